This design comes from an exercise in tuning for small area and a short achievable clock period on the open sky130 flow, not from production work.
RTL that was checked went through simulation tests only; none was proved equivalent to the original.
Runs are listed by start time; runs that overlapped did not see each other's results, and the first one shown may already differ from the original design.
Not every run is shown, and edits may drop behaviour that the tests do not exercise.
Only the layout flow was run in run 3; the RTL was not checked for function there.
Power and IR drop assume default switching activity.

==> design/flow/run.sh <==
#!/bin/bash
# synth_recipe.tcl (not shown) runs the flow's synth.tcl, then flattens the netlist and writes it again
# the make line also repeats each setting of config.mk as NAME=value (left out here)
make -C /OpenROAD-flow-scripts/flow DESIGN_CONFIG=/design/flow/config.mk WORK_HOME=/design/flow/orfs CLKGATE_MAP_FILE= SYNTH_SCRIPT=/design/flow/synth_recipe.tcl finish
==> design/flow/config.mk <==
export PLATFORM = sky130hd
export DESIGN_NAME = mips_core
export DESIGN_NICKNAME = mips_core
export VERILOG_FILES = /design/flow/design.v
export SDC_FILE = /design/flow/constraint.sdc
export NUM_CORES = 4
export LEC_CHECK = 0
export CAP_MARGIN = 20
export CORE_MARGIN = 2
export CORE_UTILIZATION = 40
export SLEW_MARGIN = 20
==> design/flow/constraint.sdc <==
create_clock -name core_clock -period 20.0 [get_ports {clk}]
set_input_delay 4.0000 -clock core_clock [delete_from_list [all_inputs] [get_ports {clk}]]
set_output_delay 4.0000 -clock core_clock [all_outputs]
set_load 0.01 [all_outputs]
==> design/flow/design.v <==
`timescale 1ns / 1ps
localparam
	PC_NEXT    = 0,
	PC_JUMP    = 3,
	PC_JR      = 2,
	PC_BRANCH  = 1;
localparam
	EXE_A_RS     = 0,
	EXE_A_NEXT   = 1,
	EXE_A_SA     = 2,
	EXE_A_IR     = 3;
localparam
	EXE_B_RT     = 2,
	EXE_B_IMM    = 0,
	EXE_B_FOUR   = 1,
	EXE_B_IR		 = 3;
localparam
	ID_A_FWD_ALUOUT     = 0,
	ID_A_FWD_MEMIN   = 1,
	ID_A_FWD_MEMOUT   = 2,
	ID_A_FWD_RS = 3;
localparam
	ID_B_FWD_ALUOUT     = 0,
	ID_B_FWD_MEMIN    = 1,
	ID_B_FWD_MEMOUT   = 2,
	ID_B_FWD_RT = 3;
localparam
	EXE_ALU_ADD    = 0,
	EXE_ALU_SUB    = 1,
	EXE_ALU_SLT    = 2,
	EXE_ALU_LUI    = 3,
	EXE_ALU_AND    = 4,
	EXE_ALU_OR     = 5,
	EXE_ALU_XOR    = 6,
	EXE_ALU_NOR    = 7,
	EXE_ALU_SL     = 8,
	EXE_ALU_SR     = 9;
localparam
	WB_ADDR_RD    = 0,
	WB_ADDR_RT    = 1,
	WB_ADDR_LINK  = 2;
localparam
	WB_DATA_ALU   = 0,
	WB_DATA_MEM   = 1;
localparam
	PC_RESET  = 32'h0000_0000;
localparam   
	INST_R          = 6'b000000,   
	R_FUNC_SLL      = 6'b000000,
	R_FUNC_SRL      = 6'b000010,   
	R_FUNC_SRA      = 6'b000011,
	R_FUNC_SLLV     = 6'b000100,
	R_FUNC_SRLV     = 6'b000110,   
	R_FUNC_SRAV     = 6'b000111,
	R_FUNC_JR       = 6'b001000,
	R_FUNC_ADD      = 6'b100000,
	R_FUNC_ADDU     = 6'b100001,
	R_FUNC_SUB      = 6'b100010,
	R_FUNC_SUBU     = 6'b100011,
	R_FUNC_AND      = 6'b100100,
	R_FUNC_OR       = 6'b100101,
	R_FUNC_XOR      = 6'b100110,
	R_FUNC_NOR      = 6'b100111,
	R_FUNC_SLT      = 6'b101010,
	R_FUNC_SLTU     = 6'b101011,
	INST_J          = 6'b000010,
	INST_JAL        = 6'b000011,
	INST_BEQ        = 6'b000100,
	INST_BNE        = 6'b000101,
	INST_ADDI       = 6'b001000,
	INST_ADDIU      = 6'b001001,
	INST_SLTI       = 6'b001010,
	INST_SLTIU      = 6'b001011,
	INST_ANDI       = 6'b001100,
	INST_ORI        = 6'b001101,
	INST_XORI       = 6'b001110,
	INST_LUI        = 6'b001111,
	INST_CP0        = 6'b010000,   
	CP_FUNC_MF     = 4'b0000,
	CP_FUNC_MT     = 4'b0100,
	CP0_CO_ERET     = 6'b011000,
	INST_LW         = 6'b100011,
	INST_SW         = 6'b101011;
localparam
    CP0_EPCR = 2,
    CP0_EHBR = 3,
	 CP0_TCR = 9; 
localparam
    EXE_CP_NONE = 0,
    EXE_CP_STORE = 1,
    EXE_CP0_ERET = 2;
localparam
	GPR_ZERO = 0,
	GPR_AT = 1,
	GPR_V0 = 2,
	GPR_V1 = 3,
	GPR_A0 = 4,
	GPR_A1 = 5,
	GPR_A2 = 6,
	GPR_A3 = 7,
	GPR_T0 = 8,
	GPR_T1 = 9,
	GPR_T2 = 10,
	GPR_T3 = 11,
	GPR_T4 = 12,
	GPR_T5 = 13,
	GPR_T6 = 14,
	GPR_T7 = 15,
	GPR_S0 = 16,
	GPR_S1 = 17,
	GPR_S2 = 18,
	GPR_S3 = 19,
	GPR_S4 = 20,
	GPR_S5 = 21,
	GPR_S6 = 22,
	GPR_S7 = 23,
	GPR_T8 = 24,
	GPR_T9 = 25,
	GPR_K0 = 26,
	GPR_K1 = 27,
	GPR_GP = 28,
	GPR_SP = 29,
	GPR_FP = 30,
	GPR_RA = 31;
 `timescale 1ns / 1ps
module alu (
	input wire [31:0] a, b,   
	input wire [3:0] oper,   
	output reg [31:0] result,   
	input wire sign  
	);
localparam
	PC_NEXT    = 0,
	PC_JUMP    = 3,
	PC_JR      = 2,
	PC_BRANCH  = 1;
localparam
	EXE_A_RS     = 0,
	EXE_A_NEXT   = 1,
	EXE_A_SA     = 2,
	EXE_A_IR     = 3;
localparam
	EXE_B_RT     = 2,
	EXE_B_IMM    = 0,
	EXE_B_FOUR   = 1,
	EXE_B_IR		 = 3;
localparam
	ID_A_FWD_ALUOUT     = 0,
	ID_A_FWD_MEMIN   = 1,
	ID_A_FWD_MEMOUT   = 2,
	ID_A_FWD_RS = 3;
localparam
	ID_B_FWD_ALUOUT     = 0,
	ID_B_FWD_MEMIN    = 1,
	ID_B_FWD_MEMOUT   = 2,
	ID_B_FWD_RT = 3;
localparam
	EXE_ALU_ADD    = 0,
	EXE_ALU_SUB    = 1,
	EXE_ALU_SLT    = 2,
	EXE_ALU_LUI    = 3,
	EXE_ALU_AND    = 4,
	EXE_ALU_OR     = 5,
	EXE_ALU_XOR    = 6,
	EXE_ALU_NOR    = 7,
	EXE_ALU_SL     = 8,
	EXE_ALU_SR     = 9;
localparam
	WB_ADDR_RD    = 0,
	WB_ADDR_RT    = 1,
	WB_ADDR_LINK  = 2;
localparam
	WB_DATA_ALU   = 0,
	WB_DATA_MEM   = 1;
localparam
	PC_RESET  = 32'h0000_0000;
localparam   
	INST_R          = 6'b000000,   
	R_FUNC_SLL      = 6'b000000,
	R_FUNC_SRL      = 6'b000010,   
	R_FUNC_SRA      = 6'b000011,
	R_FUNC_SLLV     = 6'b000100,
	R_FUNC_SRLV     = 6'b000110,   
	R_FUNC_SRAV     = 6'b000111,
	R_FUNC_JR       = 6'b001000,
	R_FUNC_ADD      = 6'b100000,
	R_FUNC_ADDU     = 6'b100001,
	R_FUNC_SUB      = 6'b100010,
	R_FUNC_SUBU     = 6'b100011,
	R_FUNC_AND      = 6'b100100,
	R_FUNC_OR       = 6'b100101,
	R_FUNC_XOR      = 6'b100110,
	R_FUNC_NOR      = 6'b100111,
	R_FUNC_SLT      = 6'b101010,
	R_FUNC_SLTU     = 6'b101011,
	INST_J          = 6'b000010,
	INST_JAL        = 6'b000011,
	INST_BEQ        = 6'b000100,
	INST_BNE        = 6'b000101,
	INST_ADDI       = 6'b001000,
	INST_ADDIU      = 6'b001001,
	INST_SLTI       = 6'b001010,
	INST_SLTIU      = 6'b001011,
	INST_ANDI       = 6'b001100,
	INST_ORI        = 6'b001101,
	INST_XORI       = 6'b001110,
	INST_LUI        = 6'b001111,
	INST_CP0        = 6'b010000,   
	CP_FUNC_MF     = 4'b0000,
	CP_FUNC_MT     = 4'b0100,
	CP0_CO_ERET     = 6'b011000,
	INST_LW         = 6'b100011,
	INST_SW         = 6'b101011;
localparam
    CP0_EPCR = 2,
    CP0_EHBR = 3,
	 CP0_TCR = 9; 
localparam
    EXE_CP_NONE = 0,
    EXE_CP_STORE = 1,
    EXE_CP0_ERET = 2;
localparam
	GPR_ZERO = 0,
	GPR_AT = 1,
	GPR_V0 = 2,
	GPR_V1 = 3,
	GPR_A0 = 4,
	GPR_A1 = 5,
	GPR_A2 = 6,
	GPR_A3 = 7,
	GPR_T0 = 8,
	GPR_T1 = 9,
	GPR_T2 = 10,
	GPR_T3 = 11,
	GPR_T4 = 12,
	GPR_T5 = 13,
	GPR_T6 = 14,
	GPR_T7 = 15,
	GPR_S0 = 16,
	GPR_S1 = 17,
	GPR_S2 = 18,
	GPR_S3 = 19,
	GPR_S4 = 20,
	GPR_S5 = 21,
	GPR_S6 = 22,
	GPR_S7 = 23,
	GPR_T8 = 24,
	GPR_T9 = 25,
	GPR_K0 = 26,
	GPR_K1 = 27,
	GPR_GP = 28,
	GPR_SP = 29,
	GPR_FP = 30,
	GPR_RA = 31;
	always @(*) begin
		result = 0;
		case (oper)
			EXE_ALU_ADD: begin
				result = a + b;
			end
			EXE_ALU_SUB: begin
				result = a - b;
			end
			EXE_ALU_SLT: begin
				if (sign) 
					result = $signed(a) < $signed(b);
				else 
					result = $unsigned(a) < $unsigned(b);
			end
			EXE_ALU_AND: begin
				result = a & b;
			end
			EXE_ALU_OR: begin
				result = a | b;
			end
			EXE_ALU_XOR: begin
				result = a ^ b;
			end
			EXE_ALU_NOR: begin
				result = ~(a | b);
			end
			EXE_ALU_SL: begin
				result = b << a;
			end
			EXE_ALU_SR: begin
				if(sign)
					result = $signed(b) >>> a;  
				else 
					result = $unsigned(b) >> a;  
			end
			EXE_ALU_LUI: begin
				result = {b[15:0], 16'b0};
			end
		endcase
	end
endmodule
 `timescale 1ns / 1ps
module regfile (
	input wire clk,   
	input wire [4:0] addr_a,
	output wire [31:0] data_a,
	input wire [4:0] addr_b,
	output wire [31:0] data_b,
	input wire en_w,
	input wire [4:0] addr_w,
	input wire [31:0] data_w
	);
	reg [31:0] regfile [1:31];   
	always @(negedge clk) begin
		if (en_w && addr_w != 0)
			regfile[addr_w] <= data_w;
	end
	assign data_a = (addr_a == 0) ? 0 : regfile[addr_a];
	assign data_b = (addr_b == 0) ? 0 : regfile[addr_b];
endmodule
`timescale 1ns / 1ps
module cp0(
		input wire clk,  
		input wire [1:0] oper,  
		input wire [4:0] addr_r,  
		output wire [31:0] data_r, 
		input wire [4:0] addr_w,  
		input wire [31:0] data_w,  
		input wire rst,  
		input wire ir_en,  
		input wire ir_in,  
		input wire [31:0] ret_addr,  
		output reg jump_en,  
		output reg [31:0] jump_addr,  
		output reg ir,
		output reg ir_valid,
		output reg ir_wait,
		input wire if_rst,
		input wire if_en
	 );
localparam
	PC_NEXT    = 0,
	PC_JUMP    = 3,
	PC_JR      = 2,
	PC_BRANCH  = 1;
localparam
	EXE_A_RS     = 0,
	EXE_A_NEXT   = 1,
	EXE_A_SA     = 2,
	EXE_A_IR     = 3;
localparam
	EXE_B_RT     = 2,
	EXE_B_IMM    = 0,
	EXE_B_FOUR   = 1,
	EXE_B_IR		 = 3;
localparam
	ID_A_FWD_ALUOUT     = 0,
	ID_A_FWD_MEMIN   = 1,
	ID_A_FWD_MEMOUT   = 2,
	ID_A_FWD_RS = 3;
localparam
	ID_B_FWD_ALUOUT     = 0,
	ID_B_FWD_MEMIN    = 1,
	ID_B_FWD_MEMOUT   = 2,
	ID_B_FWD_RT = 3;
localparam
	EXE_ALU_ADD    = 0,
	EXE_ALU_SUB    = 1,
	EXE_ALU_SLT    = 2,
	EXE_ALU_LUI    = 3,
	EXE_ALU_AND    = 4,
	EXE_ALU_OR     = 5,
	EXE_ALU_XOR    = 6,
	EXE_ALU_NOR    = 7,
	EXE_ALU_SL     = 8,
	EXE_ALU_SR     = 9;
localparam
	WB_ADDR_RD    = 0,
	WB_ADDR_RT    = 1,
	WB_ADDR_LINK  = 2;
localparam
	WB_DATA_ALU   = 0,
	WB_DATA_MEM   = 1;
localparam
	PC_RESET  = 32'h0000_0000;
localparam   
	INST_R          = 6'b000000,   
	R_FUNC_SLL      = 6'b000000,
	R_FUNC_SRL      = 6'b000010,   
	R_FUNC_SRA      = 6'b000011,
	R_FUNC_SLLV     = 6'b000100,
	R_FUNC_SRLV     = 6'b000110,   
	R_FUNC_SRAV     = 6'b000111,
	R_FUNC_JR       = 6'b001000,
	R_FUNC_ADD      = 6'b100000,
	R_FUNC_ADDU     = 6'b100001,
	R_FUNC_SUB      = 6'b100010,
	R_FUNC_SUBU     = 6'b100011,
	R_FUNC_AND      = 6'b100100,
	R_FUNC_OR       = 6'b100101,
	R_FUNC_XOR      = 6'b100110,
	R_FUNC_NOR      = 6'b100111,
	R_FUNC_SLT      = 6'b101010,
	R_FUNC_SLTU     = 6'b101011,
	INST_J          = 6'b000010,
	INST_JAL        = 6'b000011,
	INST_BEQ        = 6'b000100,
	INST_BNE        = 6'b000101,
	INST_ADDI       = 6'b001000,
	INST_ADDIU      = 6'b001001,
	INST_SLTI       = 6'b001010,
	INST_SLTIU      = 6'b001011,
	INST_ANDI       = 6'b001100,
	INST_ORI        = 6'b001101,
	INST_XORI       = 6'b001110,
	INST_LUI        = 6'b001111,
	INST_CP0        = 6'b010000,   
	CP_FUNC_MF     = 4'b0000,
	CP_FUNC_MT     = 4'b0100,
	CP0_CO_ERET     = 6'b011000,
	INST_LW         = 6'b100011,
	INST_SW         = 6'b101011;
localparam
    CP0_EPCR = 2,
    CP0_EHBR = 3,
	 CP0_TCR = 9; 
localparam
    EXE_CP_NONE = 0,
    EXE_CP_STORE = 1,
    EXE_CP0_ERET = 2;
localparam
	GPR_ZERO = 0,
	GPR_AT = 1,
	GPR_V0 = 2,
	GPR_V1 = 3,
	GPR_A0 = 4,
	GPR_A1 = 5,
	GPR_A2 = 6,
	GPR_A3 = 7,
	GPR_T0 = 8,
	GPR_T1 = 9,
	GPR_T2 = 10,
	GPR_T3 = 11,
	GPR_T4 = 12,
	GPR_T5 = 13,
	GPR_T6 = 14,
	GPR_T7 = 15,
	GPR_S0 = 16,
	GPR_S1 = 17,
	GPR_S2 = 18,
	GPR_S3 = 19,
	GPR_S4 = 20,
	GPR_S5 = 21,
	GPR_S6 = 22,
	GPR_S7 = 23,
	GPR_T8 = 24,
	GPR_T9 = 25,
	GPR_K0 = 26,
	GPR_K1 = 27,
	GPR_GP = 28,
	GPR_SP = 29,
	GPR_FP = 30,
	GPR_RA = 31;
	reg [31:0] regs[31:0];
	reg ir_in_prev;
	wire eret;
	assign eret	= (oper ==  EXE_CP0_ERET);
	always @(posedge clk)begin
		if(rst)begin
			ir_valid = 1;
			ir_wait = 0;
			ir_in_prev = 0;
		end
		else begin
			if(eret)
				ir_valid = 1;
			else if (ir)
				ir_valid = 0; 
			if (ir_in && !ir_in_prev)
				ir_wait = 1;
			else if(eret)
				ir_wait = 0;
			ir_in_prev = ir_in;
		end
		ir = ir_en & ir_wait & ir_valid;
	end
	assign data_r = regs[addr_r];
	always @(negedge clk)begin
		if(if_rst)begin
			jump_addr=0;
			jump_en=0;
		end 
		else begin
			if(oper == EXE_CP0_ERET) begin  
				jump_addr = regs[CP0_EPCR];
				jump_en = 1;
			end
			else if (oper == EXE_CP_STORE) begin
				regs[addr_w] = data_w;
			end
			else if (ir) begin  
				jump_addr = regs[CP0_EHBR];
				jump_en = 1;
			end
			else begin
				if(if_en)begin
					jump_en = 0;
					jump_addr = 32'b0;
				end
			end
		end
		if(ir)
			regs[CP0_EPCR]=ret_addr;
		if(rst)begin
			regs[CP0_TCR]=0;
		end
		else begin
			regs[CP0_TCR]=regs[CP0_TCR]+1;
		end
	end
endmodule
 `timescale 1ns / 1ps
module controller ( 
	input wire clk,   
	input wire rst,   
	input wire [31:0] inst,   
	input wire [4:0] regw_addr_exe,   
	input wire wb_wen_exe,   
	input wire [4:0] regw_addr_mem,   
	input wire wb_wen_mem, 	 
	output reg [2:0] pc_src,   
	output reg imm_ext,   
	output reg [1:0] exe_a_src,   
	output reg [1:0] exe_b_src,   
	output reg [3:0] exe_alu_oper,   
	output reg mem_ren,   
	output reg mem_wen,   
	output reg [1:0] wb_addr_src,   
	output reg wb_data_src,   
	output reg wb_wen,   
	output reg unrecognized,   
	output reg if_rst,   
	output reg if_en,   
	input wire if_valid,   
	output reg id_rst,
	output reg id_en,
	input wire id_valid,
	output reg exe_rst,
	output reg exe_en,
	input wire exe_valid,
	output reg mem_rst,
	output reg mem_en,
	input wire mem_valid,
	output reg wb_rst,
	output reg wb_en,
	input wire wb_valid,
	input wire [4:0] regw_addr_wb,
	input wire mem_ren_mem,
	input wire wb_wen_wb,
	output reg [1:0] exe_fwd_a_ctrl,
	output reg [1:0] exe_fwd_b_ctrl,
	input wire rs_rt_equal,
	output reg fwd_m,
	output reg sign, 
	output reg [1:0] oper, 
	input wire jump_en, 
	input wire rom_stall,
	input wire ram_stall,
	output wire rom_cs,
	output reg ram_cs
	);
localparam
	PC_NEXT    = 0,
	PC_JUMP    = 3,
	PC_JR      = 2,
	PC_BRANCH  = 1;
localparam
	EXE_A_RS     = 0,
	EXE_A_NEXT   = 1,
	EXE_A_SA     = 2,
	EXE_A_IR     = 3;
localparam
	EXE_B_RT     = 2,
	EXE_B_IMM    = 0,
	EXE_B_FOUR   = 1,
	EXE_B_IR		 = 3;
localparam
	ID_A_FWD_ALUOUT     = 0,
	ID_A_FWD_MEMIN   = 1,
	ID_A_FWD_MEMOUT   = 2,
	ID_A_FWD_RS = 3;
localparam
	ID_B_FWD_ALUOUT     = 0,
	ID_B_FWD_MEMIN    = 1,
	ID_B_FWD_MEMOUT   = 2,
	ID_B_FWD_RT = 3;
localparam
	EXE_ALU_ADD    = 0,
	EXE_ALU_SUB    = 1,
	EXE_ALU_SLT    = 2,
	EXE_ALU_LUI    = 3,
	EXE_ALU_AND    = 4,
	EXE_ALU_OR     = 5,
	EXE_ALU_XOR    = 6,
	EXE_ALU_NOR    = 7,
	EXE_ALU_SL     = 8,
	EXE_ALU_SR     = 9;
localparam
	WB_ADDR_RD    = 0,
	WB_ADDR_RT    = 1,
	WB_ADDR_LINK  = 2;
localparam
	WB_DATA_ALU   = 0,
	WB_DATA_MEM   = 1;
localparam
	PC_RESET  = 32'h0000_0000;
localparam   
	INST_R          = 6'b000000,   
	R_FUNC_SLL      = 6'b000000,
	R_FUNC_SRL      = 6'b000010,   
	R_FUNC_SRA      = 6'b000011,
	R_FUNC_SLLV     = 6'b000100,
	R_FUNC_SRLV     = 6'b000110,   
	R_FUNC_SRAV     = 6'b000111,
	R_FUNC_JR       = 6'b001000,
	R_FUNC_ADD      = 6'b100000,
	R_FUNC_ADDU     = 6'b100001,
	R_FUNC_SUB      = 6'b100010,
	R_FUNC_SUBU     = 6'b100011,
	R_FUNC_AND      = 6'b100100,
	R_FUNC_OR       = 6'b100101,
	R_FUNC_XOR      = 6'b100110,
	R_FUNC_NOR      = 6'b100111,
	R_FUNC_SLT      = 6'b101010,
	R_FUNC_SLTU     = 6'b101011,
	INST_J          = 6'b000010,
	INST_JAL        = 6'b000011,
	INST_BEQ        = 6'b000100,
	INST_BNE        = 6'b000101,
	INST_ADDI       = 6'b001000,
	INST_ADDIU      = 6'b001001,
	INST_SLTI       = 6'b001010,
	INST_SLTIU      = 6'b001011,
	INST_ANDI       = 6'b001100,
	INST_ORI        = 6'b001101,
	INST_XORI       = 6'b001110,
	INST_LUI        = 6'b001111,
	INST_CP0        = 6'b010000,   
	CP_FUNC_MF     = 4'b0000,
	CP_FUNC_MT     = 4'b0100,
	CP0_CO_ERET     = 6'b011000,
	INST_LW         = 6'b100011,
	INST_SW         = 6'b101011;
localparam
    CP0_EPCR = 2,
    CP0_EHBR = 3,
	 CP0_TCR = 9; 
localparam
    EXE_CP_NONE = 0,
    EXE_CP_STORE = 1,
    EXE_CP0_ERET = 2;
localparam
	GPR_ZERO = 0,
	GPR_AT = 1,
	GPR_V0 = 2,
	GPR_V1 = 3,
	GPR_A0 = 4,
	GPR_A1 = 5,
	GPR_A2 = 6,
	GPR_A3 = 7,
	GPR_T0 = 8,
	GPR_T1 = 9,
	GPR_T2 = 10,
	GPR_T3 = 11,
	GPR_T4 = 12,
	GPR_T5 = 13,
	GPR_T6 = 14,
	GPR_T7 = 15,
	GPR_S0 = 16,
	GPR_S1 = 17,
	GPR_S2 = 18,
	GPR_S3 = 19,
	GPR_S4 = 20,
	GPR_S5 = 21,
	GPR_S6 = 22,
	GPR_S7 = 23,
	GPR_T8 = 24,
	GPR_T9 = 25,
	GPR_K0 = 26,
	GPR_K1 = 27,
	GPR_GP = 28,
	GPR_SP = 29,
	GPR_FP = 30,
	GPR_RA = 31;
	reg rs_used, rt_used; 
	reg is_load, is_store;
	reg is_load_exe;
	reg load_stall;
	always@(posedge clk)begin
		is_load_exe<=is_load;
	end
	assign rom_cs = 1;
	always @(*) begin
		sign=0; 
		is_store=0;
		is_load=0;
		pc_src = PC_NEXT;
		imm_ext = 0;
		exe_a_src = EXE_A_RS;
		exe_b_src = EXE_B_RT;
		exe_alu_oper = EXE_ALU_ADD;
		mem_ren = 0;
		mem_wen = 0;
		wb_addr_src = WB_ADDR_RD;
		wb_data_src = WB_DATA_ALU;
		wb_wen = 0;
		rs_used = 0;
		rt_used = 0;
		unrecognized = 0;
		oper=EXE_CP_NONE; 
		ram_cs = 0;
		case (inst[31:26])
			INST_R: begin
				case (inst[5:0])
					R_FUNC_JR: begin
						pc_src = PC_JR;
						rs_used = 1;
					end
					R_FUNC_ADD: begin
						exe_alu_oper = EXE_ALU_ADD;
						wb_addr_src = WB_ADDR_RD;
						wb_data_src = WB_DATA_ALU;
						wb_wen = 1;
						rs_used = 1;
						rt_used = 1;
					end
					R_FUNC_SUB: begin
						exe_alu_oper = EXE_ALU_SUB;
						wb_addr_src = WB_ADDR_RD;
						wb_data_src = WB_DATA_ALU;
						wb_wen = 1;
						rs_used = 1;
						rt_used = 1;
					end
					R_FUNC_AND: begin
						exe_alu_oper = EXE_ALU_AND;
						wb_addr_src = WB_ADDR_RD;
						wb_data_src = WB_DATA_ALU;
						wb_wen = 1;
						rs_used = 1;
						rt_used = 1;
					end
					R_FUNC_OR: begin
						exe_alu_oper = EXE_ALU_OR;
						wb_addr_src = WB_ADDR_RD;
						wb_data_src = WB_DATA_ALU;
						wb_wen = 1;
						rs_used = 1;
						rt_used = 1;
					end
					R_FUNC_SLT: begin
						exe_alu_oper = EXE_ALU_SLT;
						wb_addr_src = WB_ADDR_RD;
						wb_data_src = WB_DATA_ALU;
						wb_wen = 1;
						rs_used = 1;
						rt_used = 1;
					end
					R_FUNC_ADDU:begin 
						exe_alu_oper = EXE_ALU_ADD; 
                  wb_addr_src = WB_ADDR_RD; 
                  wb_data_src = WB_DATA_ALU; 
                  wb_wen = 1; 
                  rs_used = 1; 
                  rt_used = 1; 
						sign=0; 
					end	
					R_FUNC_SUBU:begin
						exe_alu_oper = EXE_ALU_SUB; 
                  wb_addr_src = WB_ADDR_RD; 
                  wb_data_src = WB_DATA_ALU; 
                  wb_wen = 1; 
                  rs_used = 1; 
                  rt_used = 1; 
						sign=0; 
					end
					R_FUNC_XOR:begin
						exe_alu_oper = EXE_ALU_XOR; 
						wb_addr_src = WB_ADDR_RD; 
						wb_data_src = WB_DATA_ALU; 
						wb_wen = 1; 
						rs_used = 1; 
						rt_used = 1; 
						sign=0; 
					end
					R_FUNC_NOR:begin
						exe_alu_oper = EXE_ALU_NOR; 
						wb_addr_src = WB_ADDR_RD; 
						wb_data_src = WB_DATA_ALU; 
						wb_wen = 1; 
						rs_used = 1; 
						rt_used = 1; 
						sign=0; 
					end
					R_FUNC_SLTU:begin 
						exe_alu_oper = EXE_ALU_SLT; 
                  sign = 0; 
						wb_addr_src = WB_ADDR_RD; 
						wb_data_src = WB_DATA_ALU; 
						wb_wen = 1; 
						rs_used = 1; 
						rt_used = 1; 
					end
					R_FUNC_SLL: begin 
						exe_alu_oper = EXE_ALU_SL; 
                  wb_addr_src = WB_ADDR_RD; 
						wb_data_src = WB_DATA_ALU; 
                  exe_a_src = EXE_A_SA; 
                  wb_wen = 1; 
						rt_used = 1; 
                  sign = 0; 
					end
               R_FUNC_SRL: begin 
						exe_alu_oper = EXE_ALU_SR; 
                  wb_addr_src = WB_ADDR_RD; 
						wb_data_src = WB_DATA_ALU; 
                  exe_a_src = EXE_A_SA; 
                  wb_wen = 1; 
						rt_used = 1; 
                  sign = 0; 
               end
					R_FUNC_SRA: begin 
						exe_alu_oper = EXE_ALU_SR; 
                  wb_addr_src = WB_ADDR_RD; 
						wb_data_src = WB_DATA_ALU; 
                  exe_a_src = EXE_A_SA; 
                  wb_wen = 1; 
						rt_used = 1; 
                  sign = 1; 
                end
                R_FUNC_SLLV: begin 
						exe_alu_oper = EXE_ALU_SL; 
						wb_addr_src = WB_ADDR_RD; 
                  wb_data_src = WB_DATA_ALU; 
                  wb_wen = 1; 
                  rs_used = 1; 
                  rt_used = 1; 
						sign=0; 
					end
					R_FUNC_SRLV: begin 
						exe_alu_oper = EXE_ALU_SR; 
                  wb_addr_src = WB_ADDR_RD; 
                  wb_data_src = WB_DATA_ALU; 
                  wb_wen = 1; 
                  rs_used = 1; 
                  rt_used = 1; 
                  sign = 0; 
               end
               R_FUNC_SRAV: begin 
						exe_alu_oper = EXE_ALU_SR; 
               	wb_addr_src = WB_ADDR_RD; 
               	wb_data_src = WB_DATA_ALU; 
               	wb_wen = 1; 
               	rs_used = 1; 
               	rt_used = 1; 
               	sign = 1; 
					end
					default: begin
						unrecognized = 1;
					end
				endcase
			end
			INST_J: begin
				pc_src = PC_JUMP;
			end
			INST_JAL: begin
				pc_src = PC_JUMP;
				exe_a_src = EXE_A_NEXT;
				exe_b_src = EXE_B_FOUR;
				exe_alu_oper = EXE_ALU_ADD;
				wb_addr_src = WB_ADDR_LINK;
				wb_data_src = WB_DATA_ALU;
				wb_wen = 1;
			end
			INST_BEQ: begin
				pc_src = rs_rt_equal ? PC_BRANCH:PC_NEXT;
				imm_ext = 1;
				rs_used = 1;
				rt_used = 1;
			end
			INST_BNE: begin
				pc_src = rs_rt_equal ? PC_NEXT:PC_BRANCH;
				imm_ext = 1;
				rs_used = 1;
				rt_used = 1;
			end
			INST_ADDI: begin
				imm_ext = 1;
				exe_b_src = EXE_B_IMM;
				exe_alu_oper = EXE_ALU_ADD;
				wb_addr_src = WB_ADDR_RT;
				wb_data_src = WB_DATA_ALU;
				wb_wen = 1;
				rs_used = 1;
			end
			INST_ANDI: begin
				imm_ext = 0; 
				exe_b_src = EXE_B_IMM;
				exe_alu_oper =EXE_ALU_AND;
				wb_addr_src = WB_ADDR_RT;
				wb_data_src = WB_DATA_ALU;
				wb_wen = 1;
				rs_used = 1;
			end
			INST_ORI: begin
				imm_ext = 0; 
				exe_b_src = EXE_B_IMM;
				exe_alu_oper = EXE_ALU_OR;
				wb_addr_src = WB_ADDR_RT;
				wb_data_src = WB_DATA_ALU;
				wb_wen = 1;
				rs_used = 1;
			end
			INST_LW: begin
				imm_ext = 1;
				exe_b_src = EXE_B_IMM;
				exe_alu_oper = EXE_ALU_ADD;
				mem_ren = 1;
				wb_addr_src = WB_ADDR_RT;
				wb_data_src = WB_DATA_MEM;
				wb_wen = 1;
				rs_used = 1;
				is_load = 1; 
				ram_cs = 1;
			end
			INST_SW: begin
				imm_ext = 1;
				exe_b_src = EXE_B_IMM;
				exe_alu_oper = EXE_ALU_ADD;
				mem_wen = 1;
				rs_used = 1;
				rt_used = 1;
				is_store = 1;
				ram_cs = 1;
			end
			INST_ADDIU:begin
				imm_ext = 1; 
				exe_b_src = EXE_B_IMM; 
				exe_alu_oper = EXE_ALU_ADD; 
				wb_addr_src = WB_ADDR_RT; 
				wb_data_src = WB_DATA_ALU; 
				wb_wen = 1; 
				rs_used = 1; 
				sign=0; 
			end
			INST_XORI: begin
				imm_ext = 0; 
				exe_b_src = EXE_B_IMM; 
				exe_alu_oper = EXE_ALU_XOR; 
				wb_addr_src = WB_ADDR_RT; 
				wb_data_src = WB_DATA_ALU; 
				wb_wen = 1; 
				rs_used = 1; 
				sign=0; 
			end
         	INST_SLTI: begin
				imm_ext = 1; 
				exe_b_src = EXE_B_IMM; 
				exe_alu_oper = EXE_ALU_SLT; 
				wb_addr_src = WB_ADDR_RT; 
				wb_data_src = WB_DATA_ALU; 
				wb_wen = 1; 
				rs_used = 1; 
            	sign = 1; 
			end
        	INST_SLTIU: begin
				imm_ext = 1; 
				exe_b_src = EXE_B_IMM; 
				exe_alu_oper = EXE_ALU_SLT; 
				wb_addr_src = WB_ADDR_RT; 
				wb_data_src = WB_DATA_ALU; 
				wb_wen = 1; 
				rs_used = 1; 
            	sign = 0; 
			end
			INST_LUI: begin
				exe_b_src = EXE_B_IMM; 
				exe_alu_oper = EXE_ALU_LUI; 
				wb_wen = 1; 
				rt_used = 1; 
            	wb_wen = 1; 
            	wb_addr_src =  WB_ADDR_RT; 
            	wb_data_src = WB_DATA_ALU; 
			end
			INST_CP0: begin
				if(inst[25]) begin
					if(inst[5:0] == CP0_CO_ERET) begin
						oper = EXE_CP0_ERET;
					end
				end
				else begin
					case(inst[24:21])
						CP_FUNC_MT: begin  
							oper = EXE_CP_STORE;
						end
						CP_FUNC_MF:begin  
							exe_a_src = EXE_A_IR;
							exe_b_src = EXE_B_IR;
							exe_alu_oper =  EXE_ALU_ADD;
							wb_addr_src = WB_ADDR_RT;
							wb_data_src = WB_DATA_ALU;
							wb_wen = 1;
						end
					endcase
				end
			end
			default: begin
				unrecognized = 1;
			end
		endcase
	end
	reg branch_stall;
	wire [4:0] addr_rs, addr_rt;
	assign
		addr_rs = inst[25:21],
		addr_rt = inst[20:16];
	always @(*) begin 
		exe_fwd_a_ctrl = ID_A_FWD_RS;
		exe_fwd_b_ctrl = ID_B_FWD_RT;
		fwd_m = 1'b0;
		load_stall = 1'b0;
		if (wb_wen_mem && regw_addr_mem != 0) begin
			if (regw_addr_mem == addr_rs)
				exe_fwd_a_ctrl = ID_A_FWD_MEMIN;
			if(regw_addr_mem == addr_rt)
				exe_fwd_b_ctrl = ID_B_FWD_MEMIN;
			if(regw_addr_mem == addr_rs && mem_ren_mem)
				exe_fwd_a_ctrl = ID_A_FWD_MEMOUT;
			if(regw_addr_mem == addr_rt && mem_ren_mem)
				exe_fwd_b_ctrl = ID_B_FWD_MEMOUT;
		end
		if(wb_wen_exe && regw_addr_exe != 0) begin
			if(regw_addr_exe == addr_rs)
				exe_fwd_a_ctrl = ID_A_FWD_ALUOUT;
			if(regw_addr_exe == addr_rt)
				exe_fwd_b_ctrl = ID_B_FWD_ALUOUT;
		end	
		if (rt_used && regw_addr_exe == addr_rt && wb_wen_exe && is_load_exe && is_store) begin
			fwd_m = 1;
		end	
		if((rs_used && regw_addr_exe == addr_rs && wb_wen_exe && is_load_exe)
			|| (rt_used && regw_addr_exe == addr_rt && wb_wen_exe && is_load_exe && ~is_store)) begin
				load_stall = 1;
			end
	end
	always @(*) begin
		if_rst = 0;
		if_en = 1;
		id_rst = 0;
		id_en = 1;
		exe_rst = 0;
		exe_en = 1;
		mem_rst = 0;
		mem_en = 1;
		wb_rst = 0;
		wb_en = 1;
		if (rst) begin
			if_rst = 1;
			id_rst = 1;
			exe_rst = 1;
			mem_rst = 1;
			wb_rst = 1;
		end
		else if(rom_stall) begin
			if_en = 0;
			id_en = 0;
			exe_rst = 1;
		end
		else if (ram_stall) begin
			if_en = 0;
			id_en = 0;
			exe_en = 0;
			mem_en = 0;
			wb_rst = 1;
		end
		else if (load_stall) begin
			if_en = 0;
			id_en = 0;
			exe_rst = 1;
		end	
		else if(jump_en)begin
			id_rst = 1; 
		end
	end
endmodule
 `timescale 1ns / 1ps
module datapath (
	input wire clk,   
	output reg [31:0] inst_data_id,   
	output reg [4:0] regw_addr_exe,   
	output reg wb_wen_exe,   
	output reg [4:0] regw_addr_mem,   
	output reg wb_wen_mem, 	 
	input wire [2:0] pc_src_ctrl,   
	input wire imm_ext_ctrl,   
	input wire [1:0] exe_a_src_ctrl,   
	input wire [1:0] exe_b_src_ctrl,   
	input wire [1:0] exe_fwd_a_ctrl, 
	input wire [1:0] exe_fwd_b_ctrl, 
	input wire [3:0] exe_alu_oper_ctrl,   
	input wire mem_ren_ctrl,   
	input wire mem_wen_ctrl,   
	input wire [1:0] wb_addr_src_ctrl,   
	input wire wb_data_src_ctrl,   
	input wire wb_wen_ctrl,   
	input wire if_rst,   
	input wire if_en,   
	output reg if_valid,   
	output reg inst_ren,   
	output reg [31:0] inst_addr,   
	input wire [31:0] inst_data,   
	input wire id_rst,
	input wire id_en,
	output reg id_valid,
	input wire exe_rst,
	input wire exe_en,
	output reg exe_valid,
	input wire mem_rst,
	input wire mem_en,
	output reg mem_valid,
	output wire mem_ren,   
	output wire mem_wen,   
	output wire [31:0] mem_addr,   
	output wire [31:0] mem_dout,   
	input wire [31:0] mem_din,   
	input wire wb_rst,
	input wire wb_en,
	output reg wb_valid,
	output reg wb_wen_wb,
	output reg [4:0] regw_addr_wb,
	output reg mem_ren_mem, 
	output wire rs_rt_equal,
	input wire fwd_m,
	input wire alu_sign, 
	output wire [4:0] addr_r,
	input wire [31:0] data_r, 
	output wire [4:0] addr_w,
	output wire [31:0] data_w, 
	output wire ir_en,
	output wire [31:0] ret_addr, 
	input wire jump_en,  
	input wire [31:0] jump_addr  
	);
localparam
	PC_NEXT    = 0,
	PC_JUMP    = 3,
	PC_JR      = 2,
	PC_BRANCH  = 1;
localparam
	EXE_A_RS     = 0,
	EXE_A_NEXT   = 1,
	EXE_A_SA     = 2,
	EXE_A_IR     = 3;
localparam
	EXE_B_RT     = 2,
	EXE_B_IMM    = 0,
	EXE_B_FOUR   = 1,
	EXE_B_IR		 = 3;
localparam
	ID_A_FWD_ALUOUT     = 0,
	ID_A_FWD_MEMIN   = 1,
	ID_A_FWD_MEMOUT   = 2,
	ID_A_FWD_RS = 3;
localparam
	ID_B_FWD_ALUOUT     = 0,
	ID_B_FWD_MEMIN    = 1,
	ID_B_FWD_MEMOUT   = 2,
	ID_B_FWD_RT = 3;
localparam
	EXE_ALU_ADD    = 0,
	EXE_ALU_SUB    = 1,
	EXE_ALU_SLT    = 2,
	EXE_ALU_LUI    = 3,
	EXE_ALU_AND    = 4,
	EXE_ALU_OR     = 5,
	EXE_ALU_XOR    = 6,
	EXE_ALU_NOR    = 7,
	EXE_ALU_SL     = 8,
	EXE_ALU_SR     = 9;
localparam
	WB_ADDR_RD    = 0,
	WB_ADDR_RT    = 1,
	WB_ADDR_LINK  = 2;
localparam
	WB_DATA_ALU   = 0,
	WB_DATA_MEM   = 1;
localparam
	PC_RESET  = 32'h0000_0000;
localparam   
	INST_R          = 6'b000000,   
	R_FUNC_SLL      = 6'b000000,
	R_FUNC_SRL      = 6'b000010,   
	R_FUNC_SRA      = 6'b000011,
	R_FUNC_SLLV     = 6'b000100,
	R_FUNC_SRLV     = 6'b000110,   
	R_FUNC_SRAV     = 6'b000111,
	R_FUNC_JR       = 6'b001000,
	R_FUNC_ADD      = 6'b100000,
	R_FUNC_ADDU     = 6'b100001,
	R_FUNC_SUB      = 6'b100010,
	R_FUNC_SUBU     = 6'b100011,
	R_FUNC_AND      = 6'b100100,
	R_FUNC_OR       = 6'b100101,
	R_FUNC_XOR      = 6'b100110,
	R_FUNC_NOR      = 6'b100111,
	R_FUNC_SLT      = 6'b101010,
	R_FUNC_SLTU     = 6'b101011,
	INST_J          = 6'b000010,
	INST_JAL        = 6'b000011,
	INST_BEQ        = 6'b000100,
	INST_BNE        = 6'b000101,
	INST_ADDI       = 6'b001000,
	INST_ADDIU      = 6'b001001,
	INST_SLTI       = 6'b001010,
	INST_SLTIU      = 6'b001011,
	INST_ANDI       = 6'b001100,
	INST_ORI        = 6'b001101,
	INST_XORI       = 6'b001110,
	INST_LUI        = 6'b001111,
	INST_CP0        = 6'b010000,   
	CP_FUNC_MF     = 4'b0000,
	CP_FUNC_MT     = 4'b0100,
	CP0_CO_ERET     = 6'b011000,
	INST_LW         = 6'b100011,
	INST_SW         = 6'b101011;
localparam
    CP0_EPCR = 2,
    CP0_EHBR = 3,
	 CP0_TCR = 9; 
localparam
    EXE_CP_NONE = 0,
    EXE_CP_STORE = 1,
    EXE_CP0_ERET = 2;
localparam
	GPR_ZERO = 0,
	GPR_AT = 1,
	GPR_V0 = 2,
	GPR_V1 = 3,
	GPR_A0 = 4,
	GPR_A1 = 5,
	GPR_A2 = 6,
	GPR_A3 = 7,
	GPR_T0 = 8,
	GPR_T1 = 9,
	GPR_T2 = 10,
	GPR_T3 = 11,
	GPR_T4 = 12,
	GPR_T5 = 13,
	GPR_T6 = 14,
	GPR_T7 = 15,
	GPR_S0 = 16,
	GPR_S1 = 17,
	GPR_S2 = 18,
	GPR_S3 = 19,
	GPR_S4 = 20,
	GPR_S5 = 21,
	GPR_S6 = 22,
	GPR_S7 = 23,
	GPR_T8 = 24,
	GPR_T9 = 25,
	GPR_K0 = 26,
	GPR_K1 = 27,
	GPR_GP = 28,
	GPR_SP = 29,
	GPR_FP = 30,
	GPR_RA = 31;
	reg [1:0] exe_a_src_exe, exe_b_src_exe;
	reg [3:0] exe_alu_oper_exe;
	reg mem_ren_exe;  
	reg mem_wen_exe, mem_wen_mem;
	reg wb_data_src_exe, wb_data_src_mem, wb_data_src_wb;
	wire [31:0] inst_addr_next;
	reg [31:0] inst_addr_id;
	reg [31:0] inst_addr_next_id;
	reg [4:0] regw_addr_id;
	wire [4:0] addr_rs, addr_rt, addr_rd;
	wire [31:0] data_rs, data_rt, data_imm;
	reg [31:0] fwda_id,fwdb_id; 
	reg [31:0] inst_addr_exe;
	reg [31:0] inst_addr_next_exe;
	reg [31:0] inst_data_exe;
	reg [31:0] data_rs_exe, data_rt_exe, data_imm_exe;
	reg [31:0] opa_exe, opb_exe;
	wire [31:0] alu_out_exe;
	reg [31:0] fwda_exe,fwdb_exe; 
	reg exe_fwd_m_exe;
	reg alu_sign_exe;
	reg [31:0] cp0_data_r_exe;  
	reg [31:0] inst_addr_mem;
	reg [31:0] inst_data_mem;
	reg [4:0] data_rs_mem;
	reg [31:0] data_rt_mem;
	reg [31:0] alu_out_mem;
	reg [31:0] branch_target_mem;
	reg mem_fwd_m_mem; 
	reg [31:0] alu_out_wb;
	reg [31:0] mem_din_wb;
	reg [31:0] regw_data_wb; 
	assign
		inst_addr_next = inst_addr + 4;
	always @(*) begin
		if_valid = ~if_rst & if_en;
		inst_ren = ~if_rst;
	end
	always @(posedge clk) begin
		if (if_rst) begin
			inst_addr <= 0;
		end
		else if (if_en) begin
			if(jump_en) begin
				inst_addr <= jump_addr;
			end
			else begin
				case(pc_src_ctrl)
					PC_NEXT: inst_addr<=inst_addr_next; 
					PC_JR: inst_addr<=fwda_id; 
					PC_BRANCH: inst_addr<=inst_addr_next_id[31:0]+{data_imm[29:0], 2'b0}; 
					PC_JUMP: inst_addr<={inst_addr_id[31:28],inst_data_id[25:0],2'b0}; 
				endcase
			end
		end 
	end
	assign ret_addr = pc_src_ctrl ? inst_addr_id : inst_addr; 
	always @(posedge clk) begin
		if (id_rst) begin
			id_valid <= 0;
			inst_addr_id <= 0;
			inst_data_id <= 0;
			inst_addr_next_id <= 0;
		end
		else if (id_en) begin
			id_valid <= if_valid;
			inst_addr_id <= inst_addr;
			inst_data_id <= inst_data;
			inst_addr_next_id <= inst_addr_next;
		end
	end
	assign
		addr_rs = inst_data_id[25:21],
		addr_rt = inst_data_id[20:16],
		addr_rd = inst_data_id[15:11],
		data_imm = imm_ext_ctrl ? {{16{inst_data_id[15]}}, inst_data_id[15:0]} : {16'b0, inst_data_id[15:0]};
	always @(*) begin
		fwda_id = data_rs_exe;
		fwdb_id = data_rt_exe;
		case (exe_fwd_a_ctrl)
			ID_A_FWD_ALUOUT: fwda_id = alu_out_exe; 
			ID_A_FWD_MEMIN: fwda_id = alu_out_mem; 
			ID_A_FWD_MEMOUT: fwda_id = mem_din; 
			ID_A_FWD_RS: fwda_id = data_rs; 
		endcase
		case (exe_fwd_b_ctrl)
			ID_B_FWD_ALUOUT:fwdb_id = alu_out_exe; 
			ID_B_FWD_MEMIN: fwdb_id = alu_out_mem; 
			ID_B_FWD_MEMOUT: fwdb_id = mem_din; 
			ID_B_FWD_RT: fwdb_id = data_rt; 
		endcase
	end
	assign rs_rt_equal = (fwda_id == fwdb_id); 
	always @(*) begin
		regw_addr_id = inst_data_id[15:11];
		case (wb_addr_src_ctrl)
			WB_ADDR_RD: regw_addr_id = addr_rd;
			WB_ADDR_RT: regw_addr_id = addr_rt;
			WB_ADDR_LINK: regw_addr_id = GPR_RA;
		endcase
	end
	assign 
		data_w = fwdb_id, 
		addr_w = inst_data_id[15:11], 
		addr_r = inst_data_id[15:11],
		ir_en = 1;
	regfile REGFILE (
		.clk(clk),
		.addr_a(addr_rs),
		.data_a(data_rs),
		.addr_b(addr_rt),
		.data_b(data_rt),
		.en_w(wb_wen_wb),
		.addr_w(regw_addr_wb),
		.data_w(regw_data_wb)
		);
	always @(posedge clk) begin
		if (exe_rst) begin
			exe_valid <= 0;
			inst_addr_exe <= 0;
			inst_data_exe <= 0;
			inst_addr_next_exe <= 0;
			regw_addr_exe <= 0;
			exe_a_src_exe <= 0;
			exe_b_src_exe <= 0;
			data_rs_exe <= 0;
			data_rt_exe <= 0;
			data_imm_exe <= 0;
			exe_alu_oper_exe <= 0;
			mem_ren_exe <= 0;
			mem_wen_exe <= 0;
			wb_data_src_exe <= 0;
			wb_wen_exe <= 0;
			fwda_exe <= 0;
			fwdb_exe <= 0;
			exe_fwd_m_exe<=0;
			alu_sign_exe<=0;
			cp0_data_r_exe <= 0;
		end
		else if (exe_en) begin
			exe_valid <= id_valid;
			inst_addr_exe <= inst_addr_id;
			inst_data_exe <= inst_data_id;
			inst_addr_next_exe <= inst_addr_next_id;
			regw_addr_exe <= regw_addr_id;
			exe_a_src_exe <= exe_a_src_ctrl;
			exe_b_src_exe <= exe_b_src_ctrl;
			data_rs_exe <= data_rs;
			data_rt_exe <= data_rt;
			data_imm_exe <= data_imm;
			exe_alu_oper_exe <= exe_alu_oper_ctrl;
			mem_ren_exe <= mem_ren_ctrl;
			mem_wen_exe <= mem_wen_ctrl;
			wb_data_src_exe <= wb_data_src_ctrl;
			wb_wen_exe <= wb_wen_ctrl;
			fwda_exe <= fwda_id;
			fwdb_exe <= fwdb_id;
			exe_fwd_m_exe<=fwd_m;
			alu_sign_exe<=alu_sign;
			cp0_data_r_exe <= data_r;
		end
	end
	always @(*) begin  
		opa_exe = fwda_exe;
		opb_exe = fwdb_exe;
		case (exe_a_src_exe) 
			EXE_A_RS: opa_exe = fwda_exe;
			EXE_A_NEXT: opa_exe = inst_addr_next_exe;
			EXE_A_SA: opa_exe={27'b0, inst_data_exe[10:6]}; 
			EXE_A_IR: opa_exe = cp0_data_r_exe; 
			default:;
		endcase
		case (exe_b_src_exe) 
			EXE_B_IMM: opb_exe = data_imm_exe;
			EXE_B_FOUR: opb_exe = 3'h4;  
			EXE_B_RT: opb_exe = fwdb_exe;
			EXE_B_IR: opb_exe = 0; 
		endcase
	end
	alu ALU (
		.a(opa_exe),
		.b(opb_exe),
		.oper(exe_alu_oper_exe),
		.result(alu_out_exe),
		.sign(alu_sign_exe)
		);
	always @(posedge clk) begin
		if (mem_rst) begin
			mem_valid <= 0;
			inst_addr_mem <= 0;
			inst_data_mem <= 0;
			regw_addr_mem <= 0;
			data_rs_mem <= 0;
			data_rt_mem <= 0;
			alu_out_mem <= 0;
			mem_ren_mem <= 0;
			mem_wen_mem <= 0;
			wb_data_src_mem <= 0;
			wb_wen_mem <= 0;
			mem_fwd_m_mem<=0;
		end
		else if (mem_en) begin
			mem_valid <= exe_valid;
			inst_addr_mem <= inst_addr_exe;
			inst_data_mem <= inst_data_exe;
			regw_addr_mem <= regw_addr_exe;
			data_rs_mem <= fwda_exe; 
			data_rt_mem <= fwdb_exe;
			alu_out_mem <= alu_out_exe;
			mem_ren_mem <= mem_ren_exe;
			mem_wen_mem <= mem_wen_exe;
			wb_data_src_mem <= wb_data_src_exe;
			wb_wen_mem <= wb_wen_exe;
			mem_fwd_m_mem<=exe_fwd_m_exe;
		end
	end
	assign
		mem_ren = mem_ren_mem,
		mem_wen = mem_wen_mem,
		mem_addr = alu_out_mem,
		mem_dout = mem_fwd_m_mem?data_rt_mem:regw_data_wb;
	always @(posedge clk) begin
		if (wb_rst) begin
			wb_valid <= 0;
			wb_wen_wb <= 0;
			wb_data_src_wb <= 0;
			regw_addr_wb <= 0;
			alu_out_wb <= 0;
			mem_din_wb <= 0;
		end
		else if (wb_en) begin
			wb_valid <= mem_valid;
			wb_wen_wb <= wb_wen_mem;
			wb_data_src_wb <= wb_data_src_mem;
			regw_addr_wb <= regw_addr_mem;
			alu_out_wb <= alu_out_mem;
			mem_din_wb <= mem_din;
		end
	end
	always @(*) begin
		regw_data_wb = alu_out_wb;
		case (wb_data_src_wb)
			WB_DATA_ALU: regw_data_wb = alu_out_wb;
			WB_DATA_MEM: regw_data_wb = mem_din_wb;
		endcase
	end
endmodule
 `timescale 1ns / 1ps
module mips_core (
	input wire clk,   
	input wire rst,   
	output wire inst_ren,   
	output wire [31:0] inst_addr,   
	input wire [31:0] inst_data,   
	output wire mem_ren,   
	output wire mem_wen,   
	output wire [31:0] mem_addr,   
	output wire [31:0] mem_dout,   
	input wire [31:0] mem_din,   
	input wire interrupter,
	output wire ir,
	output wire ir_en,
	output wire ir_valid,
	output wire ir_wait,
	output wire jump_en,
	input wire ram_stall,
	input wire rom_stall,
	output wire rom_cs,
	output wire ram_cs
	);
	wire [31:0] inst_data_ctrl;
	wire [2:0] pc_src_ctrl;
	wire imm_ext_ctrl;
	wire [1:0] exe_a_src_ctrl, exe_b_src_ctrl;
	wire [3:0] exe_alu_oper_ctrl;
	wire mem_ren_ctrl;
	wire mem_wen_ctrl;
	wire [1:0] wb_addr_src_ctrl;
	wire wb_data_src_ctrl;
	wire wb_wen_ctrl;
	wire [4:0] regw_addr_exe, regw_addr_mem;
	wire wb_wen_exe, wb_wen_mem;
	wire if_rst, if_en, if_valid;
	wire id_rst, id_en, id_valid;
	wire exe_rst, exe_en, exe_valid;
	wire mem_rst, mem_en, mem_valid;
	wire wb_rst, wb_en, wb_valid;
	wire is_load_exe,is_load;
	wire [1:0] exe_fwd_a_ctrl;
	wire [1:0] exe_fwd_b_ctrl;
	wire [4:0] regw_addr_wb;
	wire mem_ren_mem;
	wire wb_wen_wb;
	wire rs_rt_equal, fwd_m; 
	wire sign;
	wire [1:0] oper;
	wire [4:0] addr_r;
	wire [31:0] data_r;
	wire [4:0] addr_w;
	wire [31:0] data_w;
	wire [31:0] ret_addr;
	wire [31:0] jump_addr;
	controller CONTROLLER (
		.clk(clk),
		.rst(rst),
		.inst(inst_data_ctrl),
		.regw_addr_exe(regw_addr_exe),
		.wb_wen_exe(wb_wen_exe),
		.regw_addr_mem(regw_addr_mem),
		.wb_wen_mem(wb_wen_mem),
		.pc_src(pc_src_ctrl),
		.imm_ext(imm_ext_ctrl),
		.exe_a_src(exe_a_src_ctrl),
		.exe_b_src(exe_b_src_ctrl),
		.exe_alu_oper(exe_alu_oper_ctrl),
		.mem_ren(mem_ren_ctrl),
		.mem_wen(mem_wen_ctrl),
		.wb_addr_src(wb_addr_src_ctrl),
		.wb_data_src(wb_data_src_ctrl),
		.wb_wen(wb_wen_ctrl),
		.unrecognized(),
		.if_rst(if_rst),
		.if_en(if_en),
		.if_valid(if_valid),
		.id_rst(id_rst),
		.id_en(id_en),
		.id_valid(id_valid),
		.exe_rst(exe_rst),
		.exe_en(exe_en),
		.exe_valid(exe_valid),
		.mem_rst(mem_rst),
		.mem_en(mem_en),
		.mem_valid(mem_valid),
		.wb_rst(wb_rst),
		.wb_en(wb_en),
		.wb_valid(wb_valid),
		.regw_addr_wb(regw_addr_wb),
		.wb_wen_wb(wb_wen_wb),
		.mem_ren_mem(mem_ren_mem),
		.exe_fwd_a_ctrl(exe_fwd_a_ctrl),
		.exe_fwd_b_ctrl(exe_fwd_b_ctrl),
		.rs_rt_equal(rs_rt_equal),
		.fwd_m(fwd_m),
		.sign(sign),
		.oper(oper),
		.jump_en(jump_en),
		.ram_stall(ram_stall),
		.rom_stall(rom_stall),
		.ram_cs(ram_cs),
		.rom_cs(rom_cs)
	);
	datapath DATAPATH (
		.clk(clk),
		.inst_data_id(inst_data_ctrl),
		.regw_addr_exe(regw_addr_exe),
		.wb_wen_exe(wb_wen_exe),
		.regw_addr_mem(regw_addr_mem),
		.wb_wen_mem(wb_wen_mem),
		.pc_src_ctrl(pc_src_ctrl),
		.imm_ext_ctrl(imm_ext_ctrl),
		.exe_a_src_ctrl(exe_a_src_ctrl),
		.exe_b_src_ctrl(exe_b_src_ctrl),
		.exe_fwd_a_ctrl(exe_fwd_a_ctrl),
		.exe_fwd_b_ctrl(exe_fwd_b_ctrl),
		.exe_alu_oper_ctrl(exe_alu_oper_ctrl),
		.mem_ren_ctrl(mem_ren_ctrl),
		.mem_wen_ctrl(mem_wen_ctrl),
		.wb_addr_src_ctrl(wb_addr_src_ctrl),
		.wb_data_src_ctrl(wb_data_src_ctrl),
		.wb_wen_ctrl(wb_wen_ctrl),
		.if_rst(if_rst),
		.if_en(if_en),
		.if_valid(if_valid),
		.inst_ren(inst_ren),
		.inst_addr(inst_addr),
		.inst_data(inst_data),
		.id_rst(id_rst),
		.id_en(id_en),
		.id_valid(id_valid),
		.exe_rst(exe_rst),
		.exe_en(exe_en),
		.exe_valid(exe_valid),
		.mem_rst(mem_rst),
		.mem_en(mem_en),
		.mem_valid(mem_valid),
		.mem_ren(mem_ren),
		.mem_wen(mem_wen),
		.mem_addr(mem_addr),
		.mem_dout(mem_dout),
		.mem_din(mem_din),
		.wb_rst(wb_rst),
		.wb_en(wb_en),
		.wb_valid(wb_valid),
		.regw_addr_wb(regw_addr_wb),
		.mem_ren_mem(mem_ren_mem),
		.wb_wen_wb(wb_wen_wb),
		.rs_rt_equal(rs_rt_equal),
		.fwd_m(fwd_m),
		.alu_sign(sign),
		.addr_r(addr_r),
		.data_r(data_r),
		.addr_w(addr_w),
		.data_w(data_w),
		.ir_en(ir_en),
		.ret_addr(ret_addr),
		.jump_en(jump_en),
		.jump_addr(jump_addr)
	);
	cp0 CP0(
		 .clk(clk), 
		 .oper(oper),  
		 .addr_r(addr_r),  
		 .data_r(data_r),  
		 .addr_w(addr_w),  
		 .data_w(data_w),  
		 .rst(rst), 
		 .ir_en(ir_en),  
		 .ir_in(interrupter),  
		 .ret_addr(ret_addr), 
		 .jump_en(jump_en), 
		 .jump_addr(jump_addr), 
		 .ir(ir),
		 .ir_valid(ir_valid),
		 .ir_wait(ir_wait),
		 .if_rst(if_rst),
		 .if_en(if_en)
	);
endmodule
==> impl_metrics.yaml, run 1 <==
outcome:
  status: "no timing/DRC/antenna violations"
synthesis:
  synth_ff_type: "edfxtp_1"
  synth_async_sr_flop_share_pct: 0
  ys_types: 119
  synth-seq-area-share_pct: 59.1
  synth_seq_cells: 2496
  netlist_instances: 8623
  syn_area_per_cell_um2: 13.7
  syn_area_um2: 118000
  synth-edff-count: 1984
  ys.warnings.count: 6
final_layout:
  largest_reg_flops: 1024
  fin_area_um2: 143000
  nets: 11009
  final_common_cell: "inv_1"
  stdcell_count: 14965
  drive_above_1_share_pct: 16.1
  area_delta_synth_final_pct: 21.2
  final_cell_mix: "2233 x inv_1, 1984 x edfxtp_1, 591 x mux4_2"
  final_util_pct: 48.7
sta:
  maxSlewHeadroom_pct: 11.9
  tightest_slew_ns: 1.31
  grt_setup_unrepaired: "false"
  finalMaxSlewViolations: 0
  tns_ns: 0
  setup_violations: 0
  hold_violations: 0
  timing.clock.skew_ns: 0.0946
cts:
  h-tree-depth: 5
  cts_resized: 0
  cts_sinks: 2496
  clk_latency_ns: 0.95
  cts_buffers: 289
  cts_root_buf: "clkbuf_16"
  cts_tree: "yes"
  cts_hold_buffers: 0
  clock_path_buffers: 4
  cts_setup_buffers: 0
  clk_pin_slew_ns: 0.07
setup_path:
  critPathRequiredTime_ns: 10.57
  startpoint: "DATAPATH.exe_a_src_exe[0]$_SDFFE_PP0P_"
  reg2reg_from: "DATAPATH.exe_a_src_exe[0]$_SDFFE_PP0P_"
  r2r-end: "CP0.regs[2][28]$_DFFE_NP_"
  crit_path_end_kind: "flip-flop"
  critPathArrivalTime_ns: 9.76
  critical_path_class: "flip-flop to flip-flop"
  startpoint_type: "flip-flop"
  ff2ff_path_depth: 24
  r2r_slack_ns: 0.81
  cp_max_fo: 33
grt:
  grt_pass1_vias: 94062
  grt_antenna_before_repair: 28
  grt_overflow: 0
  grtUsageTotal_pct: 33.7
  grt_start_max_net_pins: 128
  grt_pass1_wl_mm: 711
placement:
  dp_hpwl_mm: 330
  gp_congestion: 1.01
  portBuffers: 172
  place_inst: 12384
  place_area_um2: 126000
detailed_routing:
  num_vias: 94722
  drt_first_iter_violations: 14217
  routed_wl_mm: 518
  drc_errors: 0
  viasPerCell: 6.33
  drt-wirelength-per-cell_um: 34.6
  postRouteAntennaNets: 0
  drt-pass1-iter-count: 9
power:
  switching_share_pct: 29.9
  cellInternalPower_w: 0.00988
  vdd_drop_max_mv: 0.0862
  combinationalPowerShare_pct: 8.3
  leakagePower_nw: 54.8
  switchingPower_w: 0.00421
  clockPowerShare_pct: 50.6
  power.total_w: 0.0141
  powerDensity_nw_per_um2: 98.4
  p_seq_share_pct: 41.1
job:
  drv_cap: 0
floorplanning:
  core_area_um2: 294000
  initial_core_util_pct: 40.2
  die_w_um: 548
  dieArea_um2: 300000
  die_y_um: 548
  io_pins: 175
  rows: 199
worst_hold_path:
  min_to: "DATAPATH.wb_data_src_mem$_SDFFE_PP0P_"
  hold_class: "flip-flop to flip-flop"
  min_path_cells: 2
  min_from: "DATAPATH.wb_data_src_exe$_SDFFE_PP0P_"
==> critical path: stages, from the launching register on <==
cell	delay, ns
dfxtp_2	0.65
buf_4	0.44
mux2_2	0.53
inv_2	0.61
a211oi_1	0.21
o32ai_1	0.93
nor2_1	0.10
a21oi_1	0.16
o21ai_0	0.09
a211oi_1	1.04
o21ai_0	0.46
a31o_2	0.42
mux2i_1	0.14
a2111oi_0	0.64
nand4_1	0.25
nor4_1	0.53
buf_4	0.20
and2_1	0.11
o31ai_1	0.08
nor2_1	0.24
ha_4	0.22
buf_12	0.19
mux2_2	0.36
nand2_1	0.06
o21ai_0	0.12
==> synth_stat cells, types with 29 or more instances <==
| master | number | area (um2) |
|---|---|---|
| nor3_1 | 134 | 671 |
| a22oi_1 | 39 | 293 |
| nand2_1 | 574 | 2150 |
| nand3_1 | 124 | 621 |
| nor4_1 | 29 | 181 |
| buf_2 | 75 | 375 |
| a22o_1 | 366 | 3210 |
| o21ai_0 | 399 | 2000 |
| or3_1 | 29 | 181 |
| a21o_1 | 35 | 263 |
| mux2i_1 | 272 | 2720 |
| nand4_1 | 88 | 551 |
| a221oi_1 | 289 | 2530 |
| a311oi_1 | 46 | 403 |
| ha_1 | 133 | 1660 |
| o21a_1 | 34 | 255 |
| edfxtp_1 | 1984 | 59600 |
| clkbuf_1 | 499 | 1870 |
| a211oi_1 | 82 | 616 |
| o211ai_1 | 64 | 480 |
| buf_1 | 85 | 319 |
| dfxtp_1 | 512 | 10200 |
| o221ai_1 | 82 | 718 |
| nor2_1 | 524 | 1970 |
| o22ai_1 | 43 | 269 |
| and3_1 | 92 | 576 |
| mux4_2 | 591 | 13300 |
| mux2_2 | 116 | 1310 |
| xnor2_1 | 97 | 850 |
| nor2b_1 | 31 | 194 |
| inv_1 | 145 | 544 |
| xor2_1 | 59 | 517 |
| nand2b_1 | 41 | 257 |
| a31oi_1 | 53 | 332 |
| a21oi_1 | 389 | 1950 |
==> worst max path at each step <==
stage	endpoint	slack, ns	cells after the start
6_report	CP0.regs[2][28]$_DFFE_NP_	0.81	24
5_1_grt	CP0.regs[2][28]$_DFFE_NP_	0.69	27
4_1_cts	CP0.regs[2][28]$_DFFE_NP_	1.16	27
3_5_place_dp	CP0.regs[2][28]$_DFFE_NP_	0.70	20
3_3_place_gp	CP0.regs[2][9]$_DFFE_NP_	0.81	28
2_1_floorplan	CP0.regs[2][11]$_DFFE_NP_	1.50	16
==> layout make-up <==
class	instances	area [um2]
flip-flops and latches	2496	69900
multi-input cells	5287	45800
clock buffers	318	7560
inverters	153	577
clock inverters	2249	9980
fillers	25991	151000
repair buffers	528	4560
diodes	15	37.5
well taps	3919	4900
==> cells by family after synthesis <==
logic type | share of synthesized area (%)
adder cells (fa/ha/maj) | 1.46
flip-flops | 59.1
XOR/XNOR | 1.16
AO/OA/AOI/OAI | 13.4
multiplexers | 14.9
AND/OR/NAND/NOR | 7.20
buffers and inverters | 2.88
other | 0.00317
==> per-stage QoR <==
step                      hold slack, ns  worst slack [ns]
final                              0.451             0.808
after global routing               0.462             0.689
after CTS                          0.447              1.16
after detailed placement           0.440             0.696
after global placement             0.435             0.813
after floorplan                    0.420              1.50
==> power groups by stage <==
stage | Combinational (W) | Clock [W] | Sequential [W]
final | 0.00117 | 0.00713 | 0.00580
after global routing | 0.00120 | 0.00776 | 0.00579
after CTS | 0.00113 | 0.00724 | 0.00579
after detailed placement | 0.00113 | 0.000606 | 0.00587
after global placement | 0.00112 | 0.000606 | 0.00587
after floorplan | 0.000643 | 0.000606 | 0.00581
==> metal layers <==
layer	vias to the layer above	share of wire (%)	track usage, %
met5	-	0.027	0
met2	6563	44	49.8
met3	1235	11	9.17
met4	20	6.9	22.2
li1	38935	-	-
met1	47969	38	43.6
==> run 2: changes to the inputs <==
==> design/flow/design.v (replaced) <==
module alu (
	input wire [31:0] a,
	input wire [31:0] b,
	input wire [3:0] oper,
	input wire sign,
	output reg [31:0] result
	);
	wire sub = (oper == 4'd1) | (oper == 4'd2);
	wire [32:0] sum = {1'b0, a} + {1'b0, b ^ {32{sub}}} + {32'b0, sub};
	wire lt = sign ? ((a[31] ^ b[31]) ? a[31] : sum[31]) : ~sum[32];
	wire left = (oper == 4'd8);
	wire [31:0] b_rev;
	wire [31:0] sr;
	wire [31:0] sr_rev;
	genvar i;
	generate
		for (i = 0; i < 32; i = i + 1) begin : g_rev
			assign b_rev[i] = b[31 - i];
			assign sr_rev[i] = sr[31 - i];
		end
	endgenerate
	wire [31:0] sin = left ? b_rev : b;
	wire fill = sign & b[31];
	wire big = |a[31:5];
	wire [32:0] sx = $signed({fill, sin}) >>> a[4:0];
	assign sr = big ? {32{fill}} : sx[31:0];
	always @(*) begin
		case (oper)
			4'd0, 4'd1: result = sum[31:0];
			4'd2: result = {31'b0, lt};
			4'd4: result = a & b;
			4'd5: result = a | b;
			4'd6: result = a ^ b;
			4'd7: result = ~(a | b);
			4'd8: result = sr_rev;
			4'd9: result = sr;
			default: result = 32'b0;
		endcase
	end
endmodule
module regfile (
	input wire clk,
	input wire [4:0] addr_a,
	output wire [31:0] data_a,
	input wire [4:0] addr_b,
	output wire [31:0] data_b,
	input wire en_w,
	input wire [4:0] addr_w,
	input wire [31:0] data_w
	);
	reg [31:0] regs [1:31];
	always @(posedge clk) begin
		if (en_w && addr_w != 0)
			regs[addr_w] <= data_w;
	end
	wire [31:0] dec_a = 32'b1 << addr_a;
	wire [31:0] dec_b = 32'b1 << addr_b;
	reg [31:0] ra, rb;
	integer i;
	always @(*) begin
		ra = 32'b0;
		rb = 32'b0;
		for (i = 1; i < 32; i = i + 1) begin
			ra = ra | ({32{dec_a[i]}} & regs[i]);
			rb = rb | ({32{dec_b[i]}} & regs[i]);
		end
	end
	assign data_a = ra;
	assign data_b = rb;
endmodule
module mips_core (
	input wire clk,   
	input wire rst,   
	output wire inst_ren,
	output wire [31:0] inst_addr,
	input wire [31:0] inst_data,
	output wire mem_ren,
	output wire mem_wen,
	output wire [31:0] mem_addr,
	output wire [31:0] mem_dout,
	input wire [31:0] mem_din,
	input wire interrupter,
	output wire ir,
	output wire ir_en,
	output wire ir_valid,
	output wire ir_wait,
	output wire jump_en,
	input wire ram_stall,
	input wire rom_stall,
	output wire rom_cs,
	output wire ram_cs
	);
	localparam [3:0]
		OP_ADD = 4'd0, OP_SUB = 4'd1, OP_SLT = 4'd2, OP_ZERO = 4'd3,
		OP_AND = 4'd4, OP_OR = 4'd5, OP_XOR = 4'd6, OP_NOR = 4'd7,
		OP_SL = 4'd8, OP_SR = 4'd9;
	reg [31:0] pc;
	reg [31:0] id_pc, id_ir;
	reg [31:0] ex_a, ex_b;
	reg [3:0] ex_op;
	reg ex_sign;
	reg [4:0] ex_rd;
	reg ex_wen, ex_ld, ex_st, ex_fm, ex_fmz;
	reg ld_prev;   
	reg [31:0] mem_alu, mem_sd;
	reg [4:0] mem_rd;
	reg mem_wen_r, mem_ld, mem_st, mem_fm;
	reg [31:0] wb_data;
	reg [4:0] wb_rd;
	reg wb_wen;
	reg ir_valid_r, ir_wait_r, ir_prev;
	reg je_q;
	reg [31:0] ja_q;
	reg [31:0] cp0 [0:31];
	wire [5:0] op = id_ir[31:26];
	wire [5:0] fn = id_ir[5:0];
	wire [4:0] rs = id_ir[25:21];
	wire [4:0] rt = id_ir[20:16];
	wire [4:0] rd = id_ir[15:11];
	wire op_r = (op == 6'h00);
	wire r_jr = op_r & (fn == 6'h08);
	wire r_add = op_r & ((fn == 6'h20) | (fn == 6'h21));
	wire r_sub = op_r & ((fn == 6'h22) | (fn == 6'h23));
	wire r_and = op_r & (fn == 6'h24);
	wire r_or = op_r & (fn == 6'h25);
	wire r_xor = op_r & (fn == 6'h26);
	wire r_nor = op_r & (fn == 6'h27);
	wire r_slt = op_r & ((fn == 6'h2a) | (fn == 6'h2b));
	wire r_sll = op_r & (fn == 6'h00);
	wire r_srl = op_r & (fn == 6'h02);
	wire r_sra = op_r & (fn == 6'h03);
	wire r_sllv = op_r & (fn == 6'h04);
	wire r_srlv = op_r & (fn == 6'h06);
	wire r_srav = op_r & (fn == 6'h07);
	wire r_alu = r_add | r_sub | r_and | r_or | r_xor | r_nor | r_slt;
	wire r_sh = r_sll | r_srl | r_sra;
	wire r_shv = r_sllv | r_srlv | r_srav;
	wire i_j = (op == 6'h02);
	wire i_jal = (op == 6'h03);
	wire i_beq = (op == 6'h04);
	wire i_bne = (op == 6'h05);
	wire i_addi = (op == 6'h08) | (op == 6'h09);
	wire i_slti = (op == 6'h0a);
	wire i_sltiu = (op == 6'h0b);
	wire i_andi = (op == 6'h0c);
	wire i_ori = (op == 6'h0d);
	wire i_xori = (op == 6'h0e);
	wire i_lui = (op == 6'h0f);
	wire i_lw = (op == 6'h23);
	wire i_sw = (op == 6'h2b);
	wire i_cp0 = (op == 6'h10);
	wire c_eret = i_cp0 & id_ir[25] & (fn == 6'b011000);
	wire c_mt = i_cp0 & ~id_ir[25] & (id_ir[24:21] == 4'b0100);
	wire c_mf = i_cp0 & ~id_ir[25] & (id_ir[24:21] == 4'b0000);
	wire i_imm = (op[5:3] == 3'b001);   
	wire wen_id = r_alu | r_sh | r_shv | i_jal | i_imm | i_lw | c_mf;
	wire [4:0] rd_id = i_jal ? 5'd31 : (i_imm | i_lw | c_mf) ? rt : rd;
	wire rs_used = r_jr | r_alu | r_shv | i_beq | i_bne | (i_imm & ~i_lui) | i_lw | i_sw;
	wire rt_used = r_alu | r_sh | r_shv | i_beq | i_bne | i_lui | i_sw;
	wire imm_ext = i_beq | i_bne | i_addi | i_slti | i_sltiu | i_lw | i_sw;
	wire sign_id = r_sra | r_srav | i_slti;
	reg [3:0] op_id;
	always @(*) begin
		op_id = OP_ADD;
		if (r_sub) op_id = OP_SUB;
		if (r_slt | i_slti | i_sltiu) op_id = OP_SLT;
		if (r_and | i_andi) op_id = OP_AND;
		if (r_or | i_ori) op_id = OP_OR;
		if (r_xor | i_xori) op_id = OP_XOR;
		if (r_nor) op_id = OP_NOR;
		if (r_sll | r_sllv | i_lui) op_id = OP_SL;
		if (r_srl | r_sra | r_srlv | r_srav) op_id = OP_SR;
	end
	wire [31:0] imm = {{16{imm_ext & id_ir[15]}}, id_ir[15:0]};
	wire [31:0] rf_a, rf_b;   
	regfile REGFILE (
		.clk(clk),
		.addr_a(rs),
		.data_a(rf_a),
		.addr_b(rt),
		.data_b(rf_b),
		.en_w(wb_wen),
		.addr_w(wb_rd),
		.data_w(wb_data)
		);
	wire [31:0] alu_out;
	wire ex_ok = ex_wen & (ex_rd != 5'd0);
	wire mem_ok = mem_wen_r & (mem_rd != 5'd0);
	wire wb_ok = wb_wen & (wb_rd != 5'd0);
	wire ex_hit_a = ex_ok & (ex_rd == rs);
	wire ex_hit_b = ex_ok & (ex_rd == rt);
	wire mem_hit_a = mem_ok & (mem_rd == rs);
	wire mem_hit_b = mem_ok & (mem_rd == rt);
	wire wb_hit_a = wb_ok & (wb_rd == rs);
	wire wb_hit_b = wb_ok & (wb_rd == rt);
	wire [31:0] mem_fwd = mem_ld ? mem_din : mem_alu;
	wire [31:0] em_a = ex_hit_a ? alu_out : mem_fwd;
	wire [31:0] em_b = ex_hit_b ? alu_out : mem_fwd;
	wire em_sel_a = ex_hit_a | mem_hit_a;
	wire em_sel_b = ex_hit_b | mem_hit_b;
	wire [31:0] fwda = em_sel_a ? em_a : (wb_hit_a ? wb_data : rf_a);
	wire [31:0] fwdb = em_sel_b ? em_b : (wb_hit_b ? wb_data : rf_b);
	wire [31:0] fwda_s = em_sel_a ? em_a : rf_a;
	wire [31:0] fwdb_s = em_sel_b ? em_b : rf_b;
	wire eq = (fwda == fwdb);
	wire eq_s = (fwda_s == fwdb_s);
	wire ex_load = ld_prev & ex_wen;
	wire load_stall = ex_load & ((rs_used & (ex_rd == rs)) | (rt_used & ~i_sw & (ex_rd == rt)));
	wire fwd_m = i_sw & ex_load & (ex_rd == rt);
	wire go = ~rom_stall & ~ram_stall & ~load_stall;   
	wire exe_clr = rst | rom_stall | (~ram_stall & load_stall);
	wire exe_hold = ~rst & ~rom_stall & ram_stall;
	wire wb_clr = rst | (~rom_stall & ram_stall);
	wire ir_q = ir_wait_r & ir_valid_r;
	wire [31:0] data_w = fwdb_s;
	wire st_ok = c_mt & ~rst;
	wire je_go = c_eret | (c_mt ? je_q : ir_q);
	assign jump_en = ~rst & (c_eret | (c_mt ? je_q : (ir_q | (je_q & ~go))));
	wire [31:0] ja = c_eret ? cp0[2] : (~c_mt & ir_q) ? cp0[3] : ja_q;
	wire take_s = (i_beq & eq_s) | (i_bne & ~eq_s);
	wire pcs_s = r_jr | i_j | i_jal | take_s;
	wire [31:0] ret_addr = pcs_s ? id_pc : pc;
	wire [31:0] cnt_inc = ((st_ok & (rd == 5'd9)) ? data_w : cp0[9]) + 32'd1;
	wire [31:0] rd_dec = 32'b1 << rd;
	reg [31:0] cp0_rd;
	integer ci;
	always @(*) begin
		cp0_rd = ({32{rd_dec[9]}} & cnt_inc) | ({32{rd_dec[2] & ir_q}} & pc) | ({32{rd_dec[2] & ~ir_q}} & cp0[2]);
		for (ci = 0; ci < 32; ci = ci + 1)
			if (ci != 9 && ci != 2)
				cp0_rd = cp0_rd | ({32{rd_dec[ci]}} & cp0[ci]);
	end
	always @(posedge clk) begin
		if (rst) begin
			ir_valid_r <= 1'b1;
			ir_wait_r <= 1'b0;
			ir_prev <= 1'b0;
		end
		else begin
			if (c_eret)
				ir_valid_r <= 1'b1;
			else if (ir_q)
				ir_valid_r <= 1'b0;
			if (interrupter & ~ir_prev)
				ir_wait_r <= 1'b1;
			else if (c_eret)
				ir_wait_r <= 1'b0;
			ir_prev <= interrupter;
		end
	end
	always @(posedge clk) begin
		je_q <= jump_en;
		ja_q <= ja;
	end
	genvar k;
	generate
		for (k = 0; k < 32; k = k + 1) begin : g_cp0
			if (k == 9) begin : g_cnt
				always @(posedge clk)
					cp0[k] <= rst ? 32'b0 : cnt_inc;
			end
			else if (k == 2) begin : g_epc
				always @(posedge clk)
					if (ir_q)
						cp0[k] <= ret_addr;
					else if (st_ok & (rd == k))
						cp0[k] <= data_w;
			end
			else begin : g_reg
				always @(posedge clk)
					if (st_ok & (rd == k))
						cp0[k] <= data_w;
			end
		end
	endgenerate
	wire take = (i_beq & eq) | (i_bne & ~eq);
	wire [31:0] pc4 = pc + 32'd4;
	wire [31:0] btgt = {id_pc[31:2] + imm[29:0] + 30'd1, id_pc[1:0]};
	wire [31:0] jtgt = {id_pc[31:28], id_ir[25:0], 2'b00};
	wire [31:0] pc_sel = je_go ? ja : r_jr ? fwda : (i_j | i_jal) ? jtgt : take ? btgt : pc4;
	always @(posedge clk) begin
		if (rst)
			pc <= 32'b0;
		else if (go)
			pc <= pc_sel;
	end
	always @(posedge clk) begin
		if (rst | (go & je_go))
			id_ir <= 32'b0;
		else if (go)
			id_ir <= inst_data;
		if (go)
			id_pc <= pc;
		ld_prev <= i_lw;
	end
	wire [31:0] a_id = c_mf ? cp0_rd : i_jal ? id_pc : (r_sh | i_lui) ? {27'b0, i_lui ? 5'd16 : id_ir[10:6]} : fwda;
	wire [31:0] b_id = c_mf ? 32'b0 : i_jal ? 32'd8 : (i_imm | i_lw | i_sw) ? imm : fwdb;
	always @(posedge clk) begin
		if (exe_clr) begin
			ex_op <= OP_ZERO;
			ex_wen <= 1'b0;
			ex_ld <= 1'b0;
			ex_st <= 1'b0;
			ex_fm <= 1'b0;
			ex_fmz <= 1'b0;
		end
		else if (~exe_hold) begin
			ex_op <= op_id;
			ex_wen <= wen_id;
			ex_ld <= i_lw;
			ex_st <= i_sw;
			ex_fm <= fwd_m;
			ex_fmz <= fwd_m & (rt == 5'd0);
		end
		if (~exe_clr & ~exe_hold) begin
			ex_a <= a_id;
			ex_b <= b_id;
			ex_sign <= sign_id;
			ex_rd <= rd_id;
		end
	end
	alu ALU (
		.a(ex_a),
		.b(ex_b),
		.oper(ex_op),
		.sign(ex_sign),
		.result(alu_out)
		);
	always @(posedge clk) begin
		if (rst) begin
			mem_alu <= 32'b0;
			mem_wen_r <= 1'b0;
			mem_ld <= 1'b0;
			mem_st <= 1'b0;
			mem_fm <= 1'b0;
		end
		else if (~exe_hold) begin
			mem_alu <= alu_out;
			mem_wen_r <= ex_wen;
			mem_ld <= ex_ld;
			mem_st <= ex_st;
			mem_fm <= ex_fm;
		end
		if (~rst & ~exe_hold) begin
			mem_rd <= ex_rd;
			mem_sd <= ex_fmz ? 32'b0 : mem_alu;
		end
	end
	always @(posedge clk) begin
		if (wb_clr) begin
			wb_wen <= 1'b0;
			wb_data <= 32'b0;
		end
		else begin
			wb_wen <= mem_wen_r;
			wb_data <= mem_ld ? mem_din : mem_alu;
		end
		wb_rd <= mem_rd;
	end
	assign inst_ren = ~rst;
	assign inst_addr = pc;
	assign mem_ren = mem_ld;
	assign mem_wen = mem_st;
	assign mem_addr = mem_alu;
	assign mem_dout = mem_fm ? mem_sd : wb_data;
	assign ir = ir_q;
	assign ir_en = 1'b1;
	assign ir_valid = ir_valid_r;
	assign ir_wait = ir_wait_r;
	assign rom_cs = 1'b1;
	assign ram_cs = i_lw | i_sw;
endmodule
==> impl_metrics.yaml, run 2 <==
sta:
  hold_ws_ns: 0.459
  max_freq_mhz: 98.4
  grt_setup_unrepaired: "false"
  setup_violations: 0
  timing.clock.skew_ns: 0.111
  maxSlewHeadroom_pct: 10.9
  hold_violations: 0
  tns_ns: 0
  finalMaxSlewViolations: 0
  period_minus_slack_ns: 10.16
  post-route-period-util_pct: 50.8
  tightest_slew_ns: 1.32
synthesis:
  synth_async_sr_flop_share_pct: 0
  synth_largest_area_cell: "edfxtp_1"
  ys.warnings.count: 4
  synthTopCellsByArea: "edfxtp_1 57%, a22oi_1 5.6%, dfxtp_1 3.9%"
  yosys.area_share.simple_pct: 13.8
  netlist_instances: 9269
  synth_top_family_by_area: "compound AO/OA/AOI/OAI gates"
  ys_types: 96
  synth_ff_type: "edfxtp_1"
  synthAdderAreaFrac_pct: 1.46
  synth_compound_area_share_pct: 15.2
  syn_area_um2: 111000
  synth_common_cells: "2123 x edfxtp_1, 835 x a22oi_1, 648 x nand3_1"
  synth-seq-area-share_pct: 61.2
  synth-edff-count: 2123
  syn_area_per_cell_um2: 12.0
  synth_seq_cells: 2339
  muxShareOfSynthArea_pct: 3.69
  synthXorXnorAreaFrac_pct: 1.93
  post-synth-top-count-cell: "edfxtp_1"
  netlist.area_leader.share_pct: 57.3
placement:
  place_inst: 12894
  portBuffers: 172
  dp_hpwl_mm: 353
  gp_congestion: 1.03
power:
  vdd_drop_max_mv: 0.0891
  switching_share_pct: 26.3
  clockPowerShare_pct: 40.5
  leakagePower_nw: 43.8
  switchingPower_w: 0.00297
  power.total_w: 0.0113
  powerDensity_nw_per_um2: 88.4
  combinationalPowerShare_pct: 11.0
  p_seq_share_pct: 48.6
  cellInternalPower_w: 0.00833
floorplanning:
  initial_core_util_pct: 40.2
  die_y_um: 531
  dieArea_um2: 282000
  die_w_um: 531
  io_pins: 175
  rows: 193
  core_area_um2: 277000
final_layout:
  largest_reg_flops: 1024
  area_delta_synth_final_pct: 14.9
  stdcell_count: 13351
  nets: 9636
  register_area_um2: 68100
  multi_input_area_um2: 41600
  fillCellCount: 24867
  final_cell_mix: "2123 x edfxtp_1, 833 x a22oi_1, 645 x nand3_1"
  drive_above_1_share_pct: 13.2
  final_common_cell: "edfxtp_1"
setup_path:
  critical_path_class: "primary input to output pin"
  slowest_delay_ns: 0.59
  crit_path_end_kind: "output pin"
  critPathRequiredTime_ns: 16.00
  cp_max_fo: 35
  crit_path_top_delay_cell: "clkdlybuf4s50_1"
  critPathArrivalTime_ns: 6.16
  startpoint_type: "primary input"
  cp_cell_sequence: "clkdlybuf4s50_1, nor2_1, nand2_4, a21oi_1, nor2_1, clkdlybuf4s50_1"
outcome:
  status: "no timing/DRC/antenna violations"
detailed_routing:
  routed_wl_mm: 568
  drt-pass1-iter-count: 9
  drt-wirelength-per-cell_um: 42.5
  num_vias: 96545
  viasPerCell: 7.23
  drc_errors: 0
  drt_first_iter_violations: 19603
  postRouteAntennaNets: 0
grt:
  grtUsageTotal_pct: 38.7
  grt_antenna_before_repair: 53
  grt_pass1_vias: 89210
  grt_overflow: 0
  grt_start_max_net_pins: 70
  grt_pass1_wl_mm: 762
cts:
  cts_root_buf: "clkbuf_16"
  cts_buffers: 243
  cts_resized: 0
  cts_setup_buffers: 0
  clock_path_buffers: 4
  clk_latency_ns: 0.99
  cts_tree: "yes"
  cts_sinks: 2339
  h-tree-depth: 4
  clk_pin_slew_ns: 0.06
  cts_hold_buffers: 0
job:
  drv_cap: 0
worst_hold_path:
  hold_class: "flip-flop to flip-flop"
run 2: cell types whose count changed after synthesis, sizes merged, moves of 72 or more:
| cell | delta |
|---|---|
| edfxtp | +139 |
| a221oi | -158 |
| nand4 | +200 |
| a22o | -271 |
| mux4 | -542 |
| dfxtp | -296 |
| nand3 | +522 |
| a2111oi | +96 |
| and3 | +258 |
| nor4 | +72 |
| o21ai | -206 |
| a22oi | +781 |
| clkbuf | +97 |
| buf | -79 |
run 2: final timing paths:
check             slack, ns             endpoint                  start  depth (start not counted)
setup / recovery       9.84              jump_en              ram_stall                          6
hold / removal         0.46   ex_fm$_SDFFE_PP0N_     ex_fm$_SDFFE_PP0N_                          2
setup reg to reg      11.11  cp0[2][3]$_DFFE_PP_  ex_op[3]$_SDFFE_PP0N_                         22
hold reg to reg        0.46   ex_fm$_SDFFE_PP0N_     ex_fm$_SDFFE_PP0N_                          2
run 2: stage by stage:
stage,instance area (um2),setup slack (ns),utilization [%]
floorplan,111000,11.01,-
global placement,120000,9.86,43.3
detailed placement,120000,9.85,43.3
CTS,128000,9.83,46.1
global route,128000,9.70,46.2
finish,128000,9.84,46.2
run 2: layer usage:
metal	part of all wire (%)	global-route usage, %
met1	35	50.3
met2	40	53.9
met3	16	13.8
met4	8.7	25.8
met5	0.061	0.152
run 2: cells by family after synthesis:
group / after synthesis
DFF: 2339
muxes: 339
adders and majority gates: 129
AOI/OAI and AO/OA: 2365
other: 1
buffers and inverters: 820
xor gates and xnor gates: 245
and+or+nand+nor: 3031
run 2: cell type report:
type	count	share of cell area, %
flip-flops and latches	2339	53.3
multi-input cells	6111	32.5
clock buffers	309	5.11
repair buffers	628	4.07
well taps	3705	3.62
clock inverters	123	1.03
inverters	115	0.339
diodes	21	0.0411
run 2: critical path, delay by kind of cell:
| family | cells | cell delay (ns) |
|---|---|---|
| buffers and inverters | 2 | 1.15 |
| AND/OR/NAND/NOR | 3 | 0.78 |
| AO/OA/AOI/OAI | 1 | 0.17 |
run 2: power by group through the flow:
stage / Sequential (W) / Combinational (W) / Clock (W)
5_1_grt: 0.00549 / 0.00126 / 0.00474
6_report: 0.00549 / 0.00124 / 0.00458
2_1_floorplan: 0.00556 / 0.000617 / 0
3_5_place_dp: 0.00559 / 0.00116 / 0
4_1_cts: 0.00548 / 0.00117 / 0.00456
3_3_place_gp: 0.00559 / 0.00116 / 0
==> run 3: changes to the inputs <==
--- a/design/flow/design.v
+++ b/design/flow/design.v
@@ -112,3 +112,2 @@
 	reg je_q;
-	reg [31:0] ja_q;
 	reg [31:0] cp0 [0:31];
@@ -200,6 +199,6 @@
 	wire em_sel_b = ex_hit_b | mem_hit_b;
-	wire [31:0] fwda = em_sel_a ? em_a : (wb_hit_a ? wb_data : rf_a);
-	wire [31:0] fwdb = em_sel_b ? em_b : (wb_hit_b ? wb_data : rf_b);
 	wire [31:0] fwda_s = em_sel_a ? em_a : rf_a;
 	wire [31:0] fwdb_s = em_sel_b ? em_b : rf_b;
+	wire [31:0] fwda = (wb_hit_a & ~em_sel_a) ? wb_data : fwda_s;
+	wire [31:0] fwdb = (wb_hit_b & ~em_sel_b) ? wb_data : fwdb_s;
 	wire eq = (fwda == fwdb);
@@ -216,5 +215,5 @@
 	wire st_ok = c_mt & ~rst;
-	wire je_go = c_eret | (c_mt ? je_q : ir_q);
-	assign jump_en = ~rst & (c_eret | (c_mt ? je_q : (ir_q | (je_q & ~go))));
-	wire [31:0] ja = c_eret ? cp0[2] : (~c_mt & ir_q) ? cp0[3] : ja_q;
+	wire je_go = c_eret | (~c_mt & ir_q);
+	assign jump_en = ~rst & (c_eret | (~c_mt & (ir_q | (je_q & ~go))));
+	wire [31:0] ja = c_eret ? cp0[2] : cp0[3];
 	wire take_s = (i_beq & eq_s) | (i_bne & ~eq_s);
@@ -252,3 +251,2 @@
 		je_q <= jump_en;
-		ja_q <= ja;
 	end
==> design/flow/flow/run.sh (new file) <==
#!/bin/bash
# Layout flow: the standard ORFS flow (standard.sh, unchanged synthesis,
# floorplan, power grid, placement, CTS and routing) with two settings added:
#  - the input and output port buffers are sky130_fd_sc_hd__buf_2 cells
#    (the default pick is a slow delay buffer);
#  - timing repair aims for a setup slack margin, so that paths are made
#    faster than the clock period strictly needs.
# The full make output goes to standard_flow.log; ORFS keeps each step's log
# under orfs/logs/.
set -uo pipefail
export BUFFER_PORTS_ARGS="-buffer_cell sky130_fd_sc_hd__buf_2"
export SETUP_SLACK_MARGIN=11.3
bash standard.sh > standard_flow.log 2>&1
status=$?
tail -20 standard_flow.log
exit $status
==> design/flow/standard.sh (new file) <==
#!/bin/bash
# synth_recipe.tcl (not shown) runs the flow's synth.tcl, then flattens the netlist and writes it again
# the make line also repeats each setting of config.mk as NAME=value (left out here)
make -C /OpenROAD-flow-scripts/flow DESIGN_CONFIG=/design/flow/config.mk WORK_HOME=/design/flow/orfs CLKGATE_MAP_FILE= SYNTH_SCRIPT=/design/flow/synth_recipe.tcl "${@:-finish}"
removed: design/flow/run.sh
==> impl_metrics.yaml, run 3 <==
outcome:
  status: "no timing/DRC/antenna violations"
synthesis:
  netlist.area_leader.share_pct: 59.7
  synth-seq-area-share_pct: 63.1
  synth_async_sr_flop_share_pct: 0
  synth_ff_type: "edfxtp_1"
  synth_seq_cells: 2307
  synth-edff-count: 2123
  synth_largest_area_cell: "edfxtp_1"
  post-synth-top-count-cell: "edfxtp_1"
  ys_types: 98
  netlist_instances: 8540
  synth_common_cells: "2123 x edfxtp_1, 1025 x a22oi_1, 689 x nand2_1"
  syn_area_um2: 107000
  ys.warnings.count: 4
  syn_area_per_cell_um2: 12.5
  synthTopCellsByArea: "edfxtp_1 60%, a22oi_1 7.2%, dfxtp_1 3.4%"
sta:
  setup_violations: 0
  post-route-period-util_pct: 45.5
  period_minus_slack_ns: 9.11
  tns_ns: 0
  finalWorstSetupSlack_ns: 10.89
  maxSlewHeadroom_pct: 10.9
  hold_violations: 0
  tightest_slew_ns: 1.33
  grt_setup_unrepaired: "true"
  max_freq_mhz: 110
  finalMaxSlewViolations: 0
  timing.clock.skew_ns: 0.130
setup_path:
  critPathRequiredTime_ns: 16.00
  crit_path_end_kind: "output pin"
  slowest_delay_ns: 0.48
  startpoint_type: "primary input"
  critPathTopFamily: "simple AND/OR/NAND/NOR gates"
  cp_cell_sequence: "buf_12, or3_4, a31oi_4, nor2_1, buf_4, buf_6"
  crit_buf_inv: 3
  critical_path_class: "primary input to output pin"
  cp_max_fo: 2
  crit_path_top_delay_cell: "or3_4"
  critPathArrivalTime_ns: 5.11
grt:
  grt_start_max_net_pins: 76
  grt_pass1_wl_mm: 708
  grt_antenna_before_repair: 22
  use_met3_pct: 14.1
  grt_overflow: 0
  grt_busiest_layer: "met2"
  gr-usage-met1_pct: 48.7
  met2_usage_pct: 52.4
  grtUsageTotal_pct: 37.7
  grt_pass1_vias: 82784
job:
  drv_cap: 0
cts:
  cts_tree: "yes"
  clk_pin_slew_ns: 0.06
  clk_latency_ns: 0.99
  h-tree-depth: 4
  cts_sinks: 2307
  clock_path_buffers: 4
  cts_buffers: 240
  cts_root_buf: "clkbuf_16"
floorplanning:
  io_pins: 175
  initial_core_util_pct: 40.3
  die_y_um: 521
  rows: 189
  dieArea_um2: 271000
  core_area_um2: 265000
  die_w_um: 521
placement:
  portBuffers: 172
  dp_hpwl_mm: 323
  gp_congestion: 1.01
  post-place-ws_ns: 10.59
detailed_routing:
  viasPerCell: 7.23
  drt_first_iter_violations: 18038
  drt-wirelength-per-cell_um: 42.4
  routed_wl_mm: 529
  drt-pass1-iter-count: 12
  drc_errors: 0
  postRouteAntennaNets: 0
  num_vias: 90236
worst_hold_path:
  hold_class: "flip-flop to flip-flop"
final_layout:
  nets: 8933
  drive_above_1_share_pct: 14.3
  largest_reg_flops: 1024
  final_cell_mix: "2123 x edfxtp_1, 1025 x a22oi_1, 688 x nand2_1"
  final_common_cell: "edfxtp_1"
  area_delta_synth_final_pct: 14.2
power:
  power.total_w: 0.0110
  vdd_drop_max_mv: 0.0843
  powerDensity_nw_per_um2: 90.1
  leakagePower_nw: 41.1
run 3: cell families (layout without fill, tap and decap cells):
logic type	count (synthesis)	after routing	synth area share [%]
buffers and inverters	718	1107	2.61
and+or+nand+nor	2291	2292	10.3
xor gates and xnor gates	275	275	2.25
DFF	2307	2307	63.1
muxes	296	296	3.26
adders and majority gates	128	128	1.51
other	1	14	0.00351
AOI/OAI and AO/OA	2524	2524	16.9
run 3: per-stage QoR:
stage,cells,hold WS (ns),utilization [%],instance area (um2)
2_1_floorplan,8541,0.416,-,107000
5_1_grt,12466,0.463,46.0,122000
6_report,12476,0.447,46.0,122000
3_3_place_gp,12013,0.430,42.9,114000
4_1_cts,12455,0.449,45.9,122000
3_5_place_dp,12013,0.441,42.9,114000
run 3: power breakdown:
| part | internal [W] | switching, W | total (W) |
|---|---|---|---|
| combinational | 0.000295 | 0.000776 | 0.00107 |
| sequential | 0.00534 | 0.0000661 | 0.00541 |
| clock | 0.00256 | 0.00195 | 0.00451 |
run 3: worst reg2reg max path: cells and delay by family, from the launching register on:
family | cells | cell delay (ns)
compound gates | 8 | 2.94
simple gates | 9 | 3.09
xor+xnor | 4 | 0.82
buf+inv | 2 | 0.56
fa+ha+maj | 1 | 0.40
flops | 1 | 0.73
run 3: layout make-up:
class | instances | area, um2
flip-flops and latches | 2307 | 67400
inverters | 107 | 407
diodes | 12 | 30.0
repair buffers | 563 | 3920
clock buffers | 308 | 6540
clock inverters | 129 | 1210
multi-input cells | 5517 | 38100
fillers | 23709 | 143000
well taps | 3533 | 4420
run 3: repair_timing:
action,in CTS,in global routing
setup buffers,4,5
cloned,1,0
pin swaps,3,4
gates resized for setup,18,8
hold buffers,0,0
setup endpoints to repair,34,67
run 3: path summary, 6_finish.rpt:
path	cells after the start	slack, ns	startpoint	end
setup / recovery	6	10.89	rom_stall	jump_en
setup reg to reg	24	11.34	ex_op[2]$_SDFFE_PP0N_	pc[16]$_SDFFE_PP0P_
hold / removal	2	0.45	ex_fm$_SDFFE_PP0N_	ex_fm$_SDFFE_PP0N_
hold reg to reg	2	0.45	ex_fm$_SDFFE_PP0N_	ex_fm$_SDFFE_PP0N_
run 3: layer usage:
metal,vias to the layer above,part of all wire [%]
li1,34312,-
met1,44658,35
met2,9046,40
met3,2208,16
met4,12,8.6
met5,-,0.015
==> run 4: changes to the inputs <==
--- a/design/flow/design.v
+++ b/design/flow/design.v
@@ -2,13 +2,23 @@
 	input wire [31:0] a,
-	input wire [31:0] b,
+	input wire [31:0] b,   
 	input wire [3:0] oper,
 	input wire sign,
+	input wire sub,        
 	output reg [31:0] result
 	);
-	wire sub = (oper == 4'd1) | (oper == 4'd2);
-	wire [32:0] sum = {1'b0, a} + {1'b0, b ^ {32{sub}}} + {32'b0, sub};
-	wire lt = sign ? ((a[31] ^ b[31]) ? a[31] : sum[31]) : ~sum[32];
-	wire left = (oper == 4'd8);
-	wire [31:0] b_rev;
-	wire [31:0] sr;
+	wire [31:0] sum;
+	wire cout;
+	add_bk #(.N(32)) ADD (
+		.a(a),
+		.b(b),
+		.cin(sub),
+		.sum(sum),
+		.cout(cout)
+		);
+	wire b31 = b[31] ^ sub;   
+	wire lt = sign ? ((a[31] ^ b31) ? a[31] : sum[31]) : ~cout;
+	wire fill = sign & b[31];
+	wire big = |a[31:5];
+	wire [32:0] sx = $signed({fill, b}) >>> a[4:0];
+	wire [31:0] sr = big ? {32{fill}} : sx[31:0];
 	wire [31:0] sr_rev;
@@ -17,3 +27,2 @@
 		for (i = 0; i < 32; i = i + 1) begin : g_rev
-			assign b_rev[i] = b[31 - i];
 			assign sr_rev[i] = sr[31 - i];
@@ -21,10 +30,5 @@
 	endgenerate
-	wire [31:0] sin = left ? b_rev : b;
-	wire fill = sign & b[31];
-	wire big = |a[31:5];
-	wire [32:0] sx = $signed({fill, sin}) >>> a[4:0];
-	assign sr = big ? {32{fill}} : sx[31:0];
 	always @(*) begin
 		case (oper)
-			4'd0, 4'd1: result = sum[31:0];
+			4'd0, 4'd1: result = sum;
 			4'd2: result = {31'b0, lt};
@@ -40,2 +44,46 @@
 endmodule
+module add_bk #(parameter N = 32, parameter L = 5) (
+	input wire [N-1:0] a,
+	input wire [N-1:0] b,
+	input wire cin,
+	output wire [N-1:0] sum,
+	output wire cout
+	);
+	wire [N-1:0] p0 = a ^ b;
+	wire [N-1:0] g0 = a & b;
+	wire [N-1:0] g [0:2*L];
+	wire [N-1:0] p [0:2*L];
+	assign g[0] = {g0[N-1:1], g0[0] | (p0[0] & cin)};
+	assign p[0] = p0;
+	genvar l, i;
+	generate
+		for (l = 0; l < L; l = l + 1) begin : g_up
+			for (i = 0; i < N; i = i + 1) begin : g_b
+				if (((i + 1) % (2 << l)) == 0) begin : g_n
+					assign g[l + 1][i] = g[l][i] | (p[l][i] & g[l][i - (1 << l)]);
+					assign p[l + 1][i] = p[l][i] & p[l][i - (1 << l)];
+				end
+				else begin : g_k
+					assign g[l + 1][i] = g[l][i];
+					assign p[l + 1][i] = p[l][i];
+				end
+			end
+		end
+		for (l = 0; l < L; l = l + 1) begin : g_dn
+			for (i = 0; i < N; i = i + 1) begin : g_b
+				if ((i >= 3 * (1 << (L - 1 - l)) - 1) && (((i + 1) % (2 << (L - 1 - l))) == (1 << (L - 1 - l)))) begin : g_n
+					assign g[L + l + 1][i] = g[L + l][i] | (p[L + l][i] & g[L + l][i - (1 << (L - 1 - l))]);
+					assign p[L + l + 1][i] = p[L + l][i] & p[L + l][i - (1 << (L - 1 - l))];
+				end
+				else begin : g_k
+					assign g[L + l + 1][i] = g[L + l][i];
+					assign p[L + l + 1][i] = p[L + l][i];
+				end
+			end
+		end
+	endgenerate
+	wire [N:0] c = {g[2 * L], cin};
+	assign sum = p0 ^ c[N-1:0];
+	assign cout = c[N];
+endmodule
 module regfile (
@@ -100,3 +148,3 @@
 	reg [3:0] ex_op;
-	reg ex_sign;
+	reg ex_sign, ex_sub;
 	reg [4:0] ex_rd;
@@ -216,3 +264,5 @@
 	wire je_go = c_eret | (~c_mt & ir_q);
-	assign jump_en = ~rst & (c_eret | (~c_mt & (ir_q | (je_q & ~go))));
+	wire je_keep = ~c_eret & ~c_mt & je_q;
+	wire je_reg = je_go | (je_keep & load_stall);
+	assign jump_en = ~rst & (je_reg | (je_keep & (rom_stall | ram_stall)));
 	wire [31:0] ja = c_eret ? cp0[2] : cp0[3];
@@ -221,3 +271,10 @@
 	wire [31:0] ret_addr = pcs_s ? id_pc : pc;
-	wire [31:0] cnt_inc = ((st_ok & (rd == 5'd9)) ? data_w : cp0[9]) + 32'd1;
+	wire [31:0] cnt_inc;
+	add_bk #(.N(32)) CNT_INC (
+		.a((st_ok & (rd == 5'd9)) ? data_w : cp0[9]),
+		.b(32'd0),
+		.cin(1'b1),
+		.sum(cnt_inc),
+		.cout()
+		);
 	wire [31:0] rd_dec = 32'b1 << rd;
@@ -274,4 +331,25 @@
 	wire take = (i_beq & eq) | (i_bne & ~eq);
-	wire [31:0] pc4 = pc + 32'd4;
-	wire [31:0] btgt = {id_pc[31:2] + imm[29:0] + 30'd1, id_pc[1:0]};
+	wire [30:0] pc_c;
+	wire [31:0] pc4;
+	assign pc4[1:0] = pc[1:0];
+	assign pc4[2] = ~pc[2];
+	assign pc_c[2] = pc[2];
+	genvar pi;
+	generate
+		for (pi = 3; pi < 32; pi = pi + 1) begin : g_pc4
+			assign pc4[pi] = pc[pi] ^ pc_c[pi - 1];
+			if (pi < 31) begin : g_c
+				assign pc_c[pi] = pc[pi] & pc_c[pi - 1];
+			end
+		end
+	endgenerate
+	wire [29:0] btgt_hi;
+	add_bk #(.N(30)) BR_ADD (
+		.a(id_pc[31:2]),
+		.b(imm[29:0]),
+		.cin(1'b1),
+		.sum(btgt_hi),
+		.cout()
+		);
+	wire [31:0] btgt = {btgt_hi, id_pc[1:0]};
 	wire [31:0] jtgt = {id_pc[31:28], id_ir[25:0], 2'b00};
@@ -294,3 +372,13 @@
 	wire [31:0] a_id = c_mf ? cp0_rd : i_jal ? id_pc : (r_sh | i_lui) ? {27'b0, i_lui ? 5'd16 : id_ir[10:6]} : fwda;
-	wire [31:0] b_id = c_mf ? 32'b0 : i_jal ? 32'd8 : (i_imm | i_lw | i_sw) ? imm : fwdb;
+	wire [31:0] b_op = c_mf ? 32'b0 : i_jal ? 32'd8 : (i_imm | i_lw | i_sw) ? imm : fwdb;
+	wire sub_id = r_sub | r_slt | i_slti | i_sltiu;
+	wire left_id = r_sll | r_sllv | i_lui;
+	wire [31:0] b_rev;
+	genvar bi;
+	generate
+		for (bi = 0; bi < 32; bi = bi + 1) begin : g_brev
+			assign b_rev[bi] = b_op[31 - bi];
+		end
+	endgenerate
+	wire [31:0] b_id = sub_id ? ~b_op : left_id ? b_rev : b_op;
 	always @(posedge clk) begin
@@ -316,2 +404,3 @@
 			ex_sign <= sign_id;
+			ex_sub <= sub_id;
 			ex_rd <= rd_id;
@@ -324,2 +413,3 @@
 		.sign(ex_sign),
+		.sub(ex_sub),
 		.result(alu_out)
==> design/flow/flow/run.sh (replaced) <==
#!/bin/bash
# Layout flow: the standard ORFS flow (standard.sh: the standard synthesis,
# floorplan, power grid, placement, CTS and routing), with these settings added:
#  - the input and output port buffers are sky130_fd_sc_hd__buf_2 cells
#    (the default pick is a slow delay buffer);
#  - timing repair aims for a setup slack margin, so that paths are made
#    faster than the 20 ns clock strictly needs;
#  - CTS uses small clock buffers and no dummy loads.
# The full make output goes to standard_flow.log; ORFS keeps each step's log
# under orfs/logs/.
set -uo pipefail
export BUFFER_PORTS_ARGS="-buffer_cell sky130_fd_sc_hd__buf_2"
export SETUP_SLACK_MARGIN=11.5
export CTS_ARGS="-sink_clustering_enable -repair_clock_nets -dont_use_dummy_load -buf_list {sky130_fd_sc_hd__clkbuf_4 sky130_fd_sc_hd__clkbuf_8}"
bash standard.sh > standard_flow.log 2>&1
status=$?
tail -20 standard_flow.log
exit $status
--- a/design/flow/config.mk
+++ b/design/flow/config.mk
@@ -9,3 +9,3 @@
 export CORE_MARGIN = 2
-export CORE_UTILIZATION = 40
+export CORE_UTILIZATION = 50
 export SLEW_MARGIN = 20
==> impl_metrics.yaml, run 4 <==
outcome:
  status: "no timing/DRC/antenna violations"
placement:
  gp_congestion: 1.06
  portBuffers: 172
  dp_hpwl_mm: 340
  place_area_um2: 114000
synthesis:
  post-synth-top-count-cell: "edfxtp_1"
  synth_ff_type: "edfxtp_1"
  synth-seq-area-share_pct: 62.8
  synth_async_sr_flop_share_pct: 0
  ys.warnings.count: 6
  synth-edff-count: 2124
  synthTopCellsByArea: "edfxtp_1 59%, a22oi_1 5.5%, dfxtp_1 3.4%"
  synth_seq_cells: 2308
  synth_largest_area_cell: "edfxtp_1"
  ys_types: 119
  netlist.area_leader.share_pct: 59.4
  syn_area_um2: 107000
  netlist_instances: 8474
  synth_common_cells: "2124 x edfxtp_1, 782 x a22oi_1, 535 x nand2_1"
  syn_area_per_cell_um2: 12.7
final_layout:
  final_cell_mix: "2124 x edfxtp_1, 781 x a22oi_1, 534 x nand2_1"
  nets: 9090
  drive_above_1_share_pct: 17.1
  final_common_cell: "edfxtp_1"
  area_delta_synth_final_pct: 11.7
  fin_area_um2: 120000
  largest_reg_flops: 1024
sta:
  tightest_slew_ns: 1.35
  maxSlewHeadroom_pct: 9.39
  timing.clock.skew_ns: 0.147
  finalMaxSlewViolations: 0
  grt_setup_unrepaired: "true"
  period_minus_slack_ns: 8.89
  hold_violations: 0
  post-route-period-util_pct: 44.5
  max_freq_mhz: 112
  tns_ns: 0
  hold_ws_ns: 0.388
  setup_violations: 0
floorplanning:
  die_y_um: 467
  initial_core_util_pct: 50.2
  core_area_um2: 214000
  rows: 170
  io_pins: 175
  die_w_um: 467
  dieArea_um2: 218000
setup_path:
  crit_path_end_kind: "output pin"
  r2r-end: "ex_a[30]$_DFFE_PP_"
  critPathArrivalTime_ns: 4.89
  reg2reg_from: "id_ir[16]$_SDFFE_PP0P_"
  r2r_slack_ns: 11.23
  startpoint_type: "primary input"
  startpoint: "rom_stall"
  ff2ff_path_depth: 24
  critPathRequiredTime_ns: 16.00
  critical_path_class: "primary input to output pin"
  endpoint: "jump_en"
  cp_max_fo: 3
detailed_routing:
  drc_errors: 0
  postRouteAntennaNets: 0
  num_vias: 93531
  routed_wl_mm: 548
  drt_first_iter_violations: 21137
  viasPerCell: 7.95
  drt-pass1-iter-count: 11
  drt-wirelength-per-cell_um: 46.6
cts:
  cts_tree: "yes"
  cts_root_buf: "clkbuf_8"
  clk_latency_ns: 1.17
  cts_buffers: 387
  clk_pin_slew_ns: 0.07
  cts_sinks: 2308
  h-tree-depth: 5
  clock_path_buffers: 4
grt:
  grtUsageTotal_pct: 48.8
  grt_antenna_before_repair: 64
  grt_pass1_wl_mm: 723
  grt_start_max_net_pins: 101
  grt_overflow: 0
  grt_pass1_vias: 83933
power:
  leakagePower_nw: 42.2
  vdd_drop_max_mv: 0.0784
  powerDensity_nw_per_um2: 82.9
  power.total_w: 0.00994
job:
  drv_cap: 0
worst_hold_path:
  hold_class: "flip-flop to flip-flop"
[run 4: cell count changes after synthesis, sizes merged, moves of 103 or more]
cell     previous run  this run
and3               99       455
nor2              548       383
a2111oi            15       140
nand3             212       462
xnor2             180        77
a22oi            1026       783
nand2             689       536
[run 4: layout make-up]
class                   count  area, um2
fillers                 17632      94100
flip-flops and latches   2308      67500
multi-input cells        5393      38200
clock buffers             387       5330
repair buffers            635       4620
well taps                2838       3550
inverters                 129        510
diodes                     71        178
[run 4: worst min path at each step]
stage	from	depth (start not counted)	slack, ns	end
6_report	mem_rd[1]$_DFFE_PP_	0	0.39	wb_rd[1]$_DFF_P_
5_1_grt	mem_rd[3]$_DFFE_PP_	0	0.41	wb_rd[3]$_DFF_P_
4_1_cts	mem_rd[1]$_DFFE_PP_	0	0.38	wb_rd[1]$_DFF_P_
3_5_place_dp	ex_fm$_SDFFE_PP0N_	2	0.45	ex_fm$_SDFFE_PP0N_
3_3_place_gp	ex_fm$_SDFFE_PP0N_	2	0.43	ex_fm$_SDFFE_PP0N_
2_1_floorplan	ex_fm$_SDFFE_PP0N_	2	0.42	ex_fm$_SDFFE_PP0N_
[run 4: worst max-delay path, cell delays in order]
cell and delay, ns:
buf_8 0.11, or3_4 0.44, nand3_4 0.09, a21oi_4 0.11, buf_6 0.14
[run 4: cells by family after synthesis]
group | Yosys count | synth area share, %
buf+inv | 774 | 2.93
xor+xnor | 132 | 1.08
fa+ha+maj | 168 | 2.18
flops | 2308 | 62.8
other cells | 1 | 0.00349
simple gates | 2656 | 13.1
compound gates | 2197 | 15.2
mux | 238 | 2.72
[run 4: routing by layer]
layer  vias to the layer above  share of wire [%]  routed length [um]  track usage (%)
met4                        42                8.1               44300             30.1
li1                      34568                  -                   -                -
met5                         -              0.063                 346            0.176
met2                     10653                 39              214000             64.9
met3                      2576                 18              101000             22.7
met1                     45692                 35              189000             64.0
[run 4: repair_timing]
action,CTS,global route
hold buffers,0,0
pin swaps,21,35
buffers inserted,25,15
gates cloned,5,0
setup endpoints to repair,103,16
gates resized for setup,45,29
[run 4: power breakdown]
group          total, W  switching, W  internal, W  leakage, nW
clock           0.00349       0.00179      0.00170         2.78
combinational   0.00103      0.000763     0.000270         18.2
sequential      0.00541     0.0000687      0.00534         21.3
total           0.00994       0.00263      0.00731         42.2
[run 4: stage by stage]
step | util (%) | setup slack [ns] | instances
2_1_floorplan | - | 11.21 | 8475
3_3_place_gp | 53.1 | 9.74 | 11255
3_5_place_dp | 53.1 | 9.51 | 11257
4_1_cts | 55.8 | 11.12 | 11674
5_1_grt | 56.0 | 11.05 | 11703
6_report | 56.0 | 11.11 | 11761
==> run 5: changes to the inputs <==
--- a/design/flow/design.v
+++ b/design/flow/design.v
@@ -1,118 +1,12 @@
-module alu (
-	input wire [31:0] a,
-	input wire [31:0] b,   
-	input wire [3:0] oper,
-	input wire sign,
-	input wire sub,        
-	output reg [31:0] result
-	);
-	wire [31:0] sum;
-	wire cout;
-	add_bk #(.N(32)) ADD (
-		.a(a),
-		.b(b),
-		.cin(sub),
-		.sum(sum),
-		.cout(cout)
-		);
-	wire b31 = b[31] ^ sub;   
-	wire lt = sign ? ((a[31] ^ b31) ? a[31] : sum[31]) : ~cout;
-	wire fill = sign & b[31];
-	wire big = |a[31:5];
-	wire [32:0] sx = $signed({fill, b}) >>> a[4:0];
-	wire [31:0] sr = big ? {32{fill}} : sx[31:0];
-	wire [31:0] sr_rev;
-	genvar i;
-	generate
-		for (i = 0; i < 32; i = i + 1) begin : g_rev
-			assign sr_rev[i] = sr[31 - i];
-		end
-	endgenerate
-	always @(*) begin
-		case (oper)
-			4'd0, 4'd1: result = sum;
-			4'd2: result = {31'b0, lt};
-			4'd4: result = a & b;
-			4'd5: result = a | b;
-			4'd6: result = a ^ b;
-			4'd7: result = ~(a | b);
-			4'd8: result = sr_rev;
-			4'd9: result = sr;
-			default: result = 32'b0;
-		endcase
-	end
-endmodule
-module add_bk #(parameter N = 32, parameter L = 5) (
-	input wire [N-1:0] a,
-	input wire [N-1:0] b,
-	input wire cin,
-	output wire [N-1:0] sum,
-	output wire cout
-	);
-	wire [N-1:0] p0 = a ^ b;
-	wire [N-1:0] g0 = a & b;
-	wire [N-1:0] g [0:2*L];
-	wire [N-1:0] p [0:2*L];
-	assign g[0] = {g0[N-1:1], g0[0] | (p0[0] & cin)};
-	assign p[0] = p0;
-	genvar l, i;
-	generate
-		for (l = 0; l < L; l = l + 1) begin : g_up
-			for (i = 0; i < N; i = i + 1) begin : g_b
-				if (((i + 1) % (2 << l)) == 0) begin : g_n
-					assign g[l + 1][i] = g[l][i] | (p[l][i] & g[l][i - (1 << l)]);
-					assign p[l + 1][i] = p[l][i] & p[l][i - (1 << l)];
-				end
-				else begin : g_k
-					assign g[l + 1][i] = g[l][i];
-					assign p[l + 1][i] = p[l][i];
-				end
-			end
-		end
-		for (l = 0; l < L; l = l + 1) begin : g_dn
-			for (i = 0; i < N; i = i + 1) begin : g_b
-				if ((i >= 3 * (1 << (L - 1 - l)) - 1) && (((i + 1) % (2 << (L - 1 - l))) == (1 << (L - 1 - l)))) begin : g_n
-					assign g[L + l + 1][i] = g[L + l][i] | (p[L + l][i] & g[L + l][i - (1 << (L - 1 - l))]);
-					assign p[L + l + 1][i] = p[L + l][i] & p[L + l][i - (1 << (L - 1 - l))];
-				end
-				else begin : g_k
-					assign g[L + l + 1][i] = g[L + l][i];
-					assign p[L + l + 1][i] = p[L + l][i];
-				end
-			end
-		end
-	endgenerate
-	wire [N:0] c = {g[2 * L], cin};
-	assign sum = p0 ^ c[N-1:0];
-	assign cout = c[N];
-endmodule
-module regfile (
-	input wire clk,
-	input wire [4:0] addr_a,
-	output wire [31:0] data_a,
-	input wire [4:0] addr_b,
-	output wire [31:0] data_b,
-	input wire en_w,
-	input wire [4:0] addr_w,
-	input wire [31:0] data_w
+module io_out (
+	input wire rst,
+	input wire rom_stall,
+	input wire ram_stall,
+	input wire je_reg,
+	input wire je_keep,
+	output wire jump_en,
+	output wire inst_ren
 	);
-	reg [31:0] regs [1:31];
-	always @(posedge clk) begin
-		if (en_w && addr_w != 0)
-			regs[addr_w] <= data_w;
-	end
-	wire [31:0] dec_a = 32'b1 << addr_a;
-	wire [31:0] dec_b = 32'b1 << addr_b;
-	reg [31:0] ra, rb;
-	integer i;
-	always @(*) begin
-		ra = 32'b0;
-		rb = 32'b0;
-		for (i = 1; i < 32; i = i + 1) begin
-			ra = ra | ({32{dec_a[i]}} & regs[i]);
-			rb = rb | ({32{dec_b[i]}} & regs[i]);
-		end
-	end
-	assign data_a = ra;
-	assign data_b = rb;
+	assign jump_en = ~rst & (je_reg | (je_keep & (rom_stall | ram_stall)));
+	assign inst_ren = ~rst;
 endmodule
@@ -144,2 +38,26 @@
 		OP_SL = 4'd8, OP_SR = 4'd9;
+	function [32:0] add_bk32;
+		input [31:0] a;
+		input [31:0] b;
+		input cin;
+		reg [31:0] p0, g, p;
+		integer d, i;
+		begin
+			p0 = a ^ b;
+			g = a & b;
+			g[0] = g[0] | (p0[0] & cin);
+			p = p0;
+			for (d = 1; d < 32; d = d * 2)
+				for (i = 2 * d - 1; i < 32; i = i + 2 * d) begin
+					g[i] = g[i] | (p[i] & g[i - d]);
+					p[i] = p[i] & p[i - d];
+				end
+			for (d = 8; d >= 1; d = d / 2)
+				for (i = 3 * d - 1; i < 32; i = i + 2 * d) begin
+					g[i] = g[i] | (p[i] & g[i - d]);
+					p[i] = p[i] & p[i - d];
+				end
+			add_bk32 = {g[31], p0 ^ {g[30:0], cin}};
+		end
+	endfunction
 	reg [31:0] pc;
@@ -221,13 +139,19 @@
 	wire [31:0] imm = {{16{imm_ext & id_ir[15]}}, id_ir[15:0]};
-	wire [31:0] rf_a, rf_b;   
-	regfile REGFILE (
-		.clk(clk),
-		.addr_a(rs),
-		.data_a(rf_a),
-		.addr_b(rt),
-		.data_b(rf_b),
-		.en_w(wb_wen),
-		.addr_w(wb_rd),
-		.data_w(wb_data)
-		);
+	reg [31:0] gpr [1:31];
+	always @(posedge clk) begin
+		if (wb_wen && wb_rd != 0)
+			gpr[wb_rd] <= wb_data;
+	end
+	wire [31:0] rs_dec = 32'b1 << rs;
+	wire [31:0] rt_dec = 32'b1 << rt;
+	reg [31:0] rf_a, rf_b;   
+	integer ri;
+	always @(*) begin
+		rf_a = 32'b0;
+		rf_b = 32'b0;
+		for (ri = 1; ri < 32; ri = ri + 1) begin
+			rf_a = rf_a | ({32{rs_dec[ri]}} & gpr[ri]);
+			rf_b = rf_b | ({32{rt_dec[ri]}} & gpr[ri]);
+		end
+	end
 	wire [31:0] alu_out;
@@ -243,10 +167,10 @@
 	wire [31:0] mem_fwd = mem_ld ? mem_din : mem_alu;
-	wire [31:0] em_a = ex_hit_a ? alu_out : mem_fwd;
-	wire [31:0] em_b = ex_hit_b ? alu_out : mem_fwd;
-	wire em_sel_a = ex_hit_a | mem_hit_a;
-	wire em_sel_b = ex_hit_b | mem_hit_b;
-	wire [31:0] fwda_s = em_sel_a ? em_a : rf_a;
-	wire [31:0] fwdb_s = em_sel_b ? em_b : rf_b;
-	wire [31:0] fwda = (wb_hit_a & ~em_sel_a) ? wb_data : fwda_s;
-	wire [31:0] fwdb = (wb_hit_b & ~em_sel_b) ? wb_data : fwdb_s;
+	wire [31:0] nxa_s = mem_hit_a ? mem_fwd : rf_a;
+	wire [31:0] nxb_s = mem_hit_b ? mem_fwd : rf_b;
+	wire [31:0] nxa = (wb_hit_a & ~mem_hit_a) ? wb_data : nxa_s;
+	wire [31:0] nxb = (wb_hit_b & ~mem_hit_b) ? wb_data : nxb_s;
+	wire [31:0] fwda_s = ex_hit_a ? alu_out : nxa_s;
+	wire [31:0] fwdb_s = ex_hit_b ? alu_out : nxb_s;
+	wire [31:0] fwda = ex_hit_a ? alu_out : nxa;
+	wire [31:0] fwdb = ex_hit_b ? alu_out : nxb;
 	wire eq = (fwda == fwdb);
@@ -266,3 +190,11 @@
 	wire je_reg = je_go | (je_keep & load_stall);
-	assign jump_en = ~rst & (je_reg | (je_keep & (rom_stall | ram_stall)));
+	io_out IO_OUT (
+		.rst(rst),
+		.rom_stall(rom_stall),
+		.ram_stall(ram_stall),
+		.je_reg(je_reg),
+		.je_keep(je_keep),
+		.jump_en(jump_en),
+		.inst_ren(inst_ren)
+		);
 	wire [31:0] ja = c_eret ? cp0[2] : cp0[3];
@@ -271,10 +203,5 @@
 	wire [31:0] ret_addr = pcs_s ? id_pc : pc;
-	wire [31:0] cnt_inc;
-	add_bk #(.N(32)) CNT_INC (
-		.a((st_ok & (rd == 5'd9)) ? data_w : cp0[9]),
-		.b(32'd0),
-		.cin(1'b1),
-		.sum(cnt_inc),
-		.cout()
-		);
+	reg cnt_f;
+	wire [32:0] cnt_sum = add_bk32(cp0[9], 32'd0, cnt_f);
+	wire [31:0] cnt_cur = cnt_sum[31:0];
 	wire [31:0] rd_dec = 32'b1 << rd;
@@ -283,3 +210,3 @@
 	always @(*) begin
-		cp0_rd = ({32{rd_dec[9]}} & cnt_inc) | ({32{rd_dec[2] & ir_q}} & pc) | ({32{rd_dec[2] & ~ir_q}} & cp0[2]);
+		cp0_rd = ({32{rd_dec[9]}} & cnt_cur) | ({32{rd_dec[2] & ir_q}} & pc) | ({32{rd_dec[2] & ~ir_q}} & cp0[2]);
 		for (ci = 0; ci < 32; ci = ci + 1)
@@ -308,2 +235,3 @@
 		je_q <= jump_en;
+		cnt_f <= ~rst;
 	end
@@ -314,3 +242,3 @@
 				always @(posedge clk)
-					cp0[k] <= rst ? 32'b0 : cnt_inc;
+					cp0[k] <= rst ? 32'b0 : (st_ok & (rd == 5'd9)) ? data_w : cnt_cur;
 			end
@@ -345,13 +273,7 @@
 	endgenerate
-	wire [29:0] btgt_hi;
-	add_bk #(.N(30)) BR_ADD (
-		.a(id_pc[31:2]),
-		.b(imm[29:0]),
-		.cin(1'b1),
-		.sum(btgt_hi),
-		.cout()
-		);
-	wire [31:0] btgt = {btgt_hi, id_pc[1:0]};
+	wire [32:0] btgt_sum = add_bk32({2'b0, id_pc[31:2]}, {2'b0, imm[29:0]}, 1'b1);
+	wire [31:0] btgt = {btgt_sum[29:0], id_pc[1:0]};
 	wire [31:0] jtgt = {id_pc[31:28], id_ir[25:0], 2'b00};
-	wire [31:0] pc_sel = je_go ? ja : r_jr ? fwda : (i_j | i_jal) ? jtgt : take ? btgt : pc4;
+	wire [31:0] pc_o = je_go ? ja : r_jr ? fwda : (i_j | i_jal) ? jtgt : pc4;
+	wire [31:0] pc_sel = (take & ~je_go) ? btgt : pc_o;
 	always @(posedge clk) begin
@@ -372,3 +294,3 @@
 	wire [31:0] a_id = c_mf ? cp0_rd : i_jal ? id_pc : (r_sh | i_lui) ? {27'b0, i_lui ? 5'd16 : id_ir[10:6]} : fwda;
-	wire [31:0] b_op = c_mf ? 32'b0 : i_jal ? 32'd8 : (i_imm | i_lw | i_sw) ? imm : fwdb;
+	wire [31:0] b_op = c_mf ? {31'b0, rd == 5'd9} : i_jal ? 32'd8 : (i_imm | i_lw | i_sw) ? imm : fwdb;
 	wire sub_id = r_sub | r_slt | i_slti | i_sltiu;
@@ -408,10 +330,30 @@
 	end
-	alu ALU (
-		.a(ex_a),
-		.b(ex_b),
-		.oper(ex_op),
-		.sign(ex_sign),
-		.sub(ex_sub),
-		.result(alu_out)
-		);
+	wire [32:0] alu_sum = add_bk32(ex_a, ex_b, ex_sub);
+	wire alu_b31 = ex_b[31] ^ ex_sub;   
+	wire alu_lt = ex_sign ? ((ex_a[31] ^ alu_b31) ? ex_a[31] : alu_sum[31]) : ~alu_sum[32];
+	wire sh_fill = ex_sign & ex_b[31];
+	wire [32:0] sh_x = $signed({sh_fill, ex_b}) >>> ex_a[4:0];
+	wire [31:0] sh_r = (|ex_a[31:5]) ? {32{sh_fill}} : sh_x[31:0];
+	wire [31:0] sh_rev;
+	genvar si;
+	generate
+		for (si = 0; si < 32; si = si + 1) begin : g_shrev
+			assign sh_rev[si] = sh_r[31 - si];
+		end
+	endgenerate
+	reg [31:0] alu_res;
+	always @(*) begin
+		case (ex_op)
+			4'd0, 4'd1: alu_res = alu_sum[31:0];
+			4'd2: alu_res = {31'b0, alu_lt};
+			4'd4: alu_res = ex_a & ex_b;
+			4'd5: alu_res = ex_a | ex_b;
+			4'd6: alu_res = ex_a ^ ex_b;
+			4'd7: alu_res = ~(ex_a | ex_b);
+			4'd8: alu_res = sh_rev;
+			4'd9: alu_res = sh_r;
+			default: alu_res = 32'b0;
+		endcase
+	end
+	assign alu_out = alu_res;
 	always @(posedge clk) begin
@@ -447,3 +389,2 @@
 	end
-	assign inst_ren = ~rst;
 	assign inst_addr = pc;
--- a/design/flow/flow/run.sh
+++ b/design/flow/flow/run.sh
@@ -7,3 +7,5 @@
 #    faster than the 20 ns clock strictly needs;
-#  - CTS uses small clock buffers and no dummy loads.
+#  - CTS uses small clock buffers and no dummy loads;
+#  - the ports of the input-to-output paths (rst, rom_stall, ram_stall to
+#    jump_en, inst_ren) are placed next to each other.
 # The full make output goes to standard_flow.log; ORFS keeps each step's log
@@ -12,4 +14,5 @@
 export BUFFER_PORTS_ARGS="-buffer_cell sky130_fd_sc_hd__buf_2"
-export SETUP_SLACK_MARGIN=11.5
+export SETUP_SLACK_MARGIN=11.6
 export CTS_ARGS="-sink_clustering_enable -repair_clock_nets -dont_use_dummy_load -buf_list {sky130_fd_sc_hd__clkbuf_4 sky130_fd_sc_hd__clkbuf_8}"
+export PLACE_PINS_ARGS="-group_pins {rom_stall ram_stall jump_en rst inst_ren}"
 bash standard.sh > standard_flow.log 2>&1
--- a/design/flow/config.mk
+++ b/design/flow/config.mk
@@ -7,5 +7,7 @@
 export LEC_CHECK = 0
-export CAP_MARGIN = 20
+export CAP_MARGIN = 10
 export CORE_MARGIN = 2
-export CORE_UTILIZATION = 50
-export SLEW_MARGIN = 20
+export CORE_UTILIZATION = 45
+export SLEW_MARGIN = 10
+export SYNTH_HIERARCHICAL = 1
+export SYNTH_MINIMUM_KEEP_SIZE = 0
==> impl_metrics.yaml, run 5 <==
detailed_routing:
  drc_errors: 0
  routed_wl_mm: 549
  num_vias: 92431
  viasPerCell: 7.65
  drt-pass1-iter-count: 13
  drt_first_iter_violations: 19491
  drt-wirelength-per-cell_um: 45.4
  postRouteAntennaNets: 0
final_layout:
  nets: 9103
  largest_reg_flops: 1024
  drive_above_1_share_pct: 16.2
  final_common_cell: "edfxtp_1"
  final_cell_mix: "2124 x edfxtp_1, 922 x a22oi_1, 626 x nand2_1"
  area_delta_synth_final_pct: 11.1
  final_util_pct: 50.4
synthesis:
  ys_types: 126
  ys.warnings.count: 8
  synth_common_cells: "2124 x edfxtp_1, 922 x a22oi_1, 629 x nand2_1"
  post-synth-top-count-cell: "edfxtp_1"
  synth-edff-count: 2124
  synth_largest_area_cell: "edfxtp_1"
  synth_seq_cells: 2309
  netlist.area_leader.share_pct: 59.0
  synthTopCellsByArea: "edfxtp_1 59%, a22oi_1 6.4%, dfxtp_1 3.4%"
  netlist_instances: 8516
  synth_ff_type: "edfxtp_1"
  syn_area_um2: 108000
  syn_area_per_cell_um2: 12.7
  synth_async_sr_flop_share_pct: 0
  synth-seq-area-share_pct: 62.5
setup_path:
  startpoint_type: "flip-flop"
  cp_max_fo: 32
  critPathRequiredTime_ns: 16.00
  critPathArrivalTime_ns: 4.47
  crit_path_end_kind: "output pin"
  critical_path_class: "flip-flop to output pin"
sta:
  post-route-period-util_pct: 42.4
  grt_setup_unrepaired: "true"
  setup_violations: 0
  maxSlewHeadroom_pct: 6.28
  finalMaxSlewViolations: 0
  max_freq_mhz: 118
  tightest_slew_ns: 1.40
  hold_violations: 0
  finalWorstSetupSlack_ns: 11.53
  timing.clock.skew_ns: 0.110
  tns_ns: 0
  period_minus_slack_ns: 8.47
power:
  powerDensity_nw_per_um2: 83.4
  vdd_drop_max_mv: 0.0572
  leakagePower_nw: 42.0
  clockPowerShare_pct: 35.1
  switchingPower_w: 0.00266
  combinationalPowerShare_pct: 10.9
  cellInternalPower_w: 0.00735
  switching_share_pct: 26.6
  p_seq_share_pct: 54.0
cts:
  clk_pin_slew_ns: 0.06
  h-tree-depth: 5
  cts_sinks: 2309
  cts_tree: "yes"
  cts_buffers: 392
  cts_hold_buffers: 0
  clock_path_buffers: 4
  clk_latency_ns: 1.15
  cts_root_buf: "clkbuf_8"
floorplanning:
  initial_core_util_pct: 45.3
  io_pins: 175
  die_y_um: 494
  die_w_um: 494
  core_area_um2: 238000
  dieArea_um2: 244000
  rows: 179
grt:
  grt_pass1_wl_mm: 727
  grt_overflow: 0
  grt_antenna_before_repair: 69
  met2_usage_pct: 58.9
  use_met3_pct: 19.1
  grt_busiest_layer: "met2"
  grt_start_max_net_pins: 74
  grtUsageTotal_pct: 43.5
  grt_pass1_vias: 84031
  gr-usage-met1_pct: 57.2
placement:
  portBuffers: 172
  dp_hpwl_mm: 336
  post-place-ws_ns: 10.62
  gp_congestion: 1.01
outcome:
  status: "no timing/DRC/antenna violations"
worst_hold_path:
  hold_class: "flip-flop to flip-flop"
job:
  drv_cap: 0
run 5: cell families (layout without fill, tap and decap cells):
logic type | after synthesis | count (layout) | synth area share (%)
muxes | 234 | 234 | 2.63
DFF | 2309 | 2309 | 62.5
other | 1 | 59 | 0.00347
AOI/OAI and AO/OA | 2410 | 2410 | 16.3
and+or+nand+nor | 2480 | 2480 | 11.9
adders and majority gates | 169 | 169 | 2.18
xor gates and xnor gates | 173 | 173 | 1.40
buffers and inverters | 740 | 1087 | 3.14
run 5: through the flow:
stage          hold slack [ns]  power (W)  instance area (um2)  instances
2_1_floorplan            0.422    0.00599               108000       8517
3_3_place_gp             0.445    0.00651               114000      11631
3_5_place_dp             0.448    0.00652               114000      11631
4_1_cts                  0.463    0.00992               120000      12027
5_1_grt                  0.483     0.0102               120000      12033
6_report                 0.467     0.0100               120000      12088
run 5: worst paths after layout:
path,startpoint,end,slack [ns],depth (start not counted)
worst max-delay path,id_ir[23]$_SDFFE_PP0P_,jump_en,11.53,10
worst min-delay path,ex_fm$_SDFFE_PP0N_,ex_fm$_SDFFE_PP0N_,0.47,1
worst max register to register,id_ir[18]$_SDFFE_PP0P_,cp0[2][10]$_DFFE_PP_,11.67,19
worst min register to register,ex_fm$_SDFFE_PP0N_,ex_fm$_SDFFE_PP0N_,0.47,1
run 5: power by group through the flow:
stage | Combinational (W) | Clock (W) | Sequential, W
6_report | 0.00109 | 0.00351 | 0.00540
5_1_grt | 0.00111 | 0.00368 | 0.00540
4_1_cts | 0.00103 | 0.00349 | 0.00540
3_5_place_dp | 0.00102 | 0 | 0.00550
3_3_place_gp | 0.00102 | 0 | 0.00550
2_1_floorplan | 0.000522 | 0 | 0.00547
run 5: timing repair:
action | 4_1_cts | 5_1_grt
buffers inserted | 4 | 3
resized for setup | 26 | 12
pin swaps | 3 | 2
endpoints found under the setup margin | 60 | 57
run 5: modules after synthesis (local to each module, per instance):
module / cells / flops+latches / cell area (um2)
mips_core: 8512 / 2309 / 108000
io_out: 4 / 0 / 17.5
run 5: cell type report:
cell class / count / area, um2
Multi-Input combinational cell: 5468 / 38500
Antenna cell: 57 / 143
Timing Repair Buffer: 586 / 4040
Fill cell: 20567 / 118000
Inverter: 109 / 414
Tap cell: 3167 / 3960
Clock buffer: 392 / 5400
Sequential cell: 2309 / 67500
run 5: worst max-delay path: stages (launching register included):
cell     delay (ns)
dfxtp_2        0.31
buf_4          0.51
or3b_2         0.75
nor2_4         0.30
nand2_1        0.37
a21oi_2        0.27
buf_4          0.30
o21ai_0        0.15
inv_1          0.13
a21oi_4        0.07
buf_6          0.12
run 5: per-layer routing:
| metal | vias to the layer above | wire (um) |
|---|---|---|
| li1 | 34587 | - |
| met4 | 46 | 42700 |
| met2 | 9799 | 215000 |
| met3 | 2364 | 95600 |
| met5 | - | 402 |
| met1 | 45635 | 195000 |

## afterwards: timing with drivers on the ports
The results above use ideal ports. As a check the final layouts listed here were re-extracted and re-timed, cells and wires unchanged. Step 1: set_driving_cell puts a clkbuf_16 on clk and a buf_2 on each other input, an assumption about the parent block. Step 2 adds t to the input delays and takes it off the output delays; t is the mean of the earliest and latest rising clock arrival at the registers after step 1. Input paths then give back, and output paths get back, about the clock's delay inside the block. a / b / c = no drivers / after step 1 / after step 2; a / b = the first two.
run	t, ns	setup WS [ns]	slew at the worst register clock pin (ns)	worst data-port slew with drivers (ns)	cell pins on the clock port's net
run 2	1.032	9.839 / 9.812 / 9.812	0.07 / 0.07	0.09	1
run 3	1.042	10.891 / 10.839 / 10.816	0.07 / 0.07	0.09	1
run 4	1.205	11.107 / 11.035 / 10.539	0.07 / 0.07	0.08	1
run 5	1.183	11.528 / 11.441 / 11.199	0.07 / 0.07	0.08	1
After both steps setup and hold are still met in every run listed. For run 4, which loses most, drivers alone change the setup slack by -0.072 ns; drivers and shift together by -0.568 ns.
